What follows belongs to an exercise in optimizing a design on an open flow for small area and a short achievable clock period; a production flow would make more cautious choices. Where RTL was checked, it was by simulation tests only, not by an equivalence proof against the original. Runs are listed by start time; runs that overlapped did not see each other's results, and the first one shown may already differ from the original design. Some runs may be left out. An edit can pass the tests and still lose a function that they never use. The RTL of run 6 was laid out without a check of its function.

$ cat design/flow/design.v
`timescale 1ns / 1ps
module simon_datapath_shiftreg(clk,data_in,data_rdy,key_in,cipher_out,round_counter,bit_counter);
input clk,data_in,key_in;
input [1:0] data_rdy;
input round_counter;
output cipher_out;
output [5:0] bit_counter;
reg [55:0] shifter1;
reg [63:0] shifter2;
reg shift_in1,shift_in2;
wire shift_out1,shift_out2;
reg shifter_enable1,shifter_enable2;
reg fifo_ff63,fifo_ff62,fifo_ff61,fifo_ff60,fifo_ff59,fifo_ff58,fifo_ff57,fifo_ff56;
reg lut_ff63,lut_ff62,lut_ff61,lut_ff60,lut_ff59,lut_ff58,lut_ff57,lut_ff56;
reg lut_ff_input,fifo_ff_input;
reg lut_rol1,lut_rol2,lut_rol8;
reg s1,s4,s5,s6,s7;
reg [1:0] s3;
reg [5:0] bit_counter;
wire lut_out;
always @(posedge clk)
begin
	if(shifter_enable1)
	begin
		shifter1 <= {shift_in1, shifter1[55:1]};
	end
end
assign shift_out1 = shifter1[0];
always @(posedge clk)
begin
	if(shifter_enable2)
	begin
		shifter2 <= {shift_in2, shifter2[63:1]};
	end
end
assign shift_out2 = shifter2[0];
always@(posedge clk)
begin
	if(shifter_enable1)
	begin
		fifo_ff63 <= fifo_ff_input;
		fifo_ff62 <= fifo_ff63;
		fifo_ff61 <= fifo_ff62;
		fifo_ff60 <= fifo_ff61;
		fifo_ff59 <= fifo_ff60;
		fifo_ff58 <= fifo_ff59;
		fifo_ff57 <= fifo_ff58;
		fifo_ff56 <= fifo_ff57;
	end
end
always@(posedge clk)
begin
	lut_ff63 <= lut_ff_input;
	lut_ff62 <= lut_ff63;
	lut_ff61 <= lut_ff62;
	lut_ff60 <= lut_ff61;
	lut_ff59 <= lut_ff60;
	lut_ff58 <= lut_ff59;
	lut_ff57 <= lut_ff58;
	lut_ff56 <= lut_ff57;
end
always@(*)
begin
		shift_in2 = shift_out1;
end
always@(*)
begin
	if(s1==0)
		shift_in1 = lut_ff56;
	else
		shift_in1 = fifo_ff56;
end
always@(*)
begin
	if(s3==0)
		fifo_ff_input = data_in;
	else if(s3==1)
		fifo_ff_input = shift_out1;
	else if(s3==2)
		fifo_ff_input = lut_out;
	else
		fifo_ff_input = 1'b0;  
end
always@(*)
begin
	if(s5==0)
		lut_ff_input = shift_out1;
	else
		lut_ff_input = lut_out;
end
always@(*)
begin
	if(s7==0)
		lut_rol1 = fifo_ff63;
	else
		lut_rol1 = lut_ff63;
	if(s4==0)
		lut_rol2 = fifo_ff62;
	else
		lut_rol2 = lut_ff62;
	if(s6==0)
		lut_rol8 = fifo_ff56;
	else
		lut_rol8 = lut_ff56;
end
always@(*)
begin
	if((round_counter==0 && bit_counter<8)||(round_counter==1 && bit_counter>7)||(data_rdy==1))
		s1 = 1;
	else 
		s1 = 0;
	if(data_rdy==1)  
		s3 = 0;
	else if(round_counter==0)  
		s3 = 1;
	else if(round_counter==1)  
		s3 = 2;
	else 
		s3 = 1'b0;  
	if(round_counter==0)  
		s6 = 0;
	else
		s6 = 1;
	s4 = s6;
	s7 = s6;
	s5 = ~s6;
end
always@(*)
begin
	if(data_rdy==1 || data_rdy==3)
	begin
		shifter_enable1 = 1;
		shifter_enable2 = 1;
	end
	else
	begin
		shifter_enable1 = 0;
		shifter_enable2 = 0;
	end
end
always@(posedge clk)
begin
	if(data_rdy==0)
		bit_counter <= 0;
	else if(data_rdy==3)
		bit_counter <= bit_counter + 1;
	else 
		bit_counter <= bit_counter;
end
assign lut_out = (lut_rol1 & lut_rol8) ^ shift_out2 ^ lut_rol2 ^ key_in;
assign cipher_out = lut_out;
endmodule
`timescale 1ns / 1ps
module simon_key_expansion_shiftreg(clk,data_in,key_out,data_rdy,bit_counter,round_counter_out);
input clk;
input data_in;
input [1:0] data_rdy;
input [5:0] bit_counter;
output key_out;
output round_counter_out;
reg [59:0] shifter1;
reg [63:0] shifter2;
reg shift_in1,shift_in2;
wire shift_out1,shift_out2;
reg shifter_enable1,shifter_enable2;
reg lut_ff_enable,fifo_ff_enable;
wire lut_out;
reg lut_in3;
reg s2,s3;
reg [1:0] s1;
reg [6:0] round_counter;
reg z_value;
reg fifo_ff0,fifo_ff1,fifo_ff2,fifo_ff3;
reg lut_ff0,lut_ff1,lut_ff2,lut_ff3;
localparam [0:127] Z = {68'b10101111011100000011010010011000101000010001111110010110110011101011, 60'b0};
reg c;
assign round_counter_out = round_counter[0];
always @(posedge clk)
begin
	if(shifter_enable1)
	begin
		shifter1 <= {shift_in1, shifter1[59:1]};
	end
end
assign shift_out1 = shifter1[0];
always @(posedge clk)
begin
	if(shifter_enable2)
	begin
		shifter2 <= {shift_in2, shifter2[63:1]};
	end
end
assign shift_out2 = shifter2[0];
always @(posedge clk)
begin
	if(fifo_ff_enable)
	begin
		fifo_ff3 <= shift_out1;
		fifo_ff2 <= fifo_ff3;
		fifo_ff1 <= fifo_ff2;
		fifo_ff0 <= fifo_ff1;
	end
end
always@(posedge clk)
begin
	if(lut_ff_enable)
	begin
		lut_ff3 <= lut_out;
		lut_ff2 <= lut_ff3;
		lut_ff1 <= lut_ff2;
		lut_ff0 <= lut_ff1;
	end
end
always@(*)
begin
	if(data_rdy==2)
		shift_in2 = fifo_ff0;
	else if(data_rdy==3 && (round_counter<1 || bit_counter>3))
		shift_in2 = fifo_ff0;
	else if(data_rdy==3 && bit_counter<4 && round_counter>0) 
		shift_in2 = lut_ff0; 
	else
		shift_in2 = 1'b0;
end
always@(*)
begin
	if(s2==0)
		lut_in3 = fifo_ff3;
	else
		lut_in3 = lut_ff3;
end
always@(*)
begin
	if(s1==0)
		shift_in1 = fifo_ff0;
	else if(s1==1)
		shift_in1 = data_in;
	else if(s1==2)
		shift_in1 = lut_out;
	else if(s1==3)
		shift_in1 = lut_ff0;
	else
		shift_in1 = 1'b0;
end
always@(*)
begin
	if(bit_counter==0 && round_counter!=0)
		s2 = 1;
	else
		s2 = 0;
end
always@(*)
begin
	if(data_rdy==2)
		s1 = 1;
	else if(data_rdy==3 && bit_counter<4 && round_counter==0)
		s1 = 0;
	else if(data_rdy==3 && bit_counter<4 && round_counter>0)
		s1 = 3;
	else
		s1 = 2;
end
always@(*)
begin
	if(data_rdy==3 && bit_counter<4)
		lut_ff_enable = 1;
	else
		lut_ff_enable = 0;
end
always@(*)
begin
	if(data_rdy==2 || data_rdy==3)
		fifo_ff_enable = 1;
	else
		fifo_ff_enable = 0;
end
always@(*)
begin
	if(data_rdy==2 || data_rdy==3)
		shifter_enable1 = 1;
	else
		shifter_enable1 = 0;
	if(data_rdy==2 || data_rdy==3)
		shifter_enable2 = 1;
	else
		shifter_enable2 = 0;
end
always@(posedge clk)
begin
	if(data_rdy==3 && bit_counter==63)
		round_counter <= round_counter + 1;
	else if(data_rdy==0)
		round_counter <= 0;
	else
		round_counter <= round_counter;
end
always @(*)
begin
	if(bit_counter==0)
		z_value = Z[round_counter];
	else
		z_value = 0;
end
always @(*)
begin
	if(bit_counter==0 || bit_counter==1)
		c = 0;
	else 
		c = 1;
end
assign lut_out = shift_out2 ^ lut_in3 ^ shift_out1 ^ z_value ^ c;
assign key_out = shift_out2;
endmodule
`timescale 1ns / 1ps
module top_module(clk,data_in,data_rdy,cipher_out);
input clk,data_in;
input [1:0] data_rdy;
output cipher_out;
wire key;
wire [5:0] bit_counter;
wire round_counter_out;
simon_datapath_shiftreg datapath(.clk(clk), .data_in(data_in), .data_rdy(data_rdy), .key_in(key), 
								 . cipher_out(cipher_out), .round_counter(round_counter_out), .bit_counter(bit_counter));
simon_key_expansion_shiftreg key_exp(.clk(clk), .data_in(data_in), .data_rdy(data_rdy), .key_out(key), .bit_counter(bit_counter), 
									 .round_counter_out(round_counter_out));
endmodule
$ cat design/flow/run.sh
#!/bin/bash
# synth_recipe.tcl (not shown) runs the flow's synth.tcl, then flattens the netlist and writes it again
# the make line also repeats each setting of config.mk as NAME=value (left out here)
make -C /OpenROAD-flow-scripts/flow DESIGN_CONFIG=/design/flow/config.mk WORK_HOME=/design/flow/orfs CLKGATE_MAP_FILE= SYNTH_SCRIPT=/design/flow/synth_recipe.tcl finish
$ cat design/flow/config.mk
export PLATFORM = sky130hd
export DESIGN_NAME = top_module
export DESIGN_NICKNAME = top_module
export VERILOG_FILES = /design/flow/design.v
export SDC_FILE = /design/flow/constraint.sdc
export NUM_CORES = 4
export LEC_CHECK = 0
export CAP_MARGIN = 20
export CORE_MARGIN = 2
export CORE_UTILIZATION = 40
export SLEW_MARGIN = 20
$ cat design/flow/constraint.sdc
create_clock -name core_clock -period 3.3 [get_ports {clk}]
set_input_delay 0.6600 -clock core_clock [delete_from_list [all_inputs] [get_ports {clk}]]
set_output_delay 0.6600 -clock core_clock [all_outputs]
set_load 0.01 [all_outputs]
==> metrics.log, run 1 <==
INFO  metric run_status = no timing/DRC/antenna violations
INFO  metric design.final.nets = 448
INFO  metric via_per_inst = 4.74
INFO  metric postSynthCellCount = 406
INFO  metric cts_repair_resize_count = 0
INFO  metric postSynthNetCount = 420
INFO  metric layout_min_cycle_time = 2.96 ns
INFO  metric netlist_area_before_placement = 9160 µm²
INFO  metric finalSetupViolCount = 0
INFO  metric final_cell_count_no_fill = 739
INFO  metric async_reset_ff_share = 0%
INFO  metric place_worst_setup_slack = 0.810 ns
INFO  metric tns = 0 ns
INFO  metric initial_core_util = 40.6%
INFO  metric clk_transition_reported_paths = 0.06 ns
INFO  metric postSynthAreaPerCell = 22.6 µm²
INFO  metric tritoncts.num_buffers = 27
INFO  metric route.final.wire_length = 11500 µm
INFO  metric port_buffers = 4
INFO  metric synth_largest_area_cell = sky130_fd_sc_hd__edfxtp_1
INFO  metric max-clock-path-buffers = 3
INFO  metric clkLatencyLatePin = 0.52 ns
INFO  metric drt_pass1_iterations = 4
INFO  metric diodes = 0
INFO  metric grt_first_pass_wirelength = 18500 µm
INFO  metric tritoncts_num_sinks = 281
INFO  metric yosys_register_bits = 281
INFO  metric ys_seq_area_share = 90.6%
INFO  metric critical_path_arrival = 2.30 ns
INFO  metric synth_enable_flop_cells = 267
INFO  metric hold_path_end = datapath.lut_ff57$_DFF_P_
INFO  metric area_growth_syn_to_layout = 13.4%
INFO  metric layout.cell_area.non_filler = 10400 µm²
INFO  metric hold_start = datapath.lut_ff58$_DFF_P_
INFO  metric drc_errors = 0
INFO  metric worst_r2r_startpoint = key_exp.round_counter[0]$_SDFFCE_PN0P_
INFO  metric synth_top_area_share = 87.5%
INFO  metric globalRoute.totalOverflow = 0
INFO  metric htreeDepth = 1
INFO  metric gr-usage-all-layers = 9.77%
INFO  metric design.die.area = 24100 µm²
INFO  metric antenna_found_initial = 0
INFO  metric final_setup_skew = 0.0206 ns
INFO  metric critical_path.startpoint_type = flop
INFO  metric route.antenna.remaining_nets = 0
INFO  metric r2r_cells = 8
INFO  metric die_width = 155 µm
INFO  metric grt_setup_unrepaired = false
INFO  metric grt_max_degree = 142
INFO  metric wire_per_inst = 15.5 µm
INFO  metric floorplan.rows = 55
INFO  metric worst_slew_margin_rel = 27.8%
INFO  metric cp-end-kind = output port
INFO  metric grt_pass1_vias = 3383
INFO  metric final-max-slew-violation-count = 0
INFO  metric cts_root_buffer = sky130_fd_sc_hd__clkbuf_16
INFO  metric floorplan.io_pins = 5
INFO  metric path_max_fanout = 10
INFO  metric die_height = 155 µm
INFO  metric hold-path-cell-count = 0
INFO  metric r2r_slack = 0.79 ns
INFO  metric synth.distinct_cells = 37
INFO  metric dr.first_iter.drc_count = 386
INFO  metric fillCellCount = 1864
INFO  metric drv_cap = 0
INFO  metric ys_dominant_reg_cell = sky130_fd_sc_hd__edfxtp_1
INFO  metric hold_viol = 0
INFO  metric number_of_buffers_added_for_setup_after_cts = 0
INFO  metric fp.coreArea = 22600 µm²
INFO  metric cts_tree = built
INFO  metric gp_congestion = 0.744
INFO  metric critical_path_class = flop to output port
INFO  metric hold_buffers = 0
INFO  metric vias = 3505
INFO  metric final.period_utilization = 89.7%
INFO  metric r2r_end = key_exp.shifter1[59]$_DFFE_PP_
INFO  metric required = 2.64 ns
INFO  metric drive_above_1_share = 11.9%
INFO  metric yosysWarningCount = 2
INFO  metric fmax = 0.338 GHz
INFO  metric type_of_the_tightest_min_delay_check = flop to flop
INFO  metric post_detailed_placement_cell_area = 9550 µm²
INFO  metric synthTopCellsByArea = sky130_fd_sc_hd__edfxtp_1, sky130_fd_sc_hd__dfxtp_1, sky130_fd_sc_hd__ha_1, sky130_fd_sc_hd__xnor2_1, sky130_fd_sc_hd__mux2i_1
INFO  metric dp_cell_count = 690
INFO  metric detailed_place_hpwl = 5460 µm
INFO  metric max_slew.worst_pin.slew = 1.08 ns
INFO  metric final.setup.worst_slack = 0.340 ns
==> worst max-delay path, stage by stage, from the launching register on <==
cell	delay (ns)
sky130_fd_sc_hd__edfxtp_1	0.56
sky130_fd_sc_hd__mux2i_1	0.27
sky130_fd_sc_hd__xnor2_1	0.10
sky130_fd_sc_hd__xnor2_1	0.27
sky130_fd_sc_hd__clkdlybuf4s50_1	0.60
==> registers in the layout, indices dropped and copies added (netlist names), 6 cells and up <==
name                   count
datapath.bit_counter       6
datapath.shifter1         56
datapath.shifter2         64
key_exp.round_counter      7
key_exp.shifter1          60
key_exp.shifter2          64
==> placed cells by master, fill, tap and decap left out, types with 2 or more instances in the layout <==
master                              n
sky130_fd_sc_hd__a211oi_1           2
sky130_fd_sc_hd__o311ai_0           2
sky130_fd_sc_hd__edfxtp_1         267
sky130_fd_sc_hd__and2_1             2
sky130_fd_sc_hd__inv_1             10
sky130_fd_sc_hd__inv_6              2
sky130_fd_sc_hd__clkinv_2           8
sky130_fd_sc_hd__clkbuf_1           2
sky130_fd_sc_hd__clkinvlp_4         3
sky130_fd_sc_hd__mux2i_1            6
sky130_fd_sc_hd__clkbuf_16         27
sky130_fd_sc_hd__clkdlybuf4s50_1    2
sky130_fd_sc_hd__nand2_1           11
sky130_fd_sc_hd__nor2b_1            2
sky130_fd_sc_hd__buf_4              4
sky130_fd_sc_hd__and3_1             2
sky130_fd_sc_hd__nand3_1            6
sky130_fd_sc_hd__o21ai_0            6
sky130_fd_sc_hd__xnor2_1            8
sky130_fd_sc_hd__nor3_1             3
sky130_fd_sc_hd__mux2_2             3
sky130_fd_sc_hd__dfxtp_1           14
sky130_fd_sc_hd__clkinv_1           5
sky130_fd_sc_hd__nand4_1            2
sky130_fd_sc_hd__bufinv_16          2
sky130_fd_sc_hd__xor2_1             6
sky130_fd_sc_hd__a21oi_1            3
sky130_fd_sc_hd__ha_1              10
sky130_fd_sc_hd__or2b_1             2
sky130_fd_sc_hd__nor2_1            15
sky130_fd_sc_hd__a32o_1             2
==> per-layer routing <==
| layer | vias to the layer above | wire length [µm] | GRT usage, % |
|---|---|---|---|
| li1 | 1629 | - | - |
| met1 | 1793 | 5900 | 15.7 |
| met2 | 63 | 4740 | 12.7 |
| met3 | 20 | 571 | 2.28 |
| met4 | 0 | 231 | 3.89 |
| met5 | - | 0 | 0 |
==> worst max path at each step <==
stage                     slack [ns]                              startpoint                             end  depth (start not counted)
after floorplan                 0.24                             data_rdy[0]    datapath.fifo_ff56$_DFFE_PP_                          2
after global placement          0.89  key_exp.round_counter[0]$_SDFFCE_PN0P_  key_exp.shifter1[59]$_DFFE_PP_                          8
after detailed placement        0.81  key_exp.round_counter[0]$_SDFFCE_PN0P_  key_exp.shifter1[59]$_DFFE_PP_                          8
after CTS                       0.32  key_exp.round_counter[0]$_SDFFCE_PN0P_                      cipher_out                          4
after global routing            0.18  key_exp.round_counter[0]$_SDFFCE_PN0P_                      cipher_out                          4
final                           0.34  key_exp.round_counter[0]$_SDFFCE_PN0P_                      cipher_out                          4
==> cells in the mapped netlist, types with 6 or more instances <==
master	count
sky130_fd_sc_hd__inv_1	10
sky130_fd_sc_hd__dfxtp_1	14
sky130_fd_sc_hd__xor2_1	6
sky130_fd_sc_hd__nand2_1	11
sky130_fd_sc_hd__nand3_1	6
sky130_fd_sc_hd__edfxtp_1	267
sky130_fd_sc_hd__mux2i_1	6
sky130_fd_sc_hd__ha_1	10
sky130_fd_sc_hd__clkbuf_1	7
sky130_fd_sc_hd__xnor2_1	8
sky130_fd_sc_hd__o21ai_0	7
sky130_fd_sc_hd__nor2_1	15
==> cells by family (layout without fill, tap and decap cells) <==
kind of cell             Yosys count  after routing  synth area share [%]
adder cells (fa/ha/maj)           10             10                  1.37
multiplexers                       9              9                  1.02
buffers and inverters             18             66                 0.819
AND/OR/NAND/NOR                   51             51                  2.98
flip-flops                       281            281                  90.6
AO/OA/AOI/OAI                     22             22                  1.75
XOR/XNOR                          15             15                  1.52
==> stage by stage <==
step,hold WS [ns],util (%)
final,0.327,46.1
after global routing,0.331,46.1
after CTS,0.327,46.1
after detailed placement,0.312,42.3
after global placement,0.315,42.3
after floorplan,0.310,-
==> layout make-up <==
cell class | instances | area [µm²] | area share, %
Sequential cell | 281 | 8300 | 79.8
Timing Repair Buffer | 7 | 70.1 | 0.674
Clock buffer | 29 | 683 | 6.57
Clock inverter | 20 | 159 | 1.53
Tap cell | 285 | 357 | 3.43
Inverter | 10 | 37.5 | 0.361
Multi-Input combinational cell | 107 | 791 | 7.61
Power of run 1 is not shown: the default activity estimate is doubtful for this run.
==> run 2: changes to the inputs <==
==> design/flow/design.v (replaced) <==
module simon_datapath_shiftreg(clk,load,load_in,key_in,bit_cnt,cipher_out);
input clk,load,load_in,key_in;
input [5:0] bit_cnt;
output cipher_out;
reg [127:0] d;
wire rol1 = (bit_cnt == 6'd0)   ? d[0] : d[64];
wire rol2 = (bit_cnt[5:1] == 0) ? d[1] : d[65];
wire rol8 = (bit_cnt[5:3] == 0) ? d[7] : d[71];
wire new_bit = d[127] ^ (rol1 & rol8) ^ rol2 ^ key_in;
always @(posedge clk)
	d <= {d[126:0], load ? load_in : new_bit};
assign cipher_out = d[0];
endmodule
module simon_key_expansion_shiftreg(clk,load,data_in,bit_cnt,z_value,key_out,tail_out);
input clk,load,data_in,z_value;
input [5:0] bit_cnt;
output key_out,tail_out;
reg [127:0] q;
wire ror3 = (bit_cnt > 6'd60) ? q[124] : q[60];
wire ror4 = (bit_cnt > 6'd59) ? q[123] : q[59];
wire cst  = (bit_cnt[5:1] != 0) ^ ((bit_cnt == 6'd0) & z_value);
wire new_bit = q[127] ^ ror3 ^ ror4 ^ cst;
always @(posedge clk)
	q <= {q[126:0], load ? data_in : new_bit};
assign key_out  = q[127];
assign tail_out = q[127];
endmodule
module top_module(clk,data_in,data_rdy,cipher_out);
input clk,data_in;
input [1:0] data_rdy;
output cipher_out;
wire load = data_rdy[0] ^ data_rdy[1];    
wire key_bit;
wire key_tail;
reg [5:0] bit_cnt;
reg       par;
reg [4:0] lfsr;     
always @(posedge clk)
begin
	if (load) begin
		bit_cnt <= 6'd0;
		par     <= 1'b0;
		lfsr    <= 5'b11111;
	end else begin
		bit_cnt <= bit_cnt + 6'd1;
		if (&bit_cnt) begin
			par  <= ~par;
			lfsr <= {lfsr[4] ^ lfsr[2] ^ lfsr[1] ^ lfsr[0], lfsr[4:1]};
		end
	end
end
wire z_value = lfsr[0] ^ par;
simon_datapath_shiftreg datapath(.clk(clk), .load(load), .load_in(key_tail), .key_in(key_bit),
                                 .bit_cnt(bit_cnt), .cipher_out(cipher_out));
simon_key_expansion_shiftreg key_exp(.clk(clk), .load(load), .data_in(data_in), .bit_cnt(bit_cnt),
                                     .z_value(z_value), .key_out(key_bit), .tail_out(key_tail));
endmodule
==> run 2 against run 1 <==
  * Still clean
  * First-iteration DRC count decreased by 75%
  * Cell count shrank 23%
  * Clock-buffer cell count rose by 4
  * Non-clock buffer count decreased by 3
  * Flip-flop and latch count is 13 lower
  * Die area down 35%
  * Worst hold slack got worse by 0.016 ns
  * Critical path type unchanged
==> metrics.log, run 2 <==
INFO  metric run_status = no timing/DRC/antenna violations
INFO  metric floorplan.io_pins = 5 (unchanged)
INFO  metric yosys_register_bits = 268 (-4.6%)
INFO  metric floorplan.rows = 44 (-20%)
INFO  metric synth_largest_area_cell = sky130_fd_sc_hd__dfxtp_1
INFO  metric yosysWarningCount = 3 (+1)
INFO  metric final.period_utilization = 63.3% (-26 points)
INFO  metric area_growth_syn_to_layout = 19.0%
INFO  metric max-clock-path-buffers = 3 (unchanged)
INFO  metric die_height = 125 µm (-19%)
INFO  metric hold_viol = 0 (unchanged)
INFO  metric postSynthNetCount = 346 (-18%)
INFO  metric mostFrequentLayoutCells = sky130_fd_sc_hd__dfxtp_1, sky130_fd_sc_hd__clkbuf_16, sky130_fd_sc_hd__nor2_1, sky130_fd_sc_hd__xor2_1
INFO  metric mostFrequentLayoutCell = sky130_fd_sc_hd__dfxtp_1
INFO  metric tritoncts_num_sinks = 268 (-4.6%)
INFO  metric vias = 2246 (-36%)
INFO  metric grt_setup_unrepaired = false
INFO  metric dp_cell_count = 527 (-24%)
INFO  metric crit_path_cell_trace = clkdlybuf4s50_1
INFO  metric critical_path_arrival = 1.43 ns (-0.87 ns)
INFO  metric grt_first_pass_wirelength = 11000 µm (-41%)
INFO  metric number_of_buffer_and_inverter_instances_along_the_worst_setup_path = 1 (unchanged)
INFO  metric r2r_slack = 1.33 ns (+0.54 ns)
INFO  metric fmax = 0.479 GHz (+42%)
INFO  metric grt_pass1_vias = 2305 (-32%)
INFO  metric worst_slew_margin_rel = 45.6% (+18 points)
INFO  metric critical_path_class = flop to output port
INFO  metric antenna_found_initial = 0 (unchanged)
INFO  metric postSynthCellCount = 340 (-16%)
INFO  metric route.antenna.remaining_nets = 0 (unchanged)
INFO  metric final-max-slew-violation-count = 0 (unchanged)
INFO  metric number_of_buffers_added_for_setup_after_cts = 0 (unchanged)
INFO  metric drt_pass1_iterations = 3 (-1)
INFO  metric final_util = 48.4% (+2.3 points)
INFO  metric critPathMaxStageDelay = 0.55 ns (-0.05 ns)
INFO  metric ys_dominant_reg_cell = sky130_fd_sc_hd__dfxtp_1
INFO  metric synth_top_area_share = 91.1% (+3.6 points)
INFO  metric cts_repair_resize_count = 0 (unchanged)
INFO  metric initial_core_util = 40.7% (+0.060 points)
INFO  metric synth.most_common_cell = sky130_fd_sc_hd__dfxtp_1
INFO  metric netlist_area_before_placement = 5890 µm² (-36%)
INFO  metric final_cell_count_no_fill = 569 (-23%)
INFO  metric largestRegisters = datapath.d (128), key_exp.q (128), bit_cnt (6)
INFO  metric synth.distinct_cells = 33 (-11%)
INFO  metric ys_seq_area_share = 91.1% (+0.59 points)
INFO  metric critical_path.startpoint_type = flop
INFO  metric clk_transition_reported_paths = 0.06 ns (about the same)
INFO  metric die_width = 125 µm (-19%)
INFO  metric fillCellCount = 1216 (-35%)
INFO  metric design.final.nets = 375 (-16%)
INFO  metric cts_tree = built
INFO  metric path_max_fanout = 3 (-7)
INFO  metric critPathTopFamily = buffers and inverters
INFO  metric design.die.area = 15700 µm² (-35%)
INFO  metric drv_cap = 0 (unchanged)
INFO  metric route.final.wire_length = 6490 µm (-43%)
INFO  metric wire_per_inst = 11.4 µm (-26%)
INFO  metric finalSetupViolCount = 0 (unchanged)
INFO  metric via_per_inst = 3.95 (-17%)
INFO  metric globalRoute.totalOverflow = 0 (unchanged)
INFO  metric fp.coreArea = 14500 µm² (-36%)
INFO  metric synthTopCellsByArea = sky130_fd_sc_hd__dfxtp_1, sky130_fd_sc_hd__xor2_1, sky130_fd_sc_hd__mux2i_1, sky130_fd_sc_hd__xnor2_1, sky130_fd_sc_hd__nor2_1
INFO  metric layout_min_cycle_time = 2.09 ns (-0.873 ns)
INFO  metric diodes = 0 (unchanged)
INFO  metric tritoncts.num_buffers = 24 (-11%)
INFO  metric required = 2.64 ns (about the same)
INFO  metric port_buffers = 4 (unchanged)
INFO  metric type_of_the_tightest_min_delay_check = flop to flop
INFO  metric clkLatencyLatePin = 0.49 ns (-0.03 ns)
INFO  metric htreeDepth = 1 (unchanged)
INFO  metric max_slew.worst_pin.slew = 0.813 ns (-0.269 ns)
INFO  metric gr-usage-all-layers = 8.43% (-1.3 points)
INFO  metric hold_slack = 0.311 ns (-0.0159 ns)
INFO  metric grt_max_degree = 17 (-88%)
INFO  metric cts_root_buffer = sky130_fd_sc_hd__clkbuf_16
INFO  metric dr.first_iter.drc_count = 95 (-75%)
INFO  metric hold_buffers = 0 (unchanged)
INFO  metric final_setup_skew = 0.0141 ns (-0.00651 ns)
INFO  metric cp-end-kind = output port
INFO  metric detailed_place_hpwl = 3290 µm (-40%)
INFO  metric gp_congestion = 0.732 (-1.6%)
INFO  metric drive_above_1_share = 11.7% (-0.21 points)
INFO  metric async_reset_ff_share = 0% (unchanged)
INFO  metric drc_errors = 0 (unchanged)
INFO  metric slowest_stage = sky130_fd_sc_hd__clkdlybuf4s50_1
INFO  metric synth_enable_flop_cells = 0 (-100%)
INFO  metric tns = 0 ns (unchanged)
INFO  metric ys_top_cells_by_count = sky130_fd_sc_hd__dfxtp_1, sky130_fd_sc_hd__nor2_1, sky130_fd_sc_hd__xor2_1, sky130_fd_sc_hd__mux2i_1, sky130_fd_sc_hd__nand3_1
INFO  metric postSynthAreaPerCell = 17.3 µm² (-23%)
## run 2: per-layer routing
layer | GRT usage (%) | up-vias | routed length (µm)
met3 | 2.78 | 17 | 275
li1 | - | 1144 | -
met2 | 11.7 | 31 | 2580
met1 | 11.9 | 1054 | 3470
met5 | 0 | - | 0
met4 | 3.86 | 0 | 168
## run 2: worst paths after layout
path                                            start                     to  depth (start not counted)
worst min register to register  datapath.d[5]$_DFF_P_  datapath.d[6]$_DFF_P_                          0
worst min-delay path            datapath.d[5]$_DFF_P_  datapath.d[6]$_DFF_P_                          0
worst max-delay path            datapath.d[0]$_DFF_P_             cipher_out                          1
worst max register to register  bit_cnt[3]$_SDFF_PP0_  datapath.d[0]$_DFF_P_                          5
## run 2: final cells by class
class	count	area, µm²	area share [%]
repair buffers	4	40.0	0.571
inverters	3	11.3	0.161
flip-flops and latches	268	5370	76.6
clock inverters	9	161	2.30
well taps	184	230	3.29
clock buffers	33	696	9.93
multi-input cells	68	503	7.18
## run 2: metrics by stage
stage               cell area [µm²]  worst slack (ns)
floorplan                      5890              1.54
global placement               6150             0.894
detailed placement             6150             0.769
CTS                            7010              1.19
global route                   7010              1.12
finish                         7010              1.21
## run 2: cell families (layout without fill, tap and decap cells)
kind of cell / Yosys count / after routing / synth area share (%)
AOI/OAI and AO/OA: 10 / 10 / 1.40
xor gates and xnor gates: 13 / 13 / 2.17
adders and majority gates: 2 / 2 / 0.425
buffers and inverters: 4 / 49 / 0.319
DFF: 268 / 268 / 91.1
muxes: 7 / 7 / 1.21
and+or+nand+nor: 36 / 36 / 3.34
Power of run 2 is not shown: the default activity estimate is doubtful for this run.
==> run 3: changes to the inputs <==
--- a/design/flow/config.mk
+++ b/design/flow/config.mk
@@ -7,5 +7,6 @@
 export LEC_CHECK = 0
 export CAP_MARGIN = 20
 export CORE_MARGIN = 2
-export CORE_UTILIZATION = 40
+export CORE_UTILIZATION = 60
+export SETUP_SLACK_MARGIN = 2.0
 export SLEW_MARGIN = 20
==> run 3 against run 2 <==
  * Cell count down 8.1%
  * Critical path type is now flop to flop
  * Clock-buffer cell count up 1
  * Utilization up 24 points
==> metrics.log, run 3 <==
INFO  metric initial_core_util = 61.1% (+20 points)
INFO  metric cp-end-kind = flop
INFO  metric grt_max_degree = 16 (-1)
INFO  metric tritoncts.num_buffers = 24 (unchanged)
INFO  metric async_reset_ff_share = 0% (unchanged)
INFO  metric critical_path_class = flop to flop
INFO  metric fillCellCount = 671 (-45%)
INFO  metric port_buffers = 4 (unchanged)
INFO  metric drive_above_1_share = 15.9% (+4.2 points)
INFO  metric design.die.area = 10600 µm² (-32%)
INFO  metric gp_congestion = 0.709 (-3.1%)
INFO  metric floorplan.rows = 36 (-18%)
INFO  metric mostFrequentLayoutCell = sky130_fd_sc_hd__dfxtp_1
INFO  metric netlist_area_before_placement = 5890 µm² (unchanged)
INFO  metric detailed_place_hpwl = 3090 µm (-5.9%)
INFO  metric tritoncts_num_sinks = 268 (unchanged)
INFO  metric cts_tree = built
INFO  metric final_setup_skew = 0.00796 ns (-0.00616 ns)
INFO  metric r2r_slack = 1.48 ns (+0.15 ns)
INFO  metric mostFrequentLayoutCells = sky130_fd_sc_hd__dfxtp_1, sky130_fd_sc_hd__clkbuf_16, sky130_fd_sc_hd__nor2_1, sky130_fd_sc_hd__clkbuf_8
INFO  metric ys_dominant_reg_cell = sky130_fd_sc_hd__dfxtp_1
INFO  metric clkLatencyLatePin = 0.56 ns (+0.07 ns)
INFO  metric yosysWarningCount = 3 (unchanged)
INFO  metric max_slew.worst_pin.slew = 0.418 ns (-0.395 ns)
INFO  metric cts_root_buffer = sky130_fd_sc_hd__clkbuf_8
INFO  metric gr-usage-all-layers = 12.2% (+3.8 points)
INFO  metric route.final.wire_length = 6200 µm (-4.6%)
INFO  metric globalRoute.totalOverflow = 0 (unchanged)
INFO  metric floorplan.io_pins = 5 (unchanged)
INFO  metric area_growth_syn_to_layout = 18.0%
INFO  metric synth_largest_area_cell = sky130_fd_sc_hd__dfxtp_1
INFO  metric critical_path_arrival = 2.31 ns (+0.88 ns)
INFO  metric synth.distinct_cells = 33 (unchanged)
INFO  metric tns = 0 ns (unchanged)
INFO  metric finalSetupViolCount = 0 (unchanged)
INFO  metric die_width = 103 µm (-18%)
INFO  metric dr.first_iter.drc_count = 46 (-52%)
INFO  metric vias = 2267 (+0.93%)
INFO  metric drv_cap = 0 (unchanged)
INFO  metric type_of_the_tightest_min_delay_check = flop to flop
INFO  metric route.antenna.remaining_nets = 0 (unchanged)
INFO  metric clk_transition_reported_paths = 0.06 ns (about the same)
INFO  metric grt_setup_unrepaired = true
INFO  metric postSynthNetCount = 346 (unchanged)
INFO  metric worst_slew_margin_rel = 71.9% (+26 points)
INFO  metric wire_per_inst = 11.8 µm (+3.8%)
INFO  metric grt_first_pass_wirelength = 10200 µm (-6.9%)
INFO  metric required = 3.79 ns (+1.15 ns)
INFO  metric place_worst_setup_slack = 0.810 ns (+0.0413 ns)
INFO  metric diodes = 0 (unchanged)
INFO  metric drt_pass1_iterations = 3 (unchanged)
INFO  metric postSynthCellCount = 340 (unchanged)
INFO  metric critical_path.startpoint_type = flop
INFO  metric critPathMaxStageDelay = 0.56 ns (about the same)
INFO  metric postSynthAreaPerCell = 17.3 µm² (unchanged)
INFO  metric yosys_register_bits = 268 (unchanged)
INFO  metric run_status = no timing/DRC/antenna violations
INFO  metric synth.most_common_cell = sky130_fd_sc_hd__dfxtp_1
INFO  metric fmax = 0.550 GHz (+15%)
INFO  metric slowest_stage = sky130_fd_sc_hd__or4_4
INFO  metric ys_top_cells_by_count = sky130_fd_sc_hd__dfxtp_1, sky130_fd_sc_hd__nor2_1, sky130_fd_sc_hd__xor2_1, sky130_fd_sc_hd__mux2i_1, sky130_fd_sc_hd__nand3_1
INFO  metric max-clock-path-buffers = 3 (unchanged)
INFO  metric final.period_utilization = 55.1% (-8.1 points)
INFO  metric synthTopCellsByArea = sky130_fd_sc_hd__dfxtp_1, sky130_fd_sc_hd__xor2_1, sky130_fd_sc_hd__mux2i_1, sky130_fd_sc_hd__xnor2_1, sky130_fd_sc_hd__nor2_1
INFO  metric htreeDepth = 1 (unchanged)
INFO  metric antenna_found_initial = 0 (unchanged)
INFO  metric hold_viol = 0 (unchanged)
INFO  metric path_max_fanout = 4 (+1)
INFO  metric ys_seq_area_share = 91.1% (unchanged)
INFO  metric fp.coreArea = 9640 µm² (-33%)
INFO  metric design.final.nets = 382 (+1.9%)
INFO  metric via_per_inst = 4.33 (+9.8%)
INFO  metric grt_pass1_vias = 2198 (-4.6%)
INFO  metric synth_enable_flop_cells = 0 (unchanged)
INFO  metric die_height = 103 µm (-18%)
INFO  metric largestRegisters = datapath.d (128), key_exp.q (128), bit_cnt (6)
INFO  metric final-max-slew-violation-count = 0 (unchanged)
INFO  metric final.setup.worst_slack = 1.48 ns (+0.269 ns)
INFO  metric crit_path_cell_trace = or4_4 -> o22ai_4 -> nand2_2 -> or4_1 -> nand4_1
INFO  metric layout_min_cycle_time = 1.82 ns (-0.269 ns)
INFO  metric synth_top_area_share = 91.1% (unchanged)
INFO  metric drc_errors = 0 (unchanged)
-- run 3: what timing repair did --
item | 4_1_cts | 5_1_grt
resized for setup | 16 | 8
hold buffers | 0 | 0
setup endpoints to repair | 14 | 14
pin swaps | 2 | 2
buffers inserted | 5 | 2
cloned | 0 | 0
-- run 3: worst max-delay path: cells and delay by family (launching register included) --
family,cells,cell delay [ns]
AND/OR/NAND/NOR,4,1.23
AO/OA/AOI/OAI,1,0.18
flip-flops,1,0.35
-- run 3: cells by family after synthesis --
kind of cell | synth area share, %
adders and majority gates | 0.425
AOI/OAI and AO/OA | 1.40
and+or+nand+nor | 3.34
DFF | 91.1
xor gates and xnor gates | 2.17
buffers and inverters | 0.319
muxes | 1.21
-- run 3: routing by layer --
metal  share of wire (%)  global-route usage [%]  up-vias
met5                   0                       0        -
met4                 1.3                    4.76        0
met3                 2.9                    3.66        5
met2                  40                    16.9       21
met1                  56                    18.2     1080
li1                    -                       -     1161
-- run 3: area by class of cell --
type / instances / area (µm²) / area share (%)
Multi-Input combinational cell: 68 / 579 / 8.34
Clock buffer: 34 / 654 / 9.42
Sequential cell: 268 / 5380 / 77.4
Tap cell: 133 / 166 / 2.40
Inverter: 3 / 11.3 / 0.162
Clock inverter: 6 / 47.5 / 0.684
Timing Repair Buffer: 11 / 110 / 1.59
-- run 3: stage by stage --
step	util [%]	cell area, µm²	hold slack [ns]	std cells
2_1_floorplan	-	5890	0.310	340
3_3_place_gp	63.2	6090	0.312	476
3_5_place_dp	63.2	6090	0.312	476
4_1_cts	71.6	6900	0.318	521
5_1_grt	72.1	6950	0.329	523
6_report	72.1	6950	0.323	523
-- run 3: worst paths after layout --
kind                                        startpoint                      to  cells past startpoint
worst max-delay path             bit_cnt[3]$_SDFF_PP0_   datapath.d[0]$_DFF_P_                      5
worst max register to register   bit_cnt[3]$_SDFF_PP0_   datapath.d[0]$_DFF_P_                      5
worst min register to register  datapath.d[93]$_DFF_P_  datapath.d[94]$_DFF_P_                      0
worst min-delay path            datapath.d[93]$_DFF_P_  datapath.d[94]$_DFF_P_                      0
Power of run 3 is not shown: the default activity estimate is doubtful for this run.
==> run 4: changes to the inputs <==
==> design/flow/design.v (replaced) <==
module simon_datapath_shiftreg(clk,load,load_in,key_in,j_0,j_lt2,j_lt8,cipher_out);
input clk,load,load_in,key_in;
input j_0,j_lt2,j_lt8;
output cipher_out;
reg [127:0] d;
wire rol1 = j_0   ? d[0] : d[64];
wire rol2 = j_lt2 ? d[1] : d[65];
wire rol8 = j_lt8 ? d[7] : d[71];
wire new_bit = d[127] ^ (rol1 & rol8) ^ rol2 ^ key_in;
always @(posedge clk)
	d <= {d[126:0], load ? load_in : new_bit};
assign cipher_out = d[0];
endmodule
module simon_key_expansion_shiftreg(clk,load,data_in,j_gt59,j_gt60,cst,key_out,tail_out);
input clk,load,data_in;
input j_gt59,j_gt60,cst;
output key_out,tail_out;
reg [127:0] q;
wire ror3 = j_gt60 ? q[124] : q[60];
wire ror4 = j_gt59 ? q[123] : q[59];
wire new_bit = q[127] ^ ror3 ^ ror4 ^ cst;
always @(posedge clk)
	q <= {q[126:0], load ? data_in : new_bit};
assign key_out  = q[127];
assign tail_out = q[127];
endmodule
module top_module(clk,data_in,data_rdy,cipher_out);
input clk,data_in;
input [1:0] data_rdy;
output cipher_out;
wire load = data_rdy[0] ^ data_rdy[1];    
wire key_bit;
wire key_tail;
reg [5:0] bit_cnt;
reg       par;
reg [4:0] lfsr;     
reg j_0, j_lt2, j_lt8, j_gt59, j_gt60;
reg cst;
wire last = &bit_cnt;
always @(posedge clk)
begin
	if (load) begin
		bit_cnt <= 6'd0;
		par     <= 1'b0;
		lfsr    <= 5'b11111;
	end else begin
		bit_cnt <= bit_cnt + 6'd1;
		if (last) begin
			par  <= ~par;
			lfsr <= {lfsr[4] ^ lfsr[2] ^ lfsr[1] ^ lfsr[0], lfsr[4:1]};
		end
	end
end
always @(posedge clk)
begin
	j_0    <= load | last;
	j_lt2  <= load | last | j_0;
	j_lt8  <= load | last | (bit_cnt[5:3] == 3'd0 && bit_cnt[2:0] != 3'd7);
	j_gt59 <= ~load & (bit_cnt == 6'd59 || (bit_cnt[5:2] == 4'hF && !last));
	j_gt60 <= ~load & (bit_cnt[5:2] == 4'hF && !last);
	cst    <= load | (last ? lfsr[1] ^ ~par : bit_cnt != 6'd0);
end
simon_datapath_shiftreg datapath(.clk(clk), .load(load), .load_in(key_tail), .key_in(key_bit),
                                 .j_0(j_0), .j_lt2(j_lt2), .j_lt8(j_lt8), .cipher_out(cipher_out));
simon_key_expansion_shiftreg key_exp(.clk(clk), .load(load), .data_in(data_in),
                                     .j_gt59(j_gt59), .j_gt60(j_gt60), .cst(cst),
                                     .key_out(key_bit), .tail_out(key_tail));
endmodule
--- a/design/flow/config.mk
+++ b/design/flow/config.mk
@@ -5,8 +5,12 @@
 export SDC_FILE = /design/flow/constraint.sdc
 export NUM_CORES = 4
 export LEC_CHECK = 0
+export ABC_CLOCK_PERIOD_IN_PS = 1000
 export CAP_MARGIN = 20
 export CORE_MARGIN = 2
 export CORE_UTILIZATION = 60
+export CTS_BUF_LIST = sky130_fd_sc_hd__clkbuf_16
+export CTS_CLUSTER_DIAMETER = 60
+export CTS_CLUSTER_SIZE = 30
 export SETUP_SLACK_MARGIN = 2.0
 export SLEW_MARGIN = 20
==> run 4 against run 3 <==
  * Synthesized cell count is 0.59% higher
  * Clock skew is 0.0065 ns higher
  * Largest cell class unchanged
  * Cell count is 3.4% lower
  * Highest routed layer unchanged
  * Wire length is 3.2% lower
  * Utilization is 2.4 points lower
  * Flip-flop and latch count is 6 higher
  * Global-route usage is 0.82 points lower
  * Still clean
  * Sequential share of layout area is 4.1 points higher
  * First-iteration DRC count is 6.5% higher
  * Die area is 1.2% higher
  * Non-clock buffer count is 3 lower
  * Critical path type is now flop to output port
  * Maximum frequency is 17% higher
==> metrics.log, run 4 <==
INFO  metric wire_per_inst = 11.9 µm (+0.25%)
INFO  metric max-clock-path-buffers = 3 (unchanged)
INFO  metric synth_compound_area_share = 0.966% (-0.44 points)
INFO  metric hold-path-cell-count = 0 (unchanged)
INFO  metric cts_tree = built
INFO  metric gr-usage-all-layers = 11.4% (-0.82 points)
INFO  metric synth_enable_flop_cells = 0 (unchanged)
INFO  metric synth.distinct_cells = 23 (-30%)
INFO  metric route.antenna.remaining_nets = 0 (unchanged)
INFO  metric synthTopCellsByArea = sky130_fd_sc_hd__dfxtp_1, sky130_fd_sc_hd__xnor2_1, sky130_fd_sc_hd__mux2i_1, sky130_fd_sc_hd__o21ai_0, sky130_fd_sc_hd__ha_1
INFO  metric drt_pass1_iterations = 4 (+1)
INFO  metric diodes = 0 (unchanged)
INFO  metric gp_congestion = 0.721 (+1.6%)
INFO  metric clkLatencyLatePin = 0.47 ns (-0.09 ns)
INFO  metric tritoncts.num_buffers = 14 (-42%)
INFO  metric postSynthAreaPerCell = 17.4 µm² (+0.62%)
INFO  metric synth-adder-area-share = 0.630% (+0.20 points)
INFO  metric vias = 2170 (-4.3%)
INFO  metric drv_cap = 0 (unchanged)
INFO  metric fmax = 0.641 GHz (+17%)
INFO  metric clk_transition_reported_paths = 0.10 ns (+0.04 ns)
INFO  metric mostFrequentLayoutCells = sky130_fd_sc_hd__dfxtp_1, sky130_fd_sc_hd__clkbuf_16, sky130_fd_sc_hd__nand2_1, sky130_fd_sc_hd__o21ai_0, sky130_fd_sc_hd__xnor2_1
INFO  metric design.final.nets = 374 (-2.1%)
INFO  metric hold_start = datapath.d[72]$_DFF_P_
INFO  metric die_height = 104 µm (+0.58%)
INFO  metric cp-startpoint = datapath.d[0]$_DFF_P_
INFO  metric critPathMaxStageDelay = 0.34 ns (-0.22 ns)
INFO  metric postSynthNetCount = 349 (+0.87%)
INFO  metric ys_top_cells_by_count = sky130_fd_sc_hd__dfxtp_1, sky130_fd_sc_hd__nand2_1, sky130_fd_sc_hd__o21ai_0, sky130_fd_sc_hd__xnor2_1
INFO  metric floorplan.io_pins = 5 (unchanged)
INFO  metric hold_viol = 0 (unchanged)
INFO  metric synth.most_common_cell = sky130_fd_sc_hd__dfxtp_1
INFO  metric yosys_register_bits = 274 (+2.2%)
INFO  metric fp.coreArea = 9680 µm² (+0.47%)
INFO  metric number_of_buffer_and_inverter_instances_along_the_worst_setup_path = 1 (+1)
INFO  metric design.die.area = 10700 µm² (+1.2%)
INFO  metric post_synth_and_or_nand_nor_area_fraction = 2.67% (-0.67 points)
INFO  metric cts_root_buffer = sky130_fd_sc_hd__clkbuf_16
INFO  metric port_buffers = 4 (unchanged)
INFO  metric floorplan.rows = 36 (unchanged)
INFO  metric antenna_found_initial = 0 (unchanged)
INFO  metric path_max_fanout = 2 (-2)
INFO  metric critical_path.startpoint_type = flop
INFO  metric type_of_the_tightest_min_delay_check = flop to flop
INFO  metric largestRegisters = datapath.d (128), key_exp.q (128), bit_cnt (6)
INFO  metric grt_max_degree = 31 (+15)
INFO  metric run_status = no timing/DRC/antenna violations
INFO  metric grt_first_pass_wirelength = 9910 µm (-3.0%)
INFO  metric synth-xor-area-share = 2.54% (+0.37 points)
INFO  metric initial_core_util = 61.5% (+0.45 points)
INFO  metric crit_path_cell_trace = buf_6
INFO  metric synth_top_area_share = 92.1% (+0.93 points)
INFO  metric slowest_stage = sky130_fd_sc_hd__dfxtp_2
INFO  metric drive_above_1_share = 12.4% (-3.5 points)
INFO  metric ys_dominant_reg_cell = sky130_fd_sc_hd__dfxtp_1
INFO  metric layout_min_cycle_time = 1.56 ns (-0.258 ns)
INFO  metric worst_r2r_startpoint = lfsr[2]$_SDFFE_PN1P_
INFO  metric worst_slew_margin_rel = 79.3% (+7.4 points)
INFO  metric async_reset_ff_share = 0% (unchanged)
INFO  metric ys_seq_area_share = 92.1% (+0.93 points)
INFO  metric tritoncts_num_sinks = 274 (+2.2%)
INFO  metric detailed_place_hpwl = 2860 µm (-7.4%)
INFO  metric r2r_cells = 4 (-1)
INFO  metric cp-end-kind = output port
INFO  metric dr.first_iter.drc_count = 49 (+6.5%)
INFO  metric netlist_area_before_placement = 5960 µm² (+1.2%)
INFO  metric die_width = 104 µm (+0.58%)
INFO  metric globalRoute.totalOverflow = 0 (unchanged)
INFO  metric r2r_end = lfsr[4]$_SDFFE_PN1P_
INFO  metric synth.area.mux_share = 1.01% (-0.20 points)
INFO  metric area_growth_syn_to_layout = 13.3%
INFO  metric max_slew.worst_pin.slew = 0.311 ns (-0.108 ns)
INFO  metric critical_path_class = flop to output port
INFO  metric critical_path_arrival = 0.90 ns (-1.41 ns)
INFO  metric htreeDepth = 1 (unchanged)
INFO  metric synth_top_family_by_area = simple AND/OR/NAND/NOR gates
INFO  metric critPathTopFamily = flip-flops
INFO  metric final-max-slew-violation-count = 0 (unchanged)
INFO  metric finalSetupViolCount = 0 (unchanged)
INFO  metric r2r_slack = 2.05 ns (+0.57 ns)
INFO  metric hold_path_end = datapath.d[73]$_DFF_P_
INFO  metric drc_errors = 0 (unchanged)
INFO  metric required = 2.64 ns (-1.15 ns)
INFO  metric tns = 0 ns (unchanged)
INFO  metric final.period_utilization = 47.3% (-7.8 points)
INFO  metric grt_setup_unrepaired = true
INFO  metric postSynthCellCount = 342 (+0.59%)
INFO  metric grt_pass1_vias = 2036 (-7.4%)
INFO  metric via_per_inst = 4.30 (-0.87%)
INFO  metric final_setup_skew = 0.0144 ns (+0.00646 ns)
INFO  metric synth_largest_area_cell = sky130_fd_sc_hd__dfxtp_1
INFO  metric yosysWarningCount = 3 (unchanged)
INFO  metric mostFrequentLayoutCell = sky130_fd_sc_hd__dfxtp_1
INFO  metric route.final.wire_length = 6000 µm (-3.2%)
run 4: cell count changes after synthesis, moves of 3 or more:
cell	before	now
sky130_fd_sc_hd__dfxtp_1	268	274
sky130_fd_sc_hd__o21ai_0	2	8
sky130_fd_sc_hd__nand2_1	5	9
sky130_fd_sc_hd__nor2_1	9	5
sky130_fd_sc_hd__xor2_1	7	4
run 4: repair_timing:
item	4_1_cts	5_1_grt
resized for setup	22	9
endpoints found under the setup margin	21	4
cloned	0	1
pin swaps	0	6
hold buffers	0	0
setup buffers	1	3
run 4: kinds of logic (layout without fill, tap and decap cells):
| kind of cell | count (synthesis) | after routing |
|---|---|---|
| AO/OA/AOI/OAI | 11 | 11 |
| XOR/XNOR | 14 | 14 |
| adder cells (fa/ha/maj) | 3 | 3 |
| buffers and inverters | 2 | 31 |
| flip-flops | 274 | 274 |
| multiplexers | 6 | 6 |
| AND/OR/NAND/NOR | 32 | 33 |
run 4: how the worst max path moves through the flow:
stage,to,slack (ns),cells past startpoint
final,cipher_out,1.74,1
after global routing,cipher_out,1.71,1
after CTS,cipher_out,1.72,1
after detailed placement,datapath.d[0]$_DFF_P_,1.05,5
after global placement,datapath.d[0]$_DFF_P_,1.07,5
after floorplan,datapath.d[0]$_DFF_P_,1.80,4
run 4: area by class of cell:
type,instances,area (µm²)
clock buffer,15,375
clock inverter,6,90.1
fill,649,2940
inverter,2,7.51
multi-input combinational,67,549
sequential,274,5500
tap,133,166
timing repair buffer,8,61.3
run 4: routing by layer:
| layer | global-route usage [%] | up-vias | part of all wire [%] | wire, µm |
|---|---|---|---|---|
| li1 | - | 1125 | - | - |
| met1 | 18.1 | 1010 | 55 | 3320 |
| met2 | 14.8 | 24 | 38 | 2300 |
| met3 | 2.96 | 11 | 3.9 | 231 |
| met4 | 4.83 | 0 | 2.3 | 140 |
| met5 | 0 | - | 0 | 0 |
run 4: stage by stage:
step	util [%]	setup WS (ns)	cells	cell area (µm²)	hold slack [ns]
global route	69.7	1.71	505	6750	0.325
detailed placement	64.0	1.05	479	6200	0.312
global placement	64.0	1.07	479	6200	0.311
CTS	69.1	1.72	501	6690	0.325
finish	69.7	1.74	505	6750	0.322
floorplan	-	1.80	342	5990	0.310
Power of run 4 is not shown: the default activity estimate is doubtful for this run.
==> run 5: changes to the inputs <==
==> design/flow/config.mk (replaced) <==
export PLATFORM = sky130hd
export DESIGN_NAME = top_module
export DESIGN_NICKNAME = top_module
export VERILOG_FILES = /design/flow/design.v
export SDC_FILE = /design/flow/constraint.sdc
export NUM_CORES = 4
export LEC_CHECK = 0
export CAP_MARGIN = 20
export CORE_MARGIN = 2
export CORE_UTILIZATION = 60
export SETUP_SLACK_MARGIN = 2.0
export SLEW_MARGIN = 20
==> run 5 against run 4 <==
  * Cell count grew 4.2%
  * Maximum frequency shrank 5.5%
  * Critical path depth unchanged
  * Register-to-register slack improved by 0.02 ns
  * Sequential share of layout area fell by 3.6 points
  * Synthesized cell count is the same
  * Utilization rose by 3.2 points
  * Highest routed layer unchanged
==> metrics.log, run 5 <==
INFO  metric hold-path-cell-count = 0 (unchanged)
INFO  metric place_worst_setup_slack = 1.05 ns (unchanged)
INFO  metric synth.most_common_cell = sky130_fd_sc_hd__dfxtp_1
INFO  metric final_util = 72.9% (+3.2 points)
INFO  metric synth.distinct_cells = 23 (unchanged)
INFO  metric synth_top_area_share = 92.1% (unchanged)
INFO  metric hold_buffers = 0 (unchanged)
INFO  metric clkLatencyLatePin = 0.56 ns (+0.09 ns)
INFO  metric floorplan.rows = 36 (unchanged)
INFO  metric route.antenna.remaining_nets = 0 (unchanged)
INFO  metric run_status = no timing/DRC/antenna violations
INFO  metric fmax = 0.605 GHz (-5.5%)
INFO  metric mostFrequentLayoutCells = sky130_fd_sc_hd__dfxtp_1, sky130_fd_sc_hd__clkbuf_16, sky130_fd_sc_hd__clkbuf_8, sky130_fd_sc_hd__nand2_1, sky130_fd_sc_hd__o21ai_0
INFO  metric die_height = 104 µm (unchanged)
INFO  metric antenna_found_initial = 0 (unchanged)
INFO  metric globalRoute.totalOverflow = 0 (unchanged)
INFO  metric yosys_register_bits = 274 (unchanged)
INFO  metric critPathTopFamily = flip-flops
INFO  metric wire_per_inst = 11.8 µm (-0.26%)
INFO  metric largestRegisters = datapath.d (128), key_exp.q (128), bit_cnt (6)
INFO  metric tritoncts_num_sinks = 274 (unchanged)
INFO  metric area_growth_syn_to_layout = 18.5%
INFO  metric port_buffers = 4 (unchanged)
INFO  metric grt_first_pass_wirelength = 10600 µm (+6.5%)
INFO  metric diodes = 0 (unchanged)
INFO  metric fp.coreArea = 9680 µm² (unchanged)
INFO  metric dr.first_iter.drc_count = 56 (+14%)
INFO  metric ys_top_cells_by_count = sky130_fd_sc_hd__dfxtp_1, sky130_fd_sc_hd__nand2_1, sky130_fd_sc_hd__o21ai_0, sky130_fd_sc_hd__xnor2_1
INFO  metric gp_congestion = 0.721 (unchanged)
INFO  metric layout_min_cycle_time = 1.65 ns (+0.0911 ns)
INFO  metric synthTopCellsByArea = sky130_fd_sc_hd__dfxtp_1, sky130_fd_sc_hd__xnor2_1, sky130_fd_sc_hd__mux2i_1, sky130_fd_sc_hd__o21ai_0, sky130_fd_sc_hd__ha_1
INFO  metric ys_seq_area_share = 92.1% (unchanged)
INFO  metric vias = 2247 (+3.5%)
INFO  metric hold_slack = 0.322 ns (-0.000531 ns)
INFO  metric gr-usage-met2 = 16.0% (+1.2 points)
INFO  metric initial_core_util = 61.5% (unchanged)
INFO  metric drive_above_1_share = 16.0% (+3.7 points)
INFO  metric r2r_end = datapath.d[0]$_DFF_P_
INFO  metric slowest_stage = sky130_fd_sc_hd__dfxtp_2
INFO  metric die_width = 104 µm (unchanged)
INFO  metric hold_viol = 0 (unchanged)
INFO  metric finalSetupViolCount = 0 (unchanged)
INFO  metric mostFrequentLayoutCell = sky130_fd_sc_hd__dfxtp_1
INFO  metric final.period_utilization = 50.1% (+2.8 points)
INFO  metric postSynthNetCount = 349 (unchanged)
INFO  metric via_per_inst = 4.27 (-0.59%)
INFO  metric path_depth = 1 (unchanged)
INFO  metric critPathCapture = cipher_out
INFO  metric tritoncts.num_buffers = 24 (+10)
INFO  metric route.final.wire_length = 6230 µm (+3.9%)
INFO  metric crit_path_cell_trace = buf_6
INFO  metric worst_r2r_startpoint = datapath.d[0]$_DFF_P_
INFO  metric netlist_area_before_placement = 5960 µm² (unchanged)
INFO  metric cp-end-kind = output port
INFO  metric critical_path.startpoint_type = flop
INFO  metric floorplan.io_pins = 5 (unchanged)
INFO  metric drt_pass1_iterations = 4 (unchanged)
INFO  metric path_max_fanout = 2 (unchanged)
INFO  metric type_of_the_tightest_min_delay_check = flop to flop
INFO  metric cts_root_buffer = sky130_fd_sc_hd__clkbuf_8
INFO  metric final_setup_skew = 0.0127 ns (-0.00172 ns)
INFO  metric fillCellCount = 615 (-5.2%)
INFO  metric postSynthAreaPerCell = 17.4 µm² (unchanged)
INFO  metric final.setup.worst_slack = 1.65 ns (-0.0911 ns)
INFO  metric global_route.peak_usage_layer = met1
INFO  metric required = 2.64 ns (about the same)
INFO  metric design.die.area = 10700 µm² (unchanged)
INFO  metric yosysWarningCount = 3 (unchanged)
INFO  metric number_of_buffer_and_inverter_instances_along_the_worst_setup_path = 1 (unchanged)
INFO  metric cts_tree = built
INFO  metric r2r_slack = 2.07 ns (+0.02 ns)
INFO  metric critical_path_arrival = 0.99 ns (+0.09 ns)
INFO  metric htreeDepth = 1 (unchanged)
INFO  metric drv_cap = 0 (unchanged)
INFO  metric synth_enable_flop_cells = 0 (unchanged)
INFO  metric drc_errors = 0 (unchanged)
INFO  metric design.final.nets = 384 (+2.7%)
INFO  metric postSynthCellCount = 342 (unchanged)
INFO  metric tns = 0 ns (unchanged)
INFO  metric final-max-slew-violation-count = 0 (unchanged)
INFO  metric grt_setup_unrepaired = true
INFO  metric grt_max_degree = 16 (-48%)
INFO  metric met3_usage = 3.52% (+0.57 points)
INFO  metric max-clock-path-buffers = 3 (unchanged)
INFO  metric critical_path_class = flop to output port
INFO  metric async_reset_ff_share = 0% (unchanged)
INFO  metric detailed_place_hpwl = 2860 µm (unchanged)
INFO  metric synth_largest_area_cell = sky130_fd_sc_hd__dfxtp_1
INFO  metric max_slew.worst_pin.slew = 0.288 ns (-0.0226 ns)
INFO  metric grt_pass1_vias = 2194 (+7.8%)
INFO  metric cp-startpoint = datapath.d[0]$_DFF_P_
INFO  metric clk_transition_reported_paths = 0.06 ns (-0.04 ns)
INFO  metric r2r_cells = 5 (+1)
INFO  metric ys_dominant_reg_cell = sky130_fd_sc_hd__dfxtp_1
INFO  metric met1_usage = 18.2% (+0.14 points)
INFO  metric critPathMaxStageDelay = 0.32 ns (-0.02 ns)
INFO  metric gr-usage-all-layers = 12.1% (+0.64 points)
INFO  metric worst_slew_margin_rel = 80.8% (+1.5 points)
run 5: changes by cell type in the layout (fill, tap and decap cells not counted), sizes merged:
cell / delta
clkbuf: +20
clkinv: +4
inv: -3
bufinv: +1
clkinvlp: -1
run 5: worst reg2reg max path, delay by kind of cell (launching register included):
kind                      cells  cell delay [ns]
DFF                           1             0.33
xor gates and xnor gates      1             0.15
buffers and inverters         1             0.11
and+or+nand+nor               1             0.34
muxes                         2             0.23
run 5: logic make-up after synthesis:
logic type / share of synthesized area [%]
flops: 92.1
simple gates: 2.67
xor+xnor: 2.54
compound gates: 0.966
mux: 1.01
fa+ha+maj: 0.630
buf+inv: 0.126
run 5: metrics by stage:
stage / instances / area, µm²
2_1_floorplan: 342 / 5990
3_3_place_gp: 479 / 6200
3_5_place_dp: 479 / 6200
4_1_cts: 522 / 7020
5_1_grt: 526 / 7060
6_report: 526 / 7060
run 5: cell type report:
class                      instances  area (µm²)  area share [%]
clock buffer                      35         689            9.76
clock inverter                     7        87.6            1.24
inverter                           2        7.51           0.106
multi-input combinational         67         549            7.78
sequential                       274        5500            77.9
tap                              133         166            2.36
timing repair buffer               8        61.3           0.868
run 5: timing repair:
action,CTS,global route
endpoints found under the setup margin,13,4
pin swaps,0,3
setup buffers,1,3
gates cloned,0,1
gates resized for setup,18,13
run 5: per-layer routing:
layer,wire [µm],vias to the layer above
met3,244,12
met5,0,-
met1,3350,1056
met2,2490,27
li1,-,1152
met4,143,0
run 5: how the worst min path moves through the flow:
stage | startpoint | slack (ns) | to
5_1_grt | key_exp.q[23]$_DFF_P_ | 0.33 | key_exp.q[24]$_DFF_P_
6_report | datapath.d[82]$_DFF_P_ | 0.32 | datapath.d[83]$_DFF_P_
3_5_place_dp | datapath.d[104]$_DFF_P_ | 0.31 | datapath.d[105]$_DFF_P_
3_3_place_gp | datapath.d[2]$_DFF_P_ | 0.31 | datapath.d[3]$_DFF_P_
4_1_cts | datapath.d[17]$_DFF_P_ | 0.33 | datapath.d[18]$_DFF_P_
2_1_floorplan | datapath.d[99]$_DFF_P_ | 0.31 | datapath.d[100]$_DFF_P_
Power of run 5 is not shown: the default activity estimate is doubtful for this run.
==> run 6: changes to the inputs <==
--- a/design/flow/design.v
+++ b/design/flow/design.v
@@ -34,9 +34,6 @@
 reg [5:0] bit_cnt;
 reg       par;
 reg [4:0] lfsr;     
-reg j_0, j_lt2, j_lt8, j_gt59, j_gt60;
-reg cst;
-wire last = &bit_cnt;
 always @(posedge clk)
 begin
 	if (load) begin
@@ -45,24 +42,20 @@
 		lfsr    <= 5'b11111;
 	end else begin
 		bit_cnt <= bit_cnt + 6'd1;
-		if (last) begin
+		if (&bit_cnt) begin
 			par  <= ~par;
 			lfsr <= {lfsr[4] ^ lfsr[2] ^ lfsr[1] ^ lfsr[0], lfsr[4:1]};
 		end
 	end
 end
-always @(posedge clk)
-begin
-	j_0    <= load | last;
-	j_lt2  <= load | last | j_0;
-	j_lt8  <= load | last | (bit_cnt[5:3] == 3'd0 && bit_cnt[2:0] != 3'd7);
-	j_gt59 <= ~load & (bit_cnt == 6'd59 || (bit_cnt[5:2] == 4'hF && !last));
-	j_gt60 <= ~load & (bit_cnt[5:2] == 4'hF && !last);
-	cst    <= load | (last ? lfsr[1] ^ ~par : bit_cnt != 6'd0);
-end
+wire z_value = lfsr[0] ^ par;
+wire j_0    = bit_cnt == 6'd0;
+wire j_lt2  = bit_cnt[5:1] == 5'd0;
+wire j_lt8  = bit_cnt[5:3] == 3'd0;
+wire j_gt59 = &bit_cnt[5:2];
+wire j_gt60 = j_gt59 & (bit_cnt[1] | bit_cnt[0]);
+wire cst    = ~j_lt2 ^ (j_0 & z_value);
 simon_datapath_shiftreg datapath(.clk(clk), .load(load), .load_in(key_tail), .key_in(key_bit),
                                  .j_0(j_0), .j_lt2(j_lt2), .j_lt8(j_lt8), .cipher_out(cipher_out));
-simon_key_expansion_shiftreg key_exp(.clk(clk), .load(load), .data_in(data_in),
-                                     .j_gt59(j_gt59), .j_gt60(j_gt60), .cst(cst),
-                                     .key_out(key_bit), .tail_out(key_tail));
+simon_key_expansion_shiftreg key_exp(.clk(clk), .load(load), .data_in(data_in), .j_gt59(j_gt59), .j_gt60(j_gt60), .cst(cst), .key_out(key_bit), .tail_out(key_tail));
 endmodule
--- a/design/flow/config.mk
+++ b/design/flow/config.mk
@@ -5,8 +5,12 @@
 export SDC_FILE = /design/flow/constraint.sdc
 export NUM_CORES = 4
 export LEC_CHECK = 0
+export ABC_CLOCK_PERIOD_IN_PS = 1000
 export CAP_MARGIN = 20
 export CORE_MARGIN = 2
 export CORE_UTILIZATION = 60
+export CTS_BUF_LIST = sky130_fd_sc_hd__clkbuf_16
+export CTS_CLUSTER_DIAMETER = 60
+export CTS_CLUSTER_SIZE = 30
 export SETUP_SLACK_MARGIN = 2.0
 export SLEW_MARGIN = 20
==> run 6 against run 5 <==
  * Still clean
  * Clock skew barely moved
  * Cell area decreased by 7.0%
  * Worst hold slack better by 0.00067 ns
  * Synthesized area is 2.0% lower
  * Wire length decreased by 6.4%
  * Critical endpoint is now datapath.d[0]$_DFF_P_
==> metrics.log, run 6 <==
INFO  metric run_status = no timing/DRC/antenna violations
INFO  metric critical-path-top-cell-by-count = sky130_fd_sc_hd__or3_4
INFO  metric htreeDepth = 1 (unchanged)
INFO  metric drt_pass1_iterations = 4 (unchanged)
INFO  metric grt_first_pass_wirelength = 9410 µm (-11%)
INFO  metric largestRegisters = datapath.d (128), key_exp.q (128), bit_cnt (6)
INFO  metric tritoncts.num_buffers = 13 (-46%)
INFO  metric ys_dominant_reg_cell = sky130_fd_sc_hd__dfxtp_1
INFO  metric cts_tree = built
INFO  metric initial_core_util = 60.9% (-0.66 points)
INFO  metric tns = 0 ns (unchanged)
INFO  metric postSynthCellCount = 336 (-1.8%)
INFO  metric grt_max_degree = 31 (+15)
INFO  metric layout_min_cycle_time = 1.78 ns (+0.126 ns)
INFO  metric critical_path_class = flop to flop
INFO  metric area_growth_syn_to_layout = 12.5%
INFO  metric type_of_the_tightest_min_delay_check = flop to flop
INFO  metric grt_pass1_vias = 1963 (-11%)
INFO  metric cts_root_buffer = sky130_fd_sc_hd__clkbuf_16
INFO  metric synthTopCellsByArea = sky130_fd_sc_hd__dfxtp_1, sky130_fd_sc_hd__xor2_1, sky130_fd_sc_hd__mux2i_1, sky130_fd_sc_hd__xnor2_1, sky130_fd_sc_hd__nand3_1
INFO  metric final_setup_skew = 0.0122 ns (-0.000462 ns)
INFO  metric wire_per_inst = 11.7 µm (-1.2%)
INFO  metric critical_path.startpoint_type = flop
INFO  metric die_height = 103 µm (-0.96%)
INFO  metric cp-end-kind = flop
INFO  metric design.final.nets = 368 (-4.2%)
INFO  metric route.met2.wl = 2250 µm (-9.8%)
INFO  metric antenna_found_initial = 0 (unchanged)
INFO  metric route.antenna.remaining_nets = 0 (unchanged)
INFO  metric m1WireLength = 3250 µm (-2.8%)
INFO  metric synth_largest_area_cell = sky130_fd_sc_hd__dfxtp_1
INFO  metric yosys_register_bits = 268 (-2.2%)
INFO  metric postSynthAreaPerCell = 17.4 µm² (-0.24%)
INFO  metric worst_slew_margin_rel = 77.8% (-3.0 points)
INFO  metric drv_cap = 0 (unchanged)
INFO  metric globalRoute.totalOverflow = 0 (unchanged)
INFO  metric synth.distinct_cells = 24 (+4.3%)
INFO  metric met3RoutedLength = 222 µm (-9.0%)
INFO  metric synth.most_common_cell = sky130_fd_sc_hd__dfxtp_1
INFO  metric required = 3.65 ns (+1.01 ns)
INFO  metric worst_r2r_startpoint = bit_cnt[4]$_SDFF_PP0_
INFO  metric drc_errors = 0 (unchanged)
INFO  metric fmax = 0.562 GHz (-7.1%)
INFO  metric dr.first_iter.drc_count = 60 (+7.1%)
INFO  metric mostFrequentLayoutCells = sky130_fd_sc_hd__dfxtp_1, sky130_fd_sc_hd__clkbuf_16, sky130_fd_sc_hd__xor2_1, sky130_fd_sc_hd__buf_4
INFO  metric clk_transition_reported_paths = 0.10 ns (+0.04 ns)
INFO  metric tritoncts_num_sinks = 268 (-2.2%)
INFO  metric slowest_stage = sky130_fd_sc_hd__or3_4
INFO  metric netlist_area_before_placement = 5840 µm² (-2.0%)
INFO  metric finalSetupViolCount = 0 (unchanged)
INFO  metric hold_start = datapath.d[18]$_DFF_P_
INFO  metric layout.cell_area.non_filler = 6570 µm² (-7.0%)
INFO  metric floorplan.io_pins = 5 (unchanged)
INFO  metric vias = 2110 (-6.1%)
INFO  metric max_slew.worst_pin.slew = 0.332 ns (+0.0438 ns)
INFO  metric hold_viol = 0 (unchanged)
INFO  metric clkLatencyLatePin = 0.46 ns (-0.10 ns)
INFO  metric critical_path_arrival = 2.13 ns (+1.14 ns)
INFO  metric ys_seq_area_share = 91.9% (-0.18 points)
INFO  metric ys_top_cells_by_count = sky130_fd_sc_hd__dfxtp_1, sky130_fd_sc_hd__xor2_1, sky130_fd_sc_hd__nand2_1, sky130_fd_sc_hd__nand3_1, sky130_fd_sc_hd__nor2_1
INFO  metric synth_enable_flop_cells = 0 (unchanged)
INFO  metric fillCellCount = 681 (+11%)
INFO  metric hold_buffers = 0 (unchanged)
INFO  metric via_per_inst = 4.24 (-0.82%)
INFO  metric top_layer_used = met4
INFO  metric port_buffers = 4 (unchanged)
INFO  metric final-max-slew-violation-count = 0 (unchanged)
INFO  metric gr-usage-all-layers = 11.4% (-0.62 points)
INFO  metric fp.coreArea = 9590 µm² (-0.93%)
INFO  metric max-clock-path-buffers = 3 (unchanged)
INFO  metric yosysWarningCount = 3 (unchanged)
INFO  metric cp-startpoint = bit_cnt[4]$_SDFF_PP0_
INFO  metric mostFrequentLayoutCell = sky130_fd_sc_hd__dfxtp_1
INFO  metric post_detailed_placement_cell_area = 6040 µm² (-2.5%)
INFO  metric drive_above_1_share = 12.1% (-4.0 points)
INFO  metric crit_path_cell_trace = or3_4 -> or3_4 -> and4_1 -> mux2_4 -> xor2_1
INFO  metric place_worst_setup_slack = 0.975 ns (-0.0795 ns)
INFO  metric postSynthNetCount = 342 (-2.0%)
INFO  metric diodes = 0 (unchanged)
INFO  metric detailed_place_hpwl = 2850 µm (-0.48%)
INFO  metric critPathMaxStageDelay = 0.40 ns (+0.08 ns)
INFO  metric design.die.area = 10500 µm² (-1.9%)
INFO  metric grt_setup_unrepaired = true
INFO  metric synth_top_area_share = 91.9% (-0.18 points)
INFO  metric die_width = 103 µm (-0.96%)
INFO  metric route.final.wire_length = 5830 µm (-6.4%)
INFO  metric final.setup.worst_slack = 1.52 ns (-0.126 ns)
INFO  metric final.period_utilization = 53.9% (+3.8 points)
INFO  metric path_max_fanout = 3 (+1)
INFO  metric async_reset_ff_share = 0% (unchanged)
INFO  metric gp_congestion = 0.722 (+0.21%)
INFO  metric floorplan.rows = 36 (unchanged)
## run 6: worst max-delay path, delay by kind of cell (launching register included)
kind,cells,cell delay [ns]
AND/OR/NAND/NOR,3,0.92
flip-flops,1,0.36
multiplexers,1,0.26
XOR/XNOR,1,0.14
## run 6: through the flow
| stage | std cells | utilization, % | hold WS, ns |
|---|---|---|---|
| after detailed placement | 472 | 63.0 | 0.312 |
| after global placement | 472 | 63.0 | 0.311 |
| after floorplan | 336 | - | 0.310 |
| after global routing | 498 | 68.5 | 0.320 |
| after CTS | 493 | 67.5 | 0.320 |
| final | 498 | 68.5 | 0.323 |
## run 6: kinds of logic after synthesis
| group | share of synthesized area [%] |
|---|---|
| muxes | 1.11 |
| adders and majority gates | 0.428 |
| AOI/OAI and AO/OA | 0.514 |
| DFF | 91.9 |
| buffers and inverters | 0.193 |
| and+or+nand+nor | 3.39 |
| xor gates and xnor gates | 2.49 |
## run 6: cell type report
| type | count | area, µm² | area share [%] |
|---|---|---|---|
| clock inverters | 5 | 37.5 | 0.572 |
| well taps | 133 | 166 | 2.53 |
| flip-flops and latches | 268 | 5380 | 81.9 |
| multi-input cells | 65 | 554 | 8.44 |
| clock buffers | 13 | 325 | 4.95 |
| inverters | 2 | 7.51 | 0.114 |
| repair buffers | 12 | 96.3 | 1.47 |
## run 6: final timing paths
check / end / slack [ns] / cells after the start
setup reg to reg: datapath.d[0]$_DFF_P_ / 1.52 / 5
hold reg to reg: datapath.d[19]$_DFF_P_ / 0.32 / 0
hold / removal: datapath.d[19]$_DFF_P_ / 0.32 / 0
setup / recovery: datapath.d[0]$_DFF_P_ / 1.52 / 5
## run 6: repair_timing
item | CTS | global route
resized for setup | 14 | 12
pin swaps | 1 | 6
endpoints found under the setup margin | 15 | 4
setup buffers | 3 | 5
endpoints found under the hold margin | 0 | 0
## run 6: metal layers
metal	vias to the layer above	GRT usage [%]
met4	0	4.00
met3	11	2.78
met5	-	0
li1	1109	-
met1	973	18.0
met2	17	15.4
Power of run 6 is not shown: the default activity estimate is doubtful for this run.
==> run 7: changes to the inputs <==
--- a/design/flow/design.v
+++ b/design/flow/design.v
@@ -34,6 +34,9 @@
 reg [5:0] bit_cnt;
 reg       par;
 reg [4:0] lfsr;     
+reg j_0, j_lt2, j_lt8, j_gt59, j_gt60;
+reg cst;
+wire last = &bit_cnt;
 always @(posedge clk)
 begin
 	if (load) begin
@@ -42,20 +45,24 @@
 		lfsr    <= 5'b11111;
 	end else begin
 		bit_cnt <= bit_cnt + 6'd1;
-		if (&bit_cnt) begin
+		if (last) begin
 			par  <= ~par;
 			lfsr <= {lfsr[4] ^ lfsr[2] ^ lfsr[1] ^ lfsr[0], lfsr[4:1]};
 		end
 	end
 end
-wire z_value = lfsr[0] ^ par;
-wire j_0    = bit_cnt == 6'd0;
-wire j_lt2  = bit_cnt[5:1] == 5'd0;
-wire j_lt8  = bit_cnt[5:3] == 3'd0;
-wire j_gt59 = &bit_cnt[5:2];
-wire j_gt60 = j_gt59 & (bit_cnt[1] | bit_cnt[0]);
-wire cst    = ~j_lt2 ^ (j_0 & z_value);
+always @(posedge clk)
+begin
+	j_0    <= load | last;
+	j_lt2  <= load | last | j_0;
+	j_lt8  <= load | last | (bit_cnt[5:3] == 3'd0 && bit_cnt[2:0] != 3'd7);
+	j_gt59 <= ~load & (bit_cnt == 6'd59 || (bit_cnt[5:2] == 4'hF && !last));
+	j_gt60 <= ~load & (bit_cnt[5:2] == 4'hF && !last);
+	cst    <= load | (last ? lfsr[1] ^ ~par : bit_cnt != 6'd0);
+end
 simon_datapath_shiftreg datapath(.clk(clk), .load(load), .load_in(key_tail), .key_in(key_bit),
                                  .j_0(j_0), .j_lt2(j_lt2), .j_lt8(j_lt8), .cipher_out(cipher_out));
-simon_key_expansion_shiftreg key_exp(.clk(clk), .load(load), .data_in(data_in), .j_gt59(j_gt59), .j_gt60(j_gt60), .cst(cst), .key_out(key_bit), .tail_out(key_tail));
+simon_key_expansion_shiftreg key_exp(.clk(clk), .load(load), .data_in(data_in),
+                                     .j_gt59(j_gt59), .j_gt60(j_gt60), .cst(cst),
+                                     .key_out(key_bit), .tail_out(key_tail));
 endmodule
--- a/design/flow/config.mk
+++ b/design/flow/config.mk
@@ -8,9 +8,9 @@
 export ABC_CLOCK_PERIOD_IN_PS = 1000
 export CAP_MARGIN = 20
 export CORE_MARGIN = 2
-export CORE_UTILIZATION = 60
+export CORE_UTILIZATION = 70
 export CTS_BUF_LIST = sky130_fd_sc_hd__clkbuf_16
-export CTS_CLUSTER_DIAMETER = 60
-export CTS_CLUSTER_SIZE = 30
-export SETUP_SLACK_MARGIN = 2.0
+export CTS_CLUSTER_DIAMETER = 50
+export CTS_CLUSTER_SIZE = 25
+export SETUP_SLACK_MARGIN = 1.8
 export SLEW_MARGIN = 20
==> run 7 against run 6 <==
  * Synthesized cell count increased by 1.8%
  * Global-route usage increased by 4.2 points
  * Sequential share of layout area increased by 1.4 points
  * Flip-flop and latch count increased by 6
  * Clock-buffer cell count increased by 2
  * Clock skew decreased by 0.00086 ns
==> metrics.log, run 7 <==
INFO  metric required = 2.64 ns (-1.01 ns)
INFO  metric floorplan.rows = 33 (-8.3%)
INFO  metric vias = 2157 (+2.2%)
INFO  metric grt_first_pass_wirelength = 11000 µm (+17%)
INFO  metric wire_per_inst = 14.7 µm (+25%)
INFO  metric worst_slew_margin_rel = 73.3% (-4.5 points)
INFO  metric mostFrequentLayoutCells = sky130_fd_sc_hd__dfxtp_1, sky130_fd_sc_hd__clkbuf_16, sky130_fd_sc_hd__nand2_1, sky130_fd_sc_hd__o21ai_0, sky130_fd_sc_hd__xnor2_1
INFO  metric hold_viol = 0 (unchanged)
INFO  metric route.antenna.remaining_nets = 0 (unchanged)
INFO  metric r2r_end = lfsr[4]$_SDFFE_PN1P_
INFO  metric floorplan.io_pins = 5 (unchanged)
INFO  metric number_of_buffer_and_inverter_instances_along_the_worst_setup_path = 1 (+1)
INFO  metric ys_seq_area_share = 92.1% (+0.18 points)
INFO  metric hold_slack = 0.322 ns (-0.000156 ns)
INFO  metric max_slew.worst_pin.slew = 0.400 ns (+0.0682 ns)
INFO  metric netlist_area_before_placement = 5960 µm² (+2.0%)
INFO  metric clkLatencyLatePin = 0.47 ns (about the same)
INFO  metric gr-usage-all-layers = 15.7% (+4.2 points)
INFO  metric design.final.nets = 370 (+0.54%)
INFO  metric grt_setup_unrepaired = true
INFO  metric die_height = 96.3 µm (-6.2%)
INFO  metric final.period_utilization = 47.9% (-6.0 points)
INFO  metric dr.first_iter.drc_count = 35 (-42%)
INFO  metric synth.most_common_cell = sky130_fd_sc_hd__dfxtp_1
INFO  metric hold_buffers = 0 (unchanged)
INFO  metric yosys_register_bits = 274 (+2.2%)
INFO  metric max-clock-path-buffers = 3 (unchanged)
INFO  metric mostFrequentLayoutCell = sky130_fd_sc_hd__dfxtp_1
INFO  metric postSynthCellCount = 342 (+1.8%)
INFO  metric tritoncts.num_buffers = 15 (+2)
INFO  metric hold-path-cell-count = 0 (unchanged)
INFO  metric synth_top_area_share = 92.1% (+0.18 points)
INFO  metric cts_root_buffer = sky130_fd_sc_hd__clkbuf_16
INFO  metric globalRoute.totalOverflow = 0 (unchanged)
INFO  metric final_setup_skew = 0.0114 ns (-0.000855 ns)
INFO  metric synth_enable_flop_cells = 0 (unchanged)
INFO  metric path_depth = 1 (-4)
INFO  metric slowest_stage = sky130_fd_sc_hd__dfxtp_2
INFO  metric drt_pass1_iterations = 4 (unchanged)
INFO  metric async_reset_ff_share = 0% (unchanged)
INFO  metric initial_core_util = 72.5% (+12 points)
INFO  metric postSynthNetCount = 349 (+2.0%)
INFO  metric grt_max_degree = 26 (-16%)
INFO  metric finalSetupViolCount = 0 (unchanged)
INFO  metric hold_path_end = key_exp.q[11]$_DFF_P_
INFO  metric drive_above_1_share = 8.74% (-3.3 points)
INFO  metric critPathTopFamily = flip-flops
INFO  metric cp-end-kind = output port
INFO  metric tritoncts_num_sinks = 274 (+2.2%)
INFO  metric type_of_the_tightest_min_delay_check = flop to flop
INFO  metric synthTopCellsByArea = sky130_fd_sc_hd__dfxtp_1, sky130_fd_sc_hd__xnor2_1, sky130_fd_sc_hd__mux2i_1, sky130_fd_sc_hd__o21ai_0, sky130_fd_sc_hd__ha_1
INFO  metric critical_path_class = flop to output port
INFO  metric r2r_cells = 5 (unchanged)
INFO  metric hold_start = key_exp.q[10]$_DFF_P_
INFO  metric fmax = 0.633 GHz (+13%)
INFO  metric port_buffers = 4 (unchanged)
INFO  metric gp_congestion = 0.739 (+2.4%)
INFO  metric critical_path_arrival = 0.92 ns (-1.21 ns)
INFO  metric cts_tree = built
INFO  metric final-max-slew-violation-count = 0 (unchanged)
INFO  metric drv_cap = 0 (unchanged)
INFO  metric via_per_inst = 4.58 (+8.1%)
INFO  metric diodes = 0 (unchanged)
INFO  metric htreeDepth = 1 (unchanged)
INFO  metric number_of_buffers_added_for_setup_after_cts = 0 (-3)
INFO  metric synth_largest_area_cell = sky130_fd_sc_hd__dfxtp_1
INFO  metric design.die.area = 9270 µm² (-12%)
INFO  metric area_growth_syn_to_layout = 10.6%
INFO  metric ys_dominant_reg_cell = sky130_fd_sc_hd__dfxtp_1
INFO  metric worst_r2r_startpoint = bit_cnt[1]$_SDFF_PN0_
INFO  metric critical_path.startpoint_type = flop
INFO  metric run_status = no timing/DRC/antenna violations
INFO  metric postSynthAreaPerCell = 17.4 µm² (+0.25%)
INFO  metric clk_transition_reported_paths = 0.09 ns (about the same)
INFO  metric drc_errors = 0 (unchanged)
INFO  metric r2r_slack = 1.96 ns (+0.44 ns)
INFO  metric detailed_place_hpwl = 2930 µm (+2.6%)
INFO  metric grt_pass1_vias = 2196 (+12%)
INFO  metric route.final.wire_length = 6910 µm (+19%)
INFO  metric die_width = 96.3 µm (-6.2%)
INFO  metric ys_top_cells_by_count = sky130_fd_sc_hd__dfxtp_1, sky130_fd_sc_hd__nand2_1, sky130_fd_sc_hd__o21ai_0, sky130_fd_sc_hd__xnor2_1
INFO  metric critPathMaxStageDelay = 0.34 ns (-0.06 ns)
INFO  metric yosysWarningCount = 3 (unchanged)
INFO  metric antenna_found_initial = 0 (unchanged)
INFO  metric crit_path_cell_trace = buf_6
INFO  metric tns = 0 ns (unchanged)
INFO  metric fp.coreArea = 8220 µm² (-14%)
INFO  metric path_max_fanout = 3 (unchanged)
INFO  metric largestRegisters = datapath.d (128), key_exp.q (128), bit_cnt (6)
INFO  metric layout_min_cycle_time = 1.58 ns (-0.198 ns)
INFO  metric synth.distinct_cells = 23 (-4.2%)
==> run 7: worst max path at each step <==
stage / endpoint / start
after floorplan: datapath.d[0]$_DFF_P_ / data_rdy[1]
after global placement: j_lt2$_DFF_P_ / data_rdy[1]
after detailed placement: j_lt2$_DFF_P_ / data_rdy[1]
after CTS: cipher_out / datapath.d[0]$_DFF_P_
after global routing: cipher_out / datapath.d[0]$_DFF_P_
final: cipher_out / datapath.d[0]$_DFF_P_
==> run 7: layout make-up <==
cell class	count	area (µm²)
inverters	2	7.51
clock buffers	15	375
clock inverters	5	43.8
well taps	105	131
repair buffers	4	31.3
fillers	418	1630
flip-flops and latches	274	5490
multi-input cells	66	510
==> run 7: cells by family after synthesis <==
group / share of synthesized area [%]
buffers and inverters: 0.126
XOR/XNOR: 2.54
multiplexers: 1.01
AND/OR/NAND/NOR: 2.67
flip-flops: 92.1
AO/OA/AOI/OAI: 0.966
adder cells (fa/ha/maj): 0.630
==> run 7: metrics by stage <==
| step | std cells | utilization [%] | worst slack, ns | instance area (µm²) |
|---|---|---|---|---|
| 6_report | 471 | 80.2 | 1.72 | 6590 |
| 5_1_grt | 471 | 80.2 | 1.69 | 6590 |
| 4_1_cts | 471 | 80.1 | 1.57 | 6590 |
| 3_5_place_dp | 451 | 74.7 | 1.06 | 6140 |
| 3_3_place_gp | 451 | 74.7 | 1.12 | 6140 |
| 2_1_floorplan | 342 | - | 1.80 | 5970 |
==> run 7: routing by layer <==
metal / track usage, % / routed length [µm] / vias to the layer above
li1: - / - / 1115
met1: 23.2 / 3630 / 995
met2: 22.5 / 2860 / 27
met3: 3.52 / 198 / 20
met4: 6.31 / 223 / 0
met5: 0 / 0 / -
==> run 7: what timing repair did <==
| item | 4_1_cts | 5_1_grt |
|---|---|---|
| pin swaps | 0 | 0 |
| setup endpoints to repair | 8 | 4 |
| resized for setup | 10 | 9 |
Power of run 7 is not shown: the default activity estimate is doubtful for this run.
==> run 8: changes to the inputs <==
--- a/design/flow/config.mk
+++ b/design/flow/config.mk
@@ -8,9 +8,9 @@
 export ABC_CLOCK_PERIOD_IN_PS = 1000
 export CAP_MARGIN = 20
 export CORE_MARGIN = 2
-export CORE_UTILIZATION = 70
+export CORE_UTILIZATION = 60
 export CTS_BUF_LIST = sky130_fd_sc_hd__clkbuf_16
-export CTS_CLUSTER_DIAMETER = 50
-export CTS_CLUSTER_SIZE = 25
+export CTS_CLUSTER_DIAMETER = 80
+export CTS_CLUSTER_SIZE = 35
 export SETUP_SLACK_MARGIN = 1.8
 export SLEW_MARGIN = 20
==> run 8 against run 7 <==
  * Still clean on timing, DRC and antenna
  * First-iteration DRC count grew 83%
  * Die area rose by 16%
  * Cell count up 4.5%
  * Register-to-register slack lost 0.06 ns
  * Clock-buffer cell count down 4
  * Critical path depth is the same
  * Utilization is 13 points lower
  * Maximum frequency grew 1.2%
==> metrics.log, run 8 <==
INFO  metric run_status = no timing/DRC/antenna violations
INFO  metric cp-end-kind = output port
INFO  metric drt_pass1_iterations = 3 (-1)
INFO  metric type_of_the_tightest_min_delay_check = flop to flop
INFO  metric hold-path-cell-count = 0 (unchanged)
INFO  metric clk_transition_reported_paths = 0.11 ns (+0.02 ns)
INFO  metric initial_core_util = 61.5% (-11 points)
INFO  metric synthTopCellsByArea = sky130_fd_sc_hd__dfxtp_1, sky130_fd_sc_hd__xnor2_1, sky130_fd_sc_hd__mux2i_1, sky130_fd_sc_hd__o21ai_0, sky130_fd_sc_hd__ha_1
INFO  metric synth_enable_flop_cells = 0 (unchanged)
INFO  metric grt_pass1_vias = 2031 (-7.5%)
INFO  metric die_width = 104 µm (+7.7%)
INFO  metric max-clock-path-buffers = 3 (unchanged)
INFO  metric grt_first_pass_wirelength = 9960 µm (-9.5%)
INFO  metric postSynthCellCount = 342 (unchanged)
INFO  metric critPathTopFamily = flip-flops
INFO  metric async_reset_ff_share = 0% (unchanged)
INFO  metric globalRoute.totalOverflow = 0 (unchanged)
INFO  metric via_per_inst = 4.23 (-7.6%)
INFO  metric htreeDepth = 1 (unchanged)
INFO  metric final_setup_skew = 0.0109 ns (-0.000495 ns)
INFO  metric drv_cap = 0 (unchanged)
INFO  metric mostFrequentLayoutCells = sky130_fd_sc_hd__dfxtp_1, sky130_fd_sc_hd__clkbuf_16, sky130_fd_sc_hd__nand2_1, sky130_fd_sc_hd__o21ai_0, sky130_fd_sc_hd__xnor2_1
INFO  metric vias = 2082 (-3.5%)
INFO  metric wire_per_inst = 11.6 µm (-21%)
INFO  metric fp.coreArea = 9680 µm² (+18%)
INFO  metric critical_path.startpoint_type = flop
INFO  metric tritoncts.num_buffers = 11 (-4)
INFO  metric post_synth_and_or_nand_nor_area_fraction = 2.67% (unchanged)
INFO  metric required = 2.64 ns (about the same)
INFO  metric clkLatencyLatePin = 0.45 ns (-0.02 ns)
INFO  metric design.final.nets = 367 (-0.81%)
INFO  metric synth_top_family_by_area = simple AND/OR/NAND/NOR gates
INFO  metric synth.most_common_cell = sky130_fd_sc_hd__dfxtp_1
INFO  metric synth.distinct_cells = 23 (unchanged)
INFO  metric drive_above_1_share = 6.69% (-2.1 points)
INFO  metric slowest_stage = sky130_fd_sc_hd__dfxtp_2
INFO  metric tritoncts_num_sinks = 274 (unchanged)
INFO  metric dr.first_iter.drc_count = 64 (+83%)
INFO  metric route.final.wire_length = 5680 µm (-18%)
INFO  metric cts_tree = built
INFO  metric grt_max_degree = 36 (+38%)
INFO  metric yosys_register_bits = 274 (unchanged)
INFO  metric port_buffers = 4 (unchanged)
INFO  metric tns = 0 ns (unchanged)
INFO  metric hold_buffers = 0 (unchanged)
INFO  metric critical_path_class = flop to output port
INFO  metric number_of_buffer_and_inverter_instances_along_the_worst_setup_path = 1 (unchanged)
INFO  metric final.period_utilization = 47.3% (-0.57 points)
INFO  metric fillCellCount = 685 (+64%)
INFO  metric crit_path_cell_trace = buf_6
INFO  metric finalSetupViolCount = 0 (unchanged)
INFO  metric final-max-slew-violation-count = 0 (unchanged)
INFO  metric largestRegisters = datapath.d (128), key_exp.q (128), bit_cnt (6)
INFO  metric antenna_found_initial = 0 (unchanged)
INFO  metric diodes = 0 (unchanged)
INFO  metric die_height = 104 µm (+7.7%)
INFO  metric synth_top_area_share = 92.1% (unchanged)
INFO  metric max_slew.worst_pin.slew = 0.403 ns (+0.00262 ns)
INFO  metric mostFrequentLayoutCell = sky130_fd_sc_hd__dfxtp_1
INFO  metric cts_root_buffer = sky130_fd_sc_hd__clkbuf_16
INFO  metric grt_setup_unrepaired = true
INFO  metric design.die.area = 10700 µm² (+16%)
INFO  metric synth.area.mux_share = 1.01% (unchanged)
INFO  metric hold_viol = 0 (unchanged)
INFO  metric floorplan.rows = 36 (+9.1%)
INFO  metric synth-adder-area-share = 0.630% (unchanged)
INFO  metric yosysWarningCount = 3 (unchanged)
INFO  metric worst_slew_margin_rel = 73.1% (-0.18 points)
INFO  metric synth_largest_area_cell = sky130_fd_sc_hd__dfxtp_1
INFO  metric area_growth_syn_to_layout = 9.09%
INFO  metric synth_compound_area_share = 0.966% (unchanged)
INFO  metric gr-usage-all-layers = 11.3% (-4.4 points)
INFO  metric path_depth = 1 (unchanged)
INFO  metric route.antenna.remaining_nets = 0 (unchanged)
INFO  metric postSynthAreaPerCell = 17.4 µm² (unchanged)
INFO  metric detailed_place_hpwl = 2840 µm (-3.0%)
INFO  metric drc_errors = 0 (unchanged)
INFO  metric postSynthNetCount = 349 (unchanged)
INFO  metric critPathMaxStageDelay = 0.34 ns (about the same)
INFO  metric ys_dominant_reg_cell = sky130_fd_sc_hd__dfxtp_1
INFO  metric synth-xor-area-share = 2.54% (unchanged)
INFO  metric fmax = 0.641 GHz (+1.2%)
INFO  metric ys_top_cells_by_count = sky130_fd_sc_hd__dfxtp_1, sky130_fd_sc_hd__nand2_1, sky130_fd_sc_hd__o21ai_0, sky130_fd_sc_hd__xnor2_1
INFO  metric critical_path_arrival = 0.90 ns (-0.02 ns)
INFO  metric r2r_cells = 5 (unchanged)
INFO  metric gp_congestion = 0.728 (-1.6%)
INFO  metric ys_seq_area_share = 92.1% (unchanged)
INFO  metric floorplan.io_pins = 5 (unchanged)
INFO  metric path_max_fanout = 2 (-1)
INFO  metric layout_min_cycle_time = 1.56 ns (-0.0189 ns)
INFO  metric netlist_area_before_placement = 5960 µm² (unchanged)
run 8: cell counts after synthesis:
Identical to the previous run, type by type.
run 8: final cells by class:
type	instances	area, µm²	share of cell area (%)
timing repair buffer	5	45.0	0.693
multi-input combinational	66	510	7.85
clock inverter	1	8.76	0.135
clock buffer	11	275	4.23
inverter	2	7.51	0.115
sequential	274	5490	84.4
tap	133	166	2.56
run 8: final timing paths:
kind / endpoint / slack, ns / start
worst max-delay path: cipher_out / 1.74 / datapath.d[0]$_DFF_P_
worst min-delay path: datapath.d[99]$_DFF_P_ / 0.33 / datapath.d[98]$_DFF_P_
worst min register to register: datapath.d[99]$_DFF_P_ / 0.33 / datapath.d[98]$_DFF_P_
worst max register to register: lfsr[4]$_SDFFE_PN1P_ / 1.90 / bit_cnt[0]$_SDFF_PN0_
run 8: routing by layer:
layer / global-route usage, % / vias to the layer above / wire (µm)
li1: - / 1100 / -
met1: 18.2 / 962 / 3310
met2: 15.0 / 14 / 2080
met3: 3.08 / 6 / 212
met4: 2.99 / 0 / 81
met5: 0 / - / 0
run 8: logic make-up (layout without fill, tap and decap cells):
kind of cell             Yosys count  after routing
AO/OA/AOI/OAI                     11             11
XOR/XNOR                          14             14
adder cells (fa/ha/maj)            3              3
buffers and inverters              2             19
flip-flops                       274            274
multiplexers                       6              6
AND/OR/NAND/NOR                   32             32
run 8: through the flow:
step	instance area (µm²)	hold WS, ns	instances	utilization [%]	worst slack (ns)
floorplan	5970	0.310	342	-	1.80
detailed placement	6180	0.312	479	63.8	1.06
global route	6500	0.339	492	67.1	1.70
global placement	6180	0.311	479	63.8	1.10
CTS	6490	0.335	492	67.0	1.72
finish	6500	0.328	492	67.1	1.74
run 8: repair_timing:
action                                  in CTS  in global routing
setup buffers                                1                  0
endpoints found under the setup margin       6                  6
gates resized for setup                     13                  5
Power of run 8 is not shown: the default activity estimate is doubtful for this run.

-- re-timing with driven ports --
Ports are ideal in the flow. The routed layouts listed here were re-timed in OpenROAD.
Step 1: set_driving_cell puts a clkbuf_16 on clk and a buf_2 on each other input, an assumption about the parent block.
Step 2 also shifts input and output timing later by t, the mid clock arrival at the registers, as if the neighbouring blocks saw the same clock.
Slacks: ideal / step 1 / step 2; pairs: ideal / step 1.
run | t, ns | setup slack, ns | worst setup path at the end
run 1 | 0.557 | 0.340 / 0.296 / 0.790 | register to register
run 2 | 0.522 | 1.213 / 1.175 / 0.745 | input to register
run 3 | 0.585 | 1.481 / 1.481 / 1.185 | input to register
run 4 | 0.495 | 1.739 / 1.703 / 1.587 | input to register
run 5 | 0.585 | 1.648 / 1.617 / 1.546 | input to register
run 6 | 0.484 | 1.522 / 1.511 / 1.384 | input to register
run 7 | 0.499 | 1.720 / 1.685 / 1.511 | input to register
run 8 | 0.482 | 1.739 / 1.701 / 1.426 | input to register
After both steps setup and hold are still met in every run listed. The setup slack of run 2, which loses most, moves by -0.038 ns with the drivers and by -0.468 ns with both steps.
